Background: an optimization exercise with open tools, aiming at small area and a short achievable clock period. Do not read the settings as production practice. At most, simulation tests tie the RTL to the original design; equivalence was not proved. Runs are listed by start time; runs that overlapped did not see each other's results, and the first one shown may already differ from the original design. Not every run is shown, and edits may drop behaviour that the tests do not exercise. Only the layout flow was run in run 1; the RTL was not checked for function there. Power and IR drop assume default switching activity.

[design.v]
module ALU(
	input [1:0] ALUSrcB,
	input [31:0] alu_a,
	input [31:0] alu_b,
	input [2:0] alu_op,
	output reg [31:0] alu_out,
	output less,
	output equal,
	output greater,
	output overflow
    );
localparam A_NOP = 3'd0, A_ADD = 3'd1, A_SUB = 3'd2, A_AND = 3'd3,
           A_OR = 3'd4, A_XOR = 3'd5, A_NOR = 3'd6, A_SLL = 3'd7;
wire sub = (alu_op == A_SUB);
wire [31:0] bx = alu_b ^ {32{sub}};
wire [31:0] lo = {1'b0, alu_a[30:0]} + {1'b0, bx[30:0]} + {31'b0, sub};
wire c31 = lo[31];                        
wire [31:0] sum = {alu_a[31] ^ bx[31] ^ c31, lo[30:0]};
wire big_shift = |alu_a[31:5];
wire [31:0] shl = big_shift ? 32'b0 : (alu_b << alu_a[4:0]);
always @(*) begin
	case (alu_op)
	A_ADD, A_SUB: alu_out = sum;
	A_AND: alu_out = alu_a & alu_b;
	A_OR:  alu_out = alu_a | alu_b;
	A_XOR: alu_out = alu_a ^ alu_b;
	A_SLL: alu_out = shl;
	default: alu_out = 32'b0;
	endcase
end
wire eq = (alu_a == alu_b);
assign equal = sub & eq;
assign less = sub & sum[31];
assign greater = sub & !sum[31] & !eq;
wire a31 = alu_a[31], b31 = alu_b[31];
wire is_as = (alu_op == A_ADD) | sub;
wire is_zero = (alu_op == A_NOP) | (alu_op == A_XOR) | (alu_op == A_NOR);
wire is_sll = (alu_op == A_SLL);
wire ovf_as = (a31 ~^ b31) & (c31 ^ a31 ^ sub);
wire ovf_sll = a31 ? b31 : (!b31 & shl[31]);
assign overflow = (ALUSrcB != 2'd3) &
                  ((is_as & ovf_as) | (is_zero & a31 & b31) | (is_sll & ovf_sll));
endmodule
module Decoder(
    input [31:0] Instr,
    output [16:0] ControlSignal,
    output Undefined
);
parameter add_A  =32'b0000_00xx_xxxx_xxxx_xxxx_xxxx_xx10_0000;
parameter addi_A =32'b0010_00xx_xxxx_xxxx_xxxx_xxxx_xxxx_xxxx;
parameter addu_A =32'b0000_00xx_xxxx_xxxx_xxxx_xxxx_xx10_0001;  
parameter sub_A  =32'b0000_00xx_xxxx_xxxx_xxxx_xxxx_xx10_0010; 
parameter subu_A =32'b0000_00xx_xxxx_xxxx_xxxx_xxxx_xx10_0011; 
parameter and_A  =32'b0000_00xx_xxxx_xxxx_xxxx_xxxx_xx10_0100;
parameter andi_A =32'b0011_00xx_xxxx_xxxx_xxxx_xxxx_xxxx_xxxx; 
parameter or_A   =32'b0000_00xx_xxxx_xxxx_xxxx_xxxx_xx10_0101;
parameter nor_A  =32'b0000_00xx_xxxx_xxxx_xxxx_xxxx_xx10_0111;
parameter xor_A  =32'b0000_00xx_xxxx_xxxx_xxxx_xxxx_xx10_0110;
parameter bgtz_A =32'b0001_11xx_xxxx_xxxx_xxxx_xxxx_xxxx_xxxx;
parameter addiu_A=32'b0010_01xx_xxxx_xxxx_xxxx_xxxx_xxxx_xxxx;
parameter bne_A  =32'b0001_01xx_xxxx_xxxx_xxxx_xxxx_xxxx_xxxx;
parameter j_A    =32'b0000_10xx_xxxx_xxxx_xxxx_xxxx_xxxx_xxxx;
parameter jr_A   =32'b0000_00xx_xxx0_0000_0000_0000_0000_1000;
parameter lw_A   =32'b1000_11xx_xxxx_xxxx_xxxx_xxxx_xxxx_xxxx;
parameter sw_A   =32'b1010_11xx_xxxx_xxxx_xxxx_xxxx_xxxx_xxxx;
parameter blez_A =32'b0001_10xx_xxxx_xxxx_xxxx_xxxx_xxxx_xxxx;
parameter beq_A  =32'b0001_00xx_xxxx_xxxx_xxxx_xxxx_xxxx_xxxx;
parameter bgez_A =32'b0000_01xx_xxxx_xxxx_xxxx_xxxx_xxxx_xxxx;
parameter bltz_A = 32'b0000_01xx_xxxx_xxxx_xxxx_xxxx_xxxx_xxxx; 
parameter lb_A = 32'b1000_00xx_xxxx_xxxx_xxxx_xxxx_xxxx_xxxx;
parameter ori_A = 32'b0011_01xx_xxxx_xxxx_xxxx_xxxx_xxxx_xxxx;
parameter sll_A = 32'b0000_00xx_xxxx_xxxx_xxxx_xxxx_xx00_0000;
parameter sllv_A = 32'b0000_00xx_xxxx_xxxx_xxxx_xxxx_xx00_0100;
parameter xori_A = 32'b0011_10xx_xxxx_xxxx_xxxx_xxxx_xxxx_xxxx;
parameter break_A = 32'b0000_00xx_xxxx_xxxx_xxxx_xxxx_xx00_1101;
reg MemToReg;
reg RegWrite;
reg MemWrite;
reg MemRead;
reg [2:0]ALUOp;
reg ALUSrcA;
reg [1:0]ALUSrcB;
reg RegDst;
reg BranchOnEqual;
reg BranchOnGreater;
reg BranchOnLess;
reg breakpoint;
reg Jump;
reg Jr;
assign ControlSignal = {
    Jump,
    Jr,
    breakpoint,
    BranchOnLess,
    BranchOnEqual,
    BranchOnGreater,
    RegDst,
    ALUSrcB[1:0],
    ALUSrcA,
    ALUOp[2:0],
    MemRead,
    MemWrite,
    RegWrite,
    MemToReg
};
always @(*)begin
    casex(Instr)
    j_A     : Jump <= 1;
    default : Jump <= 0;
    endcase
end
always @(*)begin
    casex(Instr)
    jr_A    : Jr <= 1;
    default : Jr <= 0;
    endcase
end
always @(*)begin
    casex(Instr)
    bltz_A  : BranchOnLess <= 1;
    blez_A  : BranchOnLess <= 1;
    bne_A   : BranchOnLess <= 1;
    default:
        BranchOnLess <= 0;
    endcase
end
always @(*)begin
    casex(Instr)
    beq_A   : BranchOnEqual <= 1;
    bgez_A  : BranchOnEqual <= 1;
    default:
        BranchOnEqual <= 0;
    endcase
end
always @(*)begin
    casex(Instr)
    bgtz_A  : BranchOnGreater <= 1;
    bne_A   : BranchOnGreater <= 1;
    bgez_A  : BranchOnGreater <= 1;
    default:
        BranchOnGreater <= 0;
    endcase
end
always @(*)begin
    casex(Instr)
    break_A : breakpoint <= 1;
    default : breakpoint <= 0;
    endcase
end
always @(*)begin
    casex(Instr)
    add_A   : RegDst <= 1;
    addu_A  : RegDst <= 1;
    sub_A   : RegDst <= 1;
    subu_A  : RegDst <= 1;
    and_A   : RegDst <= 1;
    xor_A   : RegDst <= 1;
    or_A    : RegDst <= 1;
    nor_A   : RegDst <= 1;
    sllv_A  : RegDst <= 1;
    sll_A   : RegDst <= 1;
    default:
        RegDst <= 0;
    endcase
end
always @(*)begin
    casex(Instr)
    sll_A   : ALUSrcB <= 1;
    lb_A    : ALUSrcB <= 2;
    addiu_A : ALUSrcB <= 3;
    addu_A  : ALUSrcB <= 3;
    subu_A  : ALUSrcB <= 3;
    default:
        ALUSrcB <= 2'b0;
    endcase
end
always @(*)begin
    casex(Instr)
    addi_A  : ALUSrcA <= 1;
    addiu_A : ALUSrcA <= 1;
    andi_A  : ALUSrcA <= 1;
    ori_A   : ALUSrcA <= 1;
    xori_A  : ALUSrcA <= 1;
    lb_A    : ALUSrcA <= 1;
    lw_A    : ALUSrcA <= 1;
    sw_A    : ALUSrcA <= 1;
    default:
        ALUSrcA <= 0;
    endcase
end
parameter A_NOP = 3'b000;
parameter A_ADD = 3'b001;
parameter A_SUB = 3'b010;
parameter A_AND = 3'b011;
parameter A_OR = 3'b100;
parameter A_XOR = 3'b101;
parameter A_NOR = 3'b110;
parameter A_SLL = 3'b111;
always @(*)begin
    casex(Instr)
    sub_A   : ALUOp <= A_SUB;
    subu_A  : ALUOp <= A_SUB;
    bne_A   : ALUOp <= A_SUB;
    bgez_A  : ALUOp <= A_SUB;
    bgtz_A  : ALUOp <= A_SUB;
    beq_A   : ALUOp <= A_SUB;
    blez_A  : ALUOp <= A_SUB;
    bltz_A  : ALUOp <= A_SUB;
    and_A   : ALUOp <= A_AND;
    andi_A  : ALUOp <= A_AND;
    or_A    : ALUOp <= A_OR;
    ori_A   : ALUOp <= A_OR;
    xori_A  : ALUOp <= A_XOR;
    xor_A   : ALUOp <= A_XOR;
    nor_A   : ALUOp <= A_NOR;
    sllv_A  : ALUOp <= A_SLL;
    sll_A   : ALUOp <= A_SLL;
    default:
        ALUOp <= 3'b001;
    endcase
end
always @(*)begin
    casex(Instr)
    lw_A    : MemRead <= 1;
    lb_A    : MemRead <= 1;
    default:
        MemRead <= 0;
    endcase
end
always @(*)begin
    casex(Instr)
    sw_A : MemWrite <= 1;
    default:
        MemWrite <= 0;
    endcase
end
always @(*)begin
    casex(Instr)
    add_A   : RegWrite <= 1;   
    addu_A  : RegWrite <= 1;       
    sub_A   : RegWrite <= 1;    
    subu_A  : RegWrite <= 1;      
    and_A   : RegWrite <= 1;   
    or_A    : RegWrite <= 1;     
    nor_A   : RegWrite <= 1;   
    xor_A   : RegWrite <= 1;   
    xori_A  : RegWrite <= 1;
    addi_A  : RegWrite <= 1;  
    addiu_A : RegWrite <= 1;   
    andi_A  : RegWrite <= 1;      
    lw_A    : RegWrite <= 1;    
    ori_A   : RegWrite <= 1;
    lb_A    : RegWrite <= 1;
    sllv_A  : RegWrite <= 1;
    sll_A   : RegWrite <= 1;
    default:
        RegWrite <= 0;
    endcase
end
always @(*)begin
    casex(Instr)
    lb_A    : MemToReg <= 1;
    lw_A    : MemToReg <= 1;
    default:
        MemToReg <= 0;
    endcase
end
endmodule
module Forwarding(
    input [4:0] ex_DestAddr,       
    input [4:0] ex_mem_RegWriteAddr,
    input ex_FwdWrite,             
    input mem_RegWrite,
    input branch_taken,
    input interrupt,
    input stall,
    input [4:0] held_Addr,         
    input [4:0] new_Addr,          
    output next_mem,
    output next_wb
);
wire [4:0] a = stall ? held_Addr : new_Addr;
wire m = interrupt ? (a == 5'd31) : (!branch_taken & ex_FwdWrite & (ex_DestAddr == a));
wire w = mem_RegWrite & (ex_mem_RegWriteAddr == a);
assign next_mem = m;
assign next_wb = !m & w;
endmodule
module Hazard(
    input [4:0] ex_RegWriteAddr,
    input [4:0] id_RsAddr,
    input [4:0] id_RtAddr,
    input ex_Load,
    output stall
);
assign stall = ex_Load & ((ex_RegWriteAddr == id_RsAddr) || (ex_RegWriteAddr == id_RtAddr));
endmodule
module Interruption(
    input EINT,
    input overflow,
    input instr_break,
    input single_step,
    output interrupt
);
assign interrupt = EINT & (instr_break | single_step | overflow);
endmodule
module RegisterFile(
	input clk,
	input rst_n,
	input [4:0]rAddr1,
	output [31:0]rDout1,
	input [4:0]rAddr2,
	output [31:0]rDout2,
	input [4:0]wAddr,
	input [31:0]wDin,
	input wEna
    );
reg [31:0] file [0:31];
reg [31:0] valid;
always @(posedge clk)
	if (wEna)
		file[wAddr] <= wDin;
always @(posedge clk or negedge rst_n)
	if (!rst_n)
		valid <= 32'b0;
	else if (wEna)
		valid[wAddr] <= 1'b1;
wire [31:0] sel1 = valid & (32'b1 << rAddr1);
wire [31:0] sel2 = valid & (32'b1 << rAddr2);
reg [31:0] r1, r2;
integer i;
always @(*) begin
	r1 = 32'b0;
	r2 = 32'b0;
	for (i = 0; i < 32; i = i + 1) begin
		r1 = r1 | (file[i] & {32{sel1[i]}});
		r2 = r2 | (file[i] & {32{sel2[i]}});
	end
end
assign rDout1 = (rAddr1 == wAddr && wEna == 1) ? wDin : r1;
assign rDout2 = (rAddr2 == wAddr && wEna == 1) ? wDin : r2;
endmodule
`timescale 1ns / 1ps
module SignExtend(in, out);
input signed [15:0] in;
output signed [31:0] out;
assign out = in;
endmodule
module CPUTop
(
	input clk,
	input rst_n,
	input single_step,
	input recover,
	output [9:0] imem_addr,
	input [31:0] imem_rdata,
	output [9:0] dmem_addr,
	output [31:0] dmem_wdata,
	output dmem_we,
	input [31:0] dmem_rdata
    );
reg [31:0] PC;
reg [31:0] Instr;
reg [31:0] if_id_NextPC;
reg [31:0] if_PCTemp;
reg [14:0] id_ex_Control;
reg [31:0] id_ex_NextPC;
reg [31:0] id_ex_RsData;
reg [31:0] id_ex_RtData;
reg [15:0] id_ex_Imm;
reg [4:0]  id_ex_RsAddr;
reg [4:0]  id_ex_RtAddr;
reg        fwdA_mem, fwdA_wb, fwdB_mem, fwdB_wb;
reg        ex_Bubble;         
reg        ex_BubbleOvf;      
reg [3:0]  ex_mem_Control;
reg        ex_mem_ByteLoad;
reg [31:0] ex_mem_AluOut;
reg [31:0] ex_mem_MemWriteData;
reg [4:0]  ex_mem_RegWriteAddr;
reg [1:0]  mem_wb_Control;
reg [31:0] mem_wb_Data;
reg [4:0]  mem_wb_RegWriteAddr;
reg EINT;
wire [16:0] ControlSignal;
wire Undefined;
Decoder decode(Instr, ControlSignal, Undefined);
wire id_Jump = ControlSignal[16];
wire id_JR = ControlSignal[15];
wire id_Branch = ControlSignal[13] | ControlSignal[12] | ControlSignal[11];
wire [4:0] id_RsAddr = Instr[25:21];
wire [4:0] id_RtAddr = Instr[20:16];
wire [31:0] SignImm;
SignExtend SE(Instr[15:0], SignImm);
wire wb_RegWrite = mem_wb_Control[1];
wire [31:0] wb_data = mem_wb_Data;
wire [31:0] id_RsData;
wire [31:0] id_RtData;
RegisterFile Reg(clk, rst_n, id_RsAddr, id_RsData, id_RtAddr, id_RtData,
                 mem_wb_RegWriteAddr, wb_data, wb_RegWrite);
wire [31:0] BranchAddr = {SignImm[29:0], 2'b00} + if_id_NextPC;
wire [31:0] JumpAddr = {if_id_NextPC[31:28], Instr[25:0], 2'b00};
wire [31:0] PCPlus4 = PC + 32'd4;
wire [31:0] PCTempPlus4 = if_PCTemp + 32'd4;
wire ex_RegWrite  = id_ex_Control[1];
wire ex_MemRead   = id_ex_Control[3];
wire [2:0] ex_ALUOp = id_ex_Control[6:4];
wire ex_ImmB      = id_ex_Control[7];
wire [1:0] ex_ALUSrcB = id_ex_Control[9:8];
wire ex_RegDst    = id_ex_Control[10];
wire ex_BrGreater = id_ex_Control[11];
wire ex_BrEqual   = id_ex_Control[12];
wire ex_BrLess    = id_ex_Control[13];
wire ex_breakpoint = id_ex_Control[14];
wire mem_MemToReg = ex_mem_Control[0];
wire mem_RegWrite = ex_mem_Control[1];
wire mem_MemWrite = ex_mem_Control[2];
wire [31:0] fwdA = fwdA_mem ? ex_mem_AluOut : fwdA_wb ? wb_data : id_ex_RsData;
wire [31:0] fwdB = fwdB_mem ? ex_mem_AluOut : fwdB_wb ? wb_data : id_ex_RtData;
wire [31:0] alu_a = (ex_ALUSrcB == 2'd1) ? {27'b0, id_ex_Imm[10:6]} : fwdA;
wire [31:0] alu_b = ex_ImmB ? {{16{id_ex_Imm[15]}}, id_ex_Imm} : fwdB;
wire [31:0] alu_out;
wire ex_Less, ex_Equal, ex_Greater, alu_overflow;
ALU MainAlu(ex_ALUSrcB, alu_a, alu_b, ex_ALUOp, alu_out, ex_Less, ex_Equal, ex_Greater, alu_overflow);
wire overflow = ex_Bubble ? ex_BubbleOvf : alu_overflow;
wire ex_BranchTrue = (ex_BrEqual & ex_Equal) | (ex_BrGreater & ex_Greater) | (ex_BrLess & ex_Less);
wire interrupt;
Interruption CheckInterruption(EINT, overflow, ex_breakpoint, single_step, interrupt);
wire [4:0] ex_DestAddr = ex_RegDst ? id_ex_Imm[15:11] : id_ex_RtAddr;
wire ex_Load = ex_MemRead & ex_RegWrite;
wire stall_n, stall_i;
Hazard HazN(ex_DestAddr, id_RsAddr, id_RtAddr, ex_Load, stall_n);
Hazard HazI(5'd31, id_RsAddr, id_RtAddr, ex_Load, stall_i);
wire stall = interrupt ? stall_i : stall_n;
wire nfA_mem, nfA_wb, nfB_mem, nfB_wb;
Forwarding FwdA(ex_DestAddr, ex_mem_RegWriteAddr, ex_RegWrite & !ex_MemRead, mem_RegWrite,
                ex_BranchTrue, interrupt, stall, id_ex_RsAddr, id_RsAddr, nfA_mem, nfA_wb);
Forwarding FwdB(ex_DestAddr, ex_mem_RegWriteAddr, ex_RegWrite & !ex_MemRead, mem_RegWrite,
                ex_BranchTrue, interrupt, stall, id_ex_RtAddr, id_RtAddr, nfB_mem, nfB_wb);
wire [31:0] spo = dmem_rdata;
wire [1:0] bsel = ex_mem_AluOut[1:0];
wire [31:0] mem_dout = !ex_mem_ByteLoad ? spo :
                       (bsel == 2'd0) ? {24'b0, spo[7:0]}  :
                       (bsel == 2'd1) ? {24'b0, spo[15:8]} :
                       (bsel == 2'd2) ? {24'b0, spo[23:16]} :
                                        {24'b0, spo[31:24]};
wire [31:0] mem_result = mem_MemToReg ? mem_dout : ex_mem_AluOut;
assign imem_addr = PC[11:2];
assign dmem_addr = ex_mem_AluOut[11:2];
assign dmem_wdata = ex_mem_MemWriteData;
assign dmem_we = mem_MemWrite;
wire [31:0] ex_result = interrupt ? id_ex_NextPC : alu_out;
wire bub_a31 = nfA_mem ? ex_result[31] : nfA_wb ? mem_result[31] : id_ex_RsData[31];
wire bub_b31 = nfB_mem ? ex_result[31] : nfB_wb ? mem_result[31] : id_ex_RtData[31];
wire [31:0] pc_jr = id_JR ? id_RsData : 32'd208;
wire [31:0] pc_n = stall_n ? PC : (id_JR | recover) ? pc_jr : id_Jump ? JumpAddr : PCPlus4;
wire [31:0] pc_i = stall_i ? PC : (id_JR | recover) ? pc_jr : 32'd76;
wire [31:0] pc_next = ex_BranchTrue ? if_PCTemp : interrupt ? pc_i : pc_n;
wire [31:0] npc_n = stall_n ? if_id_NextPC : PCPlus4;
wire [31:0] npc_i = stall_i ? if_id_NextPC : PCPlus4;
wire [31:0] npc_next = ex_BranchTrue ? PCTempPlus4 : interrupt ? npc_i : npc_n;
wire [31:0] ins_n = stall_n ? Instr : (id_JR | id_Jump) ? 32'b0 : imem_rdata;
wire [31:0] ins_i = stall_i ? Instr : 32'b0;
wire [31:0] ins_next = ex_BranchTrue ? 32'b0 : interrupt ? ins_i : ins_n;
wire [31:0] xpc_n = stall_n ? id_ex_NextPC : if_id_NextPC;
wire [31:0] xpc_i = stall_i ? id_ex_NextPC : if_id_NextPC;
wire [31:0] xpc_next = interrupt ? xpc_i : xpc_n;
always @(posedge clk or negedge rst_n) begin
	if (!rst_n) begin
		id_ex_Control <= 15'b0;
		ex_mem_Control <= 4'b0;
		mem_wb_Control <= 2'b0;
		fwdA_mem <= 1'b0;
		fwdA_wb <= 1'b0;
		fwdB_mem <= 1'b0;
		fwdB_wb <= 1'b0;
		ex_Bubble <= 1'b0;
		EINT <= 1'b1;
		PC <= 32'b0;
		Instr <= 32'b0;
		if_id_NextPC <= 32'd4;
	end else begin
		mem_wb_Control <= ex_mem_Control[1:0];
		ex_mem_Control <= interrupt ? 4'b0010 : ex_BranchTrue ? 4'b0000 : id_ex_Control[3:0];
		id_ex_Control <= (ex_BranchTrue | interrupt | stall) ? 15'b0 : ControlSignal[14:0];
		fwdA_mem <= nfA_mem;
		fwdA_wb <= nfA_wb;
		fwdB_mem <= nfB_mem;
		fwdB_wb <= nfB_wb;
		ex_Bubble <= stall;
		EINT <= id_JR | (EINT & !interrupt);
		PC <= pc_next;
		if_id_NextPC <= npc_next;
		Instr <= ins_next;
	end
end
always @(posedge clk)
	if (id_Branch)
		if_PCTemp <= BranchAddr;
always @(posedge clk) begin
	id_ex_Imm <= Instr[15:0];
	id_ex_RsData <= id_RsData;
	id_ex_RtData <= id_RtData;
	id_ex_RsAddr <= id_RsAddr;
	id_ex_RtAddr <= id_RtAddr;
	id_ex_NextPC <= xpc_next;
	ex_BubbleOvf <= bub_a31 & bub_b31;
end
always @(posedge clk) begin
	ex_mem_ByteLoad <= (ex_ALUSrcB == 2'd2);
	ex_mem_AluOut <= ex_result;
	ex_mem_MemWriteData <= (fwdB_mem | fwdB_wb) ? mem_result : id_ex_RtData;
	ex_mem_RegWriteAddr <= ex_DestAddr | {5{interrupt}};
	mem_wb_Data <= mem_result;
	mem_wb_RegWriteAddr <= ex_mem_RegWriteAddr;
end
endmodule
[run.sh]
#!/bin/bash
# synth_recipe.tcl (not shown) runs the flow's synth.tcl, then flattens the netlist and writes it again
# the make line also repeats each setting of config.mk as NAME=value (left out here)
make -C /OpenROAD-flow-scripts/flow DESIGN_CONFIG=/design/flow/config.mk WORK_HOME=/design/flow/orfs CLKGATE_MAP_FILE= SYNTH_SCRIPT=/design/flow/synth_recipe.tcl finish
[config.mk]
export PLATFORM = sky130hd
export DESIGN_NAME = CPUTop
export DESIGN_NICKNAME = CPUTop
export VERILOG_FILES = /design/flow/design.v
export SDC_FILE = /design/flow/constraint.sdc
export NUM_CORES = 4
export LEC_CHECK = 0
export CAP_MARGIN = 20
export CORE_MARGIN = 2
export CORE_UTILIZATION = 35
export PLACE_DENSITY = 0.5
export SETUP_SLACK_MARGIN = 5
export SLEW_MARGIN = 20
[constraint.sdc]
create_clock -name core_clock -period 10.0 [get_ports {clk}]
set_input_delay 2.0000 -clock core_clock [delete_from_list [all_inputs] [get_ports {clk}]]
set_output_delay 2.0000 -clock core_clock [all_outputs]
set_load 0.01 [all_outputs]
==> results of run 1 <==
-- flip-flops by register name (all words and copies together), names as in the netlist, 3 cells and up --
register / flops
Instr: 32
ex_mem_MemWriteData: 32
PC: 32
ex_mem_RegWriteAddr: 5
Reg.valid: 32
id_ex_RtAddr: 5
if_PCTemp: 32
id_ex_Imm: 16
id_ex_NextPC: 32
id_ex_RtData: 32
if_id_NextPC: 32
mem_wb_Data: 32
Reg.file: 1024
id_ex_RsData: 32
id_ex_Control: 14
id_ex_RsAddr: 5
ex_mem_AluOut: 32
mem_wb_RegWriteAddr: 5
ex_mem_Control: 3
-- routing by layer --
layer | wire length (µm) | share of wire
met5 | 194 | 0.00053
met2 | 143000 | 0.39
met3 | 57800 | 0.16
met1 | 137000 | 0.38
met4 | 24600 | 0.068
-- worst max-delay path, cell delays in order (launching register included) --
cell      delay, ns
dfrtp_4        0.57
buf_4          0.18
mux2i_2        0.19
a221o_2        0.47
inv_6          0.15
ha_1           0.29
buf_4          0.17
a32o_2         0.26
o31ai_4        0.30
o21bai_4       0.16
a21oi_4        0.26
o31ai_4        0.09
xor2_2         0.18
mux2i_4        0.22
o21a_4         0.29
buf_16         0.16
or3_4          0.34
o41ai_4        0.48
and2_4         0.22
nor3b_2        0.05
nor4b_4        0.25
-- final cells by class --
class / count / share of cell area
repair buffers: 442 / 0.0525
clock buffers: 191 / 0.0523
inverters: 140 / 0.00693
flip-flops and latches: 1438 / 0.501
multi-input cells: 3630 / 0.333
diodes: 35 / 0.00108
well taps: 2526 / 0.0391
repair inverters: 2 / 0.000155
clock inverters: 102 / 0.0148
-- stage by stage --
step	cell area (µm²)	util	power [µW]
2_1_floorplan	68200	-	8600
3_3_place_gp	72400	0.375	9870
3_5_place_dp	72400	0.375	9870
4_1_cts	80200	0.416	16200
5_1_grt	80800	0.419	16700
6_report	80800	0.419	16300
-- path summary, 6_finish.rpt --
check | to | start
setup / recovery | ex_BubbleOvf$_DFF_P_ | fwdA_wb$_DFF_PN0_
hold / removal | mem_wb_RegWriteAddr[1]$_DFF_P_ | ex_mem_RegWriteAddr[1]$_DFF_P_
setup reg to reg | ex_BubbleOvf$_DFF_P_ | fwdA_wb$_DFF_PN0_
hold reg to reg | mem_wb_RegWriteAddr[1]$_DFF_P_ | ex_mem_RegWriteAddr[1]$_DFF_P_
max in group asynchronous | Reg.valid[3]$_DFFE_PN0P_ | rst_n
min in group asynchronous | Instr[4]$_DFFE_PN0P_ | rst_n
-- cells by family (layout without fill, tap and decap cells) --
family                     after synthesis  after routing  share of synthesized area
other                                    0             35                          0
buffers and inverters                  602            877                     0.0355
AOI/OAI and AO/OA                     1847           1849                      0.201
xor gates and xnor gates               169            169                     0.0217
DFF                                   1438           1438                      0.594
and+or+nand+nor                       1309           1310                     0.0962
muxes                                  170            170                     0.0267
adders and majority gates              132            132                     0.0245
-- cell usage in the layout (no fill, tap or decap), types with 38 or more instances in the layout --
cell / n
a21oi_1: 209
clkdlybuf4s50_1: 119
a21o_1: 55
nand3_1: 78
mux2_2: 76
edfxtp_1: 1088
nor2_4: 38
buf_4: 272
a22o_1: 188
nor2_1: 290
dfrtp_1: 141
clkbuf_16: 164
nor3_1: 61
a22oi_1: 703
mux2i_1: 61
ha_1: 118
xnor2_1: 98
inv_1: 129
xor2_1: 67
nand2_1: 298
nand4_1: 223
dfxtp_1: 192
a222oi_1: 57
a221oi_1: 144
and3_2: 64
o21ai_0: 190
-- power groups by stage --
stage	Sequential (µW)	Combinational (µW)	Clock, µW
floorplan	7470	1130	0
global placement	7480	2390	0
detailed placement	7470	2390	0
CTS	7370	2560	6240
global route	7390	2800	6490
finish	7380	2700	6250
-- what timing repair did --
action,in CTS,in global routing
hold endpoints to repair,0,0
pin swaps,73,32
cloned,16,1
gates resized for setup,234,65
setup buffers,101,16
endpoints found under the setup margin,189,134
==> out/qor.txt, run 1 <==
PLACE
--------------------------------------------------------------------------------------
Number of placed instances with taps included                                    8,042
Half-perimeter wire length of the detailed placement result                 215,000 µm
Number of port buffers                                                             120
Worst slack at placement                                                       2.72 ns
Routability cong.                                                                0.974

YOSYS
--------------------------------------------------------------------------------------
Syn Nets                                                                         5,867
Warnings from Yosys                                                                  4
Cell taking the most area after synthesis                                     edfxtp_1
Number of standard cells after synthesis                                         5,667
Number of distinct standard cells referenced by the synthesized netlist            106
Leading cell types by total area after synthesis                          edfxtp_1, a22oi_1, dfxtp_1
Dominant register cell in the synthesized netlist                             edfxtp_1
Cell with the most instances after synthesis                                  edfxtp_1
Mean post-synth cell area                                                     12.0 µm²
Share of the yosys chip area belonging to registers                              0.594
Netlist area before placement                                               0.0681 mm²
Leading cell types by count after synthesis                               edfxtp_1, a22oi_1, clkbuf_1, nor2_1, nand2_1
Synthesis-stage register bit count                                               1,438
Number of flops mapped to enable cells by yosys                                  1,088
Async set-reset flop share out of synthesis                                      0.106
Area share of the leading cell type in the synthesized netlist                   0.480

TIMING
--------------------------------------------------------------------------------------
Total setup violations reported at the end of the flow                               0
Max Fclk                                                                       185 MHz
Actual transition at the worst max-transition pin                              1.17 ns
Worst setup margin                                                             4.59 ns
Post-layout minimum cycle time                                                 5.41 ns
Period Utilization, post-route                                                   0.541
Post-Route Setup TNS                                                              0 ns
Setup repair after global routing missed its margin                               true
Final hold slack                                                              0.391 ns
Number of failing hold endpoints at the final stage                                  0
Pins over their slew limit                                                           0
Worst slew slack as a fraction of its limit                                      0.208
Worst clock skew on the final layout                                         0.0507 ns

POWER
--------------------------------------------------------------------------------------
Proportion of power drawn by combinational gates                                 0.166
Internal Dissipation                                                         11,500 µW
Power dissipated by switching net loads                                        4850 µW
Worst IR drop on VDD                                                          0.201 mV
Power per standard cell area                                                202 mW/mm²
Clock Power Share                                                                0.383
Switching fraction of total power                                                0.297
Register share of total power                                                    0.452
Leak                                                                         0.0288 µW

CLOCKING
--------------------------------------------------------------------------------------
Root buffer cell                                                             clkbuf_16
TritonCTS buffer count                                                             160
H-tree depth reported by CTS                                                         4
Maximum clock path buffer count                                                      3
Clk Latency, worst-skew pair                                                   0.85 ns
Sink count of the clock tree                                                     1,438
Clock tree from TritonCTS                                                        built
Clock Pin Slew Worst Setup and Hold Paths                                      0.06 ns
Total of hold buffers inserted after clock tree synthesis                            0

ROUTE
--------------------------------------------------------------------------------------
WL per Instance                                                                42.7 µm
Count of vias placed by the detailed router                                     59,500
Via-to-Cell Ratio                                                                 6.99
Count of nets left with antenna violations after detail routing                      0
Count of TritonRoute iterations in the first routing pass                            9
Residual DRC count                                                                   0
Drt first-iter violations                                                       12,300
Aggregate routed wire length                                                363,000 µm

JOB
--------------------------------------------------------------------------------------
Max-cap viol count                                                                   0

WORST SETUP PATH
--------------------------------------------------------------------------------------
Setup slack on the worst flop-to-flop path                                     4.59 ns
Maximum fanout encountered on the critical timing path                              12
Endpoint type of the worst setup path                                             flop
Critical path launch point type                                                   flop
Worst path arrival time                                                        6.17 ns
WP data required                                                              10.76 ns
Logic depth of the worst register-to-register path                                  20
Worst setup path class                                                         reg2reg

DIE
--------------------------------------------------------------------------------------
Chip Width                                                                      445 µm
Die Height                                                                      445 µm
Boundary Pins                                                                      121
Area enclosed by the die boundary                                            0.198 mm²
Rows                                                                               161
Initial Utilization                                                              0.353
Core area                                                                    0.193 mm²

GLOBAL ROUTING
--------------------------------------------------------------------------------------
Met2 track demand over resource                                                  0.488
Overflow after GRT                                                                   0
Wire length of the first global-routing pass                                484,000 µm
Global routing usage summed across all routing layers                            0.357
Antenna violations before repair                                                    42
Largest net degree at the start of global routing                                   88
GR Layer Usage met1                                                              0.485
Number of global-route vias before repair                                       55,400
GRT Max-Usage Layer                                                               met2
Met3 global-route usage                                                          0.138

CELLS AND AREA
--------------------------------------------------------------------------------------
Register area                                                               0.0405 mm²
Final-layout fill cell count                                                    18,000
Fraction of layout cells with a size suffix above 1                              0.169
Post-layout nets                                                                 6,014
Multi-input gate area in the final layout                                   0.0269 mm²
Number of cells in the finished layout apart from fillers                        8,506
Layout-stage area growth over the synthesis result                               18.8%

OUTCOME
--------------------------------------------------------------------------------------
Result of the run                                                         finished clean

WORST HOLD PATH
--------------------------------------------------------------------------------------
Hold Path Stages                                                                     0
Hold/Removal Path Class                                                        reg2reg

==> run 2: changes to the inputs <==
--- a/design.v
+++ b/design.v
@@ -1,4 +1,5 @@
 module ALU(
+	input sub,
 	input [1:0] ALUSrcB,
 	input [31:0] alu_a,
 	input [31:0] alu_b,
@@ -11,7 +12,6 @@
     );
 localparam A_NOP = 3'd0, A_ADD = 3'd1, A_SUB = 3'd2, A_AND = 3'd3,
            A_OR = 3'd4, A_XOR = 3'd5, A_NOR = 3'd6, A_SLL = 3'd7;
-wire sub = (alu_op == A_SUB);
 wire [31:0] bx = alu_b ^ {32{sub}};
 wire [31:0] lo = {1'b0, alu_a[30:0]} + {1'b0, bx[30:0]} + {31'b0, sub};
 wire c31 = lo[31];                        
@@ -271,19 +271,21 @@
     input [4:0] ex_mem_RegWriteAddr,
     input ex_FwdWrite,             
     input mem_RegWrite,
-    input branch_taken,
-    input interrupt,
-    input stall,
+    input stall_n,                 
+    input stall_i,                 
     input [4:0] held_Addr,         
     input [4:0] new_Addr,          
-    output next_mem,
-    output next_wb
+    output m_n, output w_n,        
+    output m_i, output w_i         
 );
-wire [4:0] a = stall ? held_Addr : new_Addr;
-wire m = interrupt ? (a == 5'd31) : (!branch_taken & ex_FwdWrite & (ex_DestAddr == a));
-wire w = mem_RegWrite & (ex_mem_RegWriteAddr == a);
-assign next_mem = m;
-assign next_wb = !m & w;
+wire mh = ex_FwdWrite & (ex_DestAddr == held_Addr);
+wire mw = ex_FwdWrite & (ex_DestAddr == new_Addr);
+wire wh = mem_RegWrite & (ex_mem_RegWriteAddr == held_Addr);
+wire ww = mem_RegWrite & (ex_mem_RegWriteAddr == new_Addr);
+assign m_n = stall_n ? mh : mw;
+assign w_n = stall_n ? wh : ww;
+assign m_i = stall_i ? (held_Addr == 5'd31) : (new_Addr == 5'd31);
+assign w_i = stall_i ? wh : ww;
 endmodule
 module Hazard(
     input [4:0] ex_RegWriteAddr,
@@ -336,8 +338,8 @@
 		r2 = r2 | (file[i] & {32{sel2[i]}});
 	end
 end
-assign rDout1 = (rAddr1 == wAddr && wEna == 1) ? wDin : r1;
-assign rDout2 = (rAddr2 == wAddr && wEna == 1) ? wDin : r2;
+assign rDout1 = r1;
+assign rDout2 = r2;
 endmodule
 `timescale 1ns / 1ps
 module SignExtend(in, out);
@@ -361,7 +363,6 @@
 reg [31:0] PC;
 reg [31:0] Instr;
 reg [31:0] if_id_NextPC;
-reg [31:0] if_PCTemp;
 reg [14:0] id_ex_Control;
 reg [31:0] id_ex_NextPC;
 reg [31:0] id_ex_RsData;
@@ -369,7 +370,10 @@
 reg [15:0] id_ex_Imm;
 reg [4:0]  id_ex_RsAddr;
 reg [4:0]  id_ex_RtAddr;
-reg        fwdA_mem, fwdA_wb, fwdB_mem, fwdB_wb;
+reg        selA_sh, selA_mem, selA_wb, selA_rs;
+reg        selB_imm, selB_mem, selB_wb, selB_rt;
+reg        fwdB_any;          
+reg        ex_Sub;            
 reg        ex_Bubble;         
 reg        ex_BubbleOvf;      
 reg [3:0]  ex_mem_Control;
@@ -377,30 +381,24 @@
 reg [31:0] ex_mem_AluOut;
 reg [31:0] ex_mem_MemWriteData;
 reg [4:0]  ex_mem_RegWriteAddr;
-reg [1:0]  mem_wb_Control;
 reg [31:0] mem_wb_Data;
-reg [4:0]  mem_wb_RegWriteAddr;
 reg EINT;
 wire [16:0] ControlSignal;
 wire Undefined;
 Decoder decode(Instr, ControlSignal, Undefined);
 wire id_Jump = ControlSignal[16];
 wire id_JR = ControlSignal[15];
-wire id_Branch = ControlSignal[13] | ControlSignal[12] | ControlSignal[11];
 wire [4:0] id_RsAddr = Instr[25:21];
 wire [4:0] id_RtAddr = Instr[20:16];
 wire [31:0] SignImm;
 SignExtend SE(Instr[15:0], SignImm);
-wire wb_RegWrite = mem_wb_Control[1];
 wire [31:0] wb_data = mem_wb_Data;
 wire [31:0] id_RsData;
 wire [31:0] id_RtData;
-RegisterFile Reg(clk, rst_n, id_RsAddr, id_RsData, id_RtAddr, id_RtData,
-                 mem_wb_RegWriteAddr, wb_data, wb_RegWrite);
-wire [31:0] BranchAddr = {SignImm[29:0], 2'b00} + if_id_NextPC;
 wire [31:0] JumpAddr = {if_id_NextPC[31:28], Instr[25:0], 2'b00};
 wire [31:0] PCPlus4 = PC + 32'd4;
-wire [31:0] PCTempPlus4 = if_PCTemp + 32'd4;
+wire [31:0] BranchTarget = {{14{id_ex_Imm[15]}}, id_ex_Imm, 2'b00} + id_ex_NextPC;
+wire [31:0] BranchTargetPlus4 = BranchTarget + 32'd4;
 wire ex_RegWrite  = id_ex_Control[1];
 wire ex_MemRead   = id_ex_Control[3];
 wire [2:0] ex_ALUOp = id_ex_Control[6:4];
@@ -414,13 +412,17 @@
 wire mem_MemToReg = ex_mem_Control[0];
 wire mem_RegWrite = ex_mem_Control[1];
 wire mem_MemWrite = ex_mem_Control[2];
-wire [31:0] fwdA = fwdA_mem ? ex_mem_AluOut : fwdA_wb ? wb_data : id_ex_RsData;
-wire [31:0] fwdB = fwdB_mem ? ex_mem_AluOut : fwdB_wb ? wb_data : id_ex_RtData;
-wire [31:0] alu_a = (ex_ALUSrcB == 2'd1) ? {27'b0, id_ex_Imm[10:6]} : fwdA;
-wire [31:0] alu_b = ex_ImmB ? {{16{id_ex_Imm[15]}}, id_ex_Imm} : fwdB;
+wire [31:0] alu_a = ({32{selA_sh}}  & {27'b0, id_ex_Imm[10:6]}) |
+                    ({32{selA_mem}} & ex_mem_AluOut) |
+                    ({32{selA_wb}}  & wb_data) |
+                    ({32{selA_rs}}  & id_ex_RsData);
+wire [31:0] alu_b = ({32{selB_imm}} & {{16{id_ex_Imm[15]}}, id_ex_Imm}) |
+                    ({32{selB_mem}} & ex_mem_AluOut) |
+                    ({32{selB_wb}}  & wb_data) |
+                    ({32{selB_rt}}  & id_ex_RtData);
 wire [31:0] alu_out;
 wire ex_Less, ex_Equal, ex_Greater, alu_overflow;
-ALU MainAlu(ex_ALUSrcB, alu_a, alu_b, ex_ALUOp, alu_out, ex_Less, ex_Equal, ex_Greater, alu_overflow);
+ALU MainAlu(ex_Sub, ex_ALUSrcB, alu_a, alu_b, ex_ALUOp, alu_out, ex_Less, ex_Equal, ex_Greater, alu_overflow);
 wire overflow = ex_Bubble ? ex_BubbleOvf : alu_overflow;
 wire ex_BranchTrue = (ex_BrEqual & ex_Equal) | (ex_BrGreater & ex_Greater) | (ex_BrLess & ex_Less);
 wire interrupt;
@@ -431,11 +433,11 @@
 Hazard HazN(ex_DestAddr, id_RsAddr, id_RtAddr, ex_Load, stall_n);
 Hazard HazI(5'd31, id_RsAddr, id_RtAddr, ex_Load, stall_i);
 wire stall = interrupt ? stall_i : stall_n;
-wire nfA_mem, nfA_wb, nfB_mem, nfB_wb;
+wire fA_mn, fA_wn, fA_mi, fA_wi, fB_mn, fB_wn, fB_mi, fB_wi;
 Forwarding FwdA(ex_DestAddr, ex_mem_RegWriteAddr, ex_RegWrite & !ex_MemRead, mem_RegWrite,
-                ex_BranchTrue, interrupt, stall, id_ex_RsAddr, id_RsAddr, nfA_mem, nfA_wb);
+                stall_n, stall_i, id_ex_RsAddr, id_RsAddr, fA_mn, fA_wn, fA_mi, fA_wi);
 Forwarding FwdB(ex_DestAddr, ex_mem_RegWriteAddr, ex_RegWrite & !ex_MemRead, mem_RegWrite,
-                ex_BranchTrue, interrupt, stall, id_ex_RtAddr, id_RtAddr, nfB_mem, nfB_wb);
+                stall_n, stall_i, id_ex_RtAddr, id_RtAddr, fB_mn, fB_wn, fB_mi, fB_wi);
 wire [31:0] spo = dmem_rdata;
 wire [1:0] bsel = ex_mem_AluOut[1:0];
 wire [31:0] mem_dout = !ex_mem_ByteLoad ? spo :
@@ -444,48 +446,79 @@
                        (bsel == 2'd2) ? {24'b0, spo[23:16]} :
                                         {24'b0, spo[31:24]};
 wire [31:0] mem_result = mem_MemToReg ? mem_dout : ex_mem_AluOut;
+RegisterFile Reg(clk, rst_n, id_RsAddr, id_RsData, id_RtAddr, id_RtData,
+                 ex_mem_RegWriteAddr, mem_result, mem_RegWrite);
 assign imem_addr = PC[11:2];
 assign dmem_addr = ex_mem_AluOut[11:2];
 assign dmem_wdata = ex_mem_MemWriteData;
 assign dmem_we = mem_MemWrite;
 wire [31:0] ex_result = interrupt ? id_ex_NextPC : alu_out;
-wire bub_a31 = nfA_mem ? ex_result[31] : nfA_wb ? mem_result[31] : id_ex_RsData[31];
-wire bub_b31 = nfB_mem ? ex_result[31] : nfB_wb ? mem_result[31] : id_ex_RtData[31];
+wire bub_wA = mem_RegWrite & (ex_mem_RegWriteAddr == id_ex_RsAddr);
+wire bub_wB = mem_RegWrite & (ex_mem_RegWriteAddr == id_ex_RtAddr);
+wire bub_a31_n = bub_wA ? mem_result[31] : id_ex_RsData[31];
+wire bub_b31_n = bub_wB ? mem_result[31] : id_ex_RtData[31];
+wire bub_a31 = (interrupt & (id_ex_RsAddr == 5'd31)) ? id_ex_NextPC[31] : bub_a31_n;
+wire bub_b31 = (interrupt & (id_ex_RtAddr == 5'd31)) ? id_ex_NextPC[31] : bub_b31_n;
 wire [31:0] pc_jr = id_JR ? id_RsData : 32'd208;
 wire [31:0] pc_n = stall_n ? PC : (id_JR | recover) ? pc_jr : id_Jump ? JumpAddr : PCPlus4;
 wire [31:0] pc_i = stall_i ? PC : (id_JR | recover) ? pc_jr : 32'd76;
-wire [31:0] pc_next = ex_BranchTrue ? if_PCTemp : interrupt ? pc_i : pc_n;
+wire [31:0] pc_next = ex_BranchTrue ? BranchTarget : interrupt ? pc_i : pc_n;
 wire [31:0] npc_n = stall_n ? if_id_NextPC : PCPlus4;
 wire [31:0] npc_i = stall_i ? if_id_NextPC : PCPlus4;
-wire [31:0] npc_next = ex_BranchTrue ? PCTempPlus4 : interrupt ? npc_i : npc_n;
+wire [31:0] npc_next = ex_BranchTrue ? BranchTargetPlus4 : interrupt ? npc_i : npc_n;
 wire [31:0] ins_n = stall_n ? Instr : (id_JR | id_Jump) ? 32'b0 : imem_rdata;
 wire [31:0] ins_i = stall_i ? Instr : 32'b0;
 wire [31:0] ins_next = ex_BranchTrue ? 32'b0 : interrupt ? ins_i : ins_n;
 wire [31:0] xpc_n = stall_n ? id_ex_NextPC : if_id_NextPC;
 wire [31:0] xpc_i = stall_i ? id_ex_NextPC : if_id_NextPC;
 wire [31:0] xpc_next = interrupt ? xpc_i : xpc_n;
+wire id_kill = ex_BranchTrue | interrupt | stall;
+wire cs_sh  = (ControlSignal[9:8] == 2'd1);      
+wire cs_imm = ControlSignal[7];                  
+wire sh_n  = !stall_n & cs_sh;
+wire imm_n = !stall_n & cs_imm;
+wire nA_sh   = !ex_BranchTrue & sh_n;
+wire nA_mem  = interrupt ? fA_mi : (!ex_BranchTrue & !sh_n & fA_mn);
+wire nA_wb   = interrupt ? (!fA_mi & fA_wi) : (!nA_sh & !(!ex_BranchTrue & fA_mn) & fA_wn);
+wire nA_rs   = interrupt ? (!fA_mi & !fA_wi) : (!nA_sh & !(!ex_BranchTrue & fA_mn) & !fA_wn);
+wire nB_imm  = !ex_BranchTrue & imm_n;
+wire nB_mem  = interrupt ? fB_mi : (!ex_BranchTrue & !imm_n & fB_mn);
+wire nB_wb   = interrupt ? (!fB_mi & fB_wi) : (!nB_imm & !(!ex_BranchTrue & fB_mn) & fB_wn);
+wire nB_rt   = interrupt ? (!fB_mi & !fB_wi) : (!nB_imm & !(!ex_BranchTrue & fB_mn) & !fB_wn);
+wire nB_any  = interrupt ? (fB_mi | fB_wi) : ((!ex_BranchTrue & fB_mn) | fB_wn);
+wire n_sub   = !id_kill & (ControlSignal[6:4] == 3'd2);
 always @(posedge clk or negedge rst_n) begin
 	if (!rst_n) begin
 		id_ex_Control <= 15'b0;
 		ex_mem_Control <= 4'b0;
-		mem_wb_Control <= 2'b0;
-		fwdA_mem <= 1'b0;
-		fwdA_wb <= 1'b0;
-		fwdB_mem <= 1'b0;
-		fwdB_wb <= 1'b0;
+		selA_sh <= 1'b0;
+		selA_mem <= 1'b0;
+		selA_wb <= 1'b0;
+		selA_rs <= 1'b0;
+		selB_imm <= 1'b0;
+		selB_mem <= 1'b0;
+		selB_wb <= 1'b0;
+		selB_rt <= 1'b0;
+		fwdB_any <= 1'b0;
+		ex_Sub <= 1'b0;
 		ex_Bubble <= 1'b0;
 		EINT <= 1'b1;
 		PC <= 32'b0;
 		Instr <= 32'b0;
 		if_id_NextPC <= 32'd4;
 	end else begin
-		mem_wb_Control <= ex_mem_Control[1:0];
 		ex_mem_Control <= interrupt ? 4'b0010 : ex_BranchTrue ? 4'b0000 : id_ex_Control[3:0];
-		id_ex_Control <= (ex_BranchTrue | interrupt | stall) ? 15'b0 : ControlSignal[14:0];
-		fwdA_mem <= nfA_mem;
-		fwdA_wb <= nfA_wb;
-		fwdB_mem <= nfB_mem;
-		fwdB_wb <= nfB_wb;
+		id_ex_Control <= id_kill ? 15'b0 : ControlSignal[14:0];
+		selA_sh <= !interrupt & nA_sh;
+		selA_mem <= nA_mem;
+		selA_wb <= nA_wb;
+		selA_rs <= nA_rs;
+		selB_imm <= !interrupt & nB_imm;
+		selB_mem <= nB_mem;
+		selB_wb <= nB_wb;
+		selB_rt <= nB_rt;
+		fwdB_any <= nB_any;
+		ex_Sub <= n_sub;
 		ex_Bubble <= stall;
 		EINT <= id_JR | (EINT & !interrupt);
 		PC <= pc_next;
@@ -493,9 +526,6 @@
 		Instr <= ins_next;
 	end
 end
-always @(posedge clk)
-	if (id_Branch)
-		if_PCTemp <= BranchAddr;
 always @(posedge clk) begin
 	id_ex_Imm <= Instr[15:0];
 	id_ex_RsData <= id_RsData;
@@ -508,9 +538,8 @@
 always @(posedge clk) begin
 	ex_mem_ByteLoad <= (ex_ALUSrcB == 2'd2);
 	ex_mem_AluOut <= ex_result;
-	ex_mem_MemWriteData <= (fwdB_mem | fwdB_wb) ? mem_result : id_ex_RtData;
+	ex_mem_MemWriteData <= fwdB_any ? mem_result : id_ex_RtData;
 	ex_mem_RegWriteAddr <= ex_DestAddr | {5{interrupt}};
 	mem_wb_Data <= mem_result;
-	mem_wb_RegWriteAddr <= ex_mem_RegWriteAddr;
 end
 endmodule
--- a/config.mk
+++ b/config.mk
@@ -7,7 +7,8 @@
 export LEC_CHECK = 0
 export CAP_MARGIN = 20
 export CORE_MARGIN = 2
-export CORE_UTILIZATION = 35
-export PLACE_DENSITY = 0.5
+export CORE_UTILIZATION = 40
+export CTS_CLUSTER_DIAMETER = 80
+export CTS_CLUSTER_SIZE = 24
 export SETUP_SLACK_MARGIN = 5
 export SLEW_MARGIN = 20
==> out/qor.txt, run 2 <==
OUTCOME
--------------------------------------------------------------------------------------
Result of the run                                                         finished clean

WORST SETUP PATH
--------------------------------------------------------------------------------------
Endpoint type of the worst setup path                                             flop
Maximum fanout encountered on the critical timing path                              32
Worst path arrival time                                                        5.59 ns
Setup slack on the worst flop-to-flop path                                     4.97 ns
WP data required                                                              10.56 ns
Worst setup path class                                                         reg2reg
Logic depth of the worst register-to-register path                                  13
Critical path launch point type                                                   flop
Reg-to-Reg Start                                                          selA_wb$_DFF_PN0_
Reg-to-reg endpoint                                                       selA_mem$_DFF_PN0_

YOSYS
--------------------------------------------------------------------------------------
Syn Nets                                                                         5,638
Async set-reset flop share out of synthesis                                      0.111
Synthesis-stage register bit count                                               1,405
Area share of the leading cell type in the synthesized netlist                   0.481
Dominant register cell in the synthesized netlist                             edfxtp_1
Mean post-synth cell area                                                     12.1 µm²
Leading cell types by count after synthesis                               edfxtp_1, a22oi_1, nand2_1, clkbuf_1, a22o_1
Number of flops mapped to enable cells by yosys                                  1,056
Number of standard cells after synthesis                                         5,438
Warnings from Yosys                                                                  4
Cell with the most instances after synthesis                                  edfxtp_1
Netlist area before placement                                               0.0659 mm²
Leading cell types by total area after synthesis                          edfxtp_1, a22oi_1, dfxtp_1
Number of distinct standard cells referenced by the synthesized netlist             92
Cell taking the most area after synthesis                                     edfxtp_1
Share of the yosys chip area belonging to registers                              0.599

CELLS AND AREA
--------------------------------------------------------------------------------------
Highest-count cells in the layout ignoring fill and taps                  edfxtp_1, a22oi_1, nand2_1, a22o_1, a221oi_1
Fraction of layout cells with a size suffix above 1                              0.111
Final-layout fill cell count                                                    14,800
Layout-stage area growth over the synthesis result                               11.3%
Post-layout nets                                                                 5,607
Flip-flop count of the largest register, all copies and words added              1,024
Leading cell type in the layout, fill and taps excluded                       edfxtp_1
Register ranked first by flip-flop count                                      Reg.file
Post-route design area                                                      0.0733 mm²

ROUTE
--------------------------------------------------------------------------------------
Aggregate routed wire length                                                329,000 µm
Residual DRC count                                                                   0
Count of TritonRoute iterations in the first routing pass                           13
WL per Instance                                                                42.9 µm
Drt first-iter violations                                                       12,400
Count of vias placed by the detailed router                                     57,200
Via-to-Cell Ratio                                                                 7.47
Count of nets left with antenna violations after detail routing                      0

DIE
--------------------------------------------------------------------------------------
Boundary Pins                                                                      121
Die Height                                                                      410 µm
Chip Width                                                                      410 µm
Core area                                                                    0.163 mm²
Initial Utilization                                                              0.404
Rows                                                                               148
Area enclosed by the die boundary                                            0.168 mm²

PLACE
--------------------------------------------------------------------------------------
Half-perimeter wire length of the detailed placement result                 189,000 µm
Routability cong.                                                                 1.01
Worst slack at placement                                                       3.51 ns
Number of port buffers                                                             120
Cell area after placement                                                   0.0697 mm²

TIMING
--------------------------------------------------------------------------------------
Post-Route Setup TNS                                                              0 ns
Worst setup margin                                                             4.97 ns
Pins over their slew limit                                                           0
Max Fclk                                                                       199 MHz
Total setup violations reported at the end of the flow                               0
Actual transition at the worst max-transition pin                              1.21 ns
Worst slew slack as a fraction of its limit                                      0.192
Period Utilization, post-route                                                   0.503
Post-layout minimum cycle time                                                 5.03 ns
Final hold slack                                                              0.452 ns
Setup repair after global routing missed its margin                              false
Number of failing hold endpoints at the final stage                                  0
Worst clock skew on the final layout                                         0.0715 ns

POWER
--------------------------------------------------------------------------------------
Power per standard cell area                                                201 mW/mm²
Register share of total power                                                    0.511
Clock Power Share                                                                0.247
Power dissipated by switching net loads                                        5040 µW
Switching fraction of total power                                                0.342
Proportion of power drawn by combinational gates                                 0.242
Leak                                                                         0.0258 µW
Internal Dissipation                                                           9690 µW
Total Power                                                                  14,700 µW
Worst IR drop on VDD                                                          0.175 mV

CLOCKING
--------------------------------------------------------------------------------------
TritonCTS buffer count                                                              75
Root buffer cell                                                             clkbuf_16
Sink count of the clock tree                                                     1,405
Total of hold buffers inserted after clock tree synthesis                            0
H-tree depth reported by CTS                                                         3
Clock Pin Slew Worst Setup and Hold Paths                                      0.10 ns
Clk Latency, worst-skew pair                                                   0.78 ns
Maximum clock path buffer count                                                      3
Clock tree from TritonCTS                                                        built

GLOBAL ROUTING
--------------------------------------------------------------------------------------
Largest net degree at the start of global routing                                   94
Global routing usage summed across all routing layers                            0.377
Number of global-route vias before repair                                       52,700
Overflow after GRT                                                                   0
Wire length of the first global-routing pass                                440,000 µm
Antenna violations before repair                                                    31

WORST HOLD PATH
--------------------------------------------------------------------------------------
Hold Path Stages                                                                     0
Startpoint of the most critical hold path                                 if_id_NextPC[23]$_DFFE_PN0P_
Hold/Removal Path Class                                                        reg2reg
Destination of the worst hold path                                        id_ex_NextPC[23]$_DFFE_PN_

JOB
--------------------------------------------------------------------------------------
Max-cap viol count                                                                   0

[run 2: cell types whose count changed in the layout (fill, tap and decap cells not counted), moves of 78 or more]
cell | before | now
nor2_1 | 290 | 164
a21oi_1 | 209 | 109
nand3_1 | 78 | 176
a22oi_1 | 703 | 607
nand2_1 | 298 | 391
clkbuf_16 | 164 | 78
buf_4 | 272 | 194
[run 2: stage by stage]
step,instances,util
final,7660,0.450
after global placement,7438,0.427
after detailed placement,7438,0.428
after floorplan,5438,-
after global routing,7645,0.449
after CTS,7609,0.446
[run 2: layer usage]
metal | track usage | up-vias | part of all wire
met4 | 0.267 | 26 | 0.094
met3 | 0.153 | 1765 | 0.16
met1 | 0.456 | 27700 | 0.33
met2 | 0.543 | 5990 | 0.41
li1 | - | 21700 | -
met5 | 0.0121 | - | 0.0014
[run 2: worst max-delay path, cell delays in order (launching register included)]
cell,delay (ns)
dfrtp_2,0.48
buf_8,0.22
a222oi_1,0.50
buf_4,0.23
inv_1,0.08
ha_4,0.26
nand3_1,0.13
and4b_1,0.24
o311a_4,0.42
o2111ai_4,0.33
a21oi_4,0.14
or4_4,0.64
and3_2,0.40
o41ai_1,0.74
[run 2: timing repair]
action / CTS / global route
setup buffers: 34 / 24
gates resized for setup: 63 / 52
endpoints found under the setup margin: 188 / 135
pin swaps: 20 / 19
cloned: 8 / 1
[run 2: cells by family (layout without fill, tap and decap cells)]
family          Yosys count  count (layout)  share of synthesized area
xor+xnor                169             169                     0.0225
fa+ha+maj               132             132                     0.0253
buf+inv                 571             585                     0.0347
other cells               0              26                          0
mux                     125             127                     0.0200
compound gates         1698            1698                      0.198
simple gates           1338            1343                      0.101
flops                  1405            1405                      0.599
[run 2: area by class of cell]
cell class	instances	area (µm²)	area share
Clock inverter	23	350	0.00478
Antenna cell	26	65.1	0.000887
Clock buffer	106	2040	0.0278
Timing Repair Buffer	339	3090	0.0421
Inverter	117	457	0.00623
Sequential cell	1405	39500	0.538
Tap cell	2175	2720	0.0371
Multi-Input combinational cell	3469	25100	0.343
[run 2: power by group through the flow]
stage	clock network (µW)	registers [µW]	logic [µW]
after floorplan	0	7440	1810
after global placement	0	7630	3250
after detailed placement	0	7630	3260
after CTS	3600	7500	3340
after global routing	3810	7540	3670
final	3640	7530	3560
[run 2: worst max path at each step]
| stage | startpoint | cells after the start | end | slack (ns) |
|---|---|---|---|---|
| 2_1_floorplan | selA_wb$_DFF_PN0_ | 18 | id_ex_NextPC[0]$_DFFE_PN_ | 5.04 |
| 3_3_place_gp | selA_mem$_DFF_PN0_ | 13 | PC[22]$_DFFE_PN0P_ | 3.59 |
| 3_5_place_dp | selB_imm$_DFF_PN0_ | 15 | PC[22]$_DFFE_PN0P_ | 3.51 |
| 4_1_cts | selA_wb$_DFF_PN0_ | 17 | PC[0]$_DFFE_PN0P_ | 5.00 |
| 5_1_grt | selB_imm$_DFF_PN0_ | 19 | if_id_NextPC[29]$_DFFE_PN0P_ | 4.85 |
| 6_report | selA_wb$_DFF_PN0_ | 13 | selA_mem$_DFF_PN0_ | 4.97 |
==> run 3: changes to the inputs <==
==> flow/run.sh (new file) <==
#!/bin/bash
set -euo pipefail
export SETUP_SLACK_MARGIN=6.5
bash standard.sh > standard.log 2>&1
==> standard.sh (new file) <==
#!/bin/bash
# synth_recipe.tcl (not shown) runs the flow's synth.tcl, then flattens the netlist and writes it again
# the make line also repeats each setting of config.mk as NAME=value (left out here)
make -C /OpenROAD-flow-scripts/flow DESIGN_CONFIG=/design/flow/config.mk WORK_HOME=/design/flow/orfs CLKGATE_MAP_FILE= SYNTH_SCRIPT=/design/flow/synth_recipe.tcl "${@:-finish}"
--- a/config.mk
+++ b/config.mk
@@ -10,5 +10,5 @@
 export CORE_UTILIZATION = 40
 export CTS_CLUSTER_DIAMETER = 80
 export CTS_CLUSTER_SIZE = 24
-export SETUP_SLACK_MARGIN = 5
 export SLEW_MARGIN = 20
+export TNS_END_PERCENT = 0
removed: run.sh
==> out/qor.txt, run 3 <==
OUTCOME
--------------------------------------------------------------------------------------
Result of the run                                                         finished clean

PLACE
--------------------------------------------------------------------------------------
Worst slack at placement                                                       3.65 ns
Number of port buffers                                                             120
Routability cong.                                                                 1.00
Half-perimeter wire length of the detailed placement result                 185,000 µm

TIMING
--------------------------------------------------------------------------------------
Setup repair after global routing missed its margin                               true
Max Fclk                                                                       205 MHz
Period Utilization, post-route                                                   0.488
Worst slew slack as a fraction of its limit                                      0.197
Worst clock skew on the final layout                                         0.0748 ns
Pins over their slew limit                                                           0
Post-layout minimum cycle time                                                 4.88 ns
Total setup violations reported at the end of the flow                               0
Worst setup margin                                                             5.12 ns
Post-Route Setup TNS                                                              0 ns
Actual transition at the worst max-transition pin                              1.20 ns
Final hold slack                                                              0.440 ns
Number of failing hold endpoints at the final stage                                  0

WORST SETUP PATH
--------------------------------------------------------------------------------------
Family with the most delay on the worst path                              compound AO/OA/AOI/OAI gates
Critical path launch point type                                                   flop
Endpoint type of the worst setup path                                             flop
Largest stage delay, worst path                                                0.51 ns
Worst path arrival time                                                        5.56 ns
Worst setup path class                                                         reg2reg
CP Buf/Inv Count                                                                     7
CP Depth                                                                            19
Sequence of cells on the critical path                                    buf_12 -> a222oi_1 -> buf_4 -> inv_4 -> ha_4 -> nand3_4 -> and4b_1 -> o311a_4 -> o2111ai_4 -> buf_6 -> a2111oi_4 -> nor4_4 -> buf_4 -> a31oi_4 -> mux2_4 -> buf_12 -> nor2_4 -> clkbuf_16 -> a22o_1
Maximum fanout encountered on the critical timing path                               8
WP data required                                                              10.68 ns
Cell with the biggest individual delay on the critical path                    dfrtp_2
Logic depth of the worst register-to-register path                                  19

POWER
--------------------------------------------------------------------------------------
Total Power                                                                  14,700 µW
Leak                                                                         0.0258 µW
Power per standard cell area                                                199 mW/mm²
Worst IR drop on VDD                                                          0.151 mV

ROUTE
--------------------------------------------------------------------------------------
Drt first-iter violations                                                       11,800
Aggregate routed wire length                                                326,000 µm
Count of nets left with antenna violations after detail routing                      0
WL per Instance                                                                42.5 µm
Count of vias placed by the detailed router                                     56,900
Residual DRC count                                                                   0
Count of TritonRoute iterations in the first routing pass                           12
Via-to-Cell Ratio                                                                 7.42

CLOCKING
--------------------------------------------------------------------------------------
TritonCTS buffer count                                                              73
Root buffer cell                                                             clkbuf_16
Clock Pin Slew Worst Setup and Hold Paths                                      0.10 ns
Sink count of the clock tree                                                     1,405
Clock tree from TritonCTS                                                        built
H-tree depth reported by CTS                                                         3
Clk Latency, worst-skew pair                                                   0.75 ns
Maximum clock path buffer count                                                      3

DIE
--------------------------------------------------------------------------------------
Chip Width                                                                      410 µm
Area enclosed by the die boundary                                            0.168 mm²
Rows                                                                               148
Core area                                                                    0.163 mm²
Boundary Pins                                                                      121
Die Height                                                                      410 µm
Initial Utilization                                                              0.404

CELLS AND AREA
--------------------------------------------------------------------------------------
Highest-count cells in the layout ignoring fill and taps                  edfxtp_1, a22oi_1, nand2_1, a22o_1, a221oi_1
Register ranked first by flip-flop count                                      Reg.file
Fraction of layout cells with a size suffix above 1                              0.118
Layout-stage area growth over the synthesis result                               11.8%
Flip-flop count of the largest register, all copies and words added              1,024
Leading cell type in the layout, fill and taps excluded                       edfxtp_1
Post-layout nets                                                                 5,610
Final Core Density                                                               0.452

YOSYS
--------------------------------------------------------------------------------------
Number of flops mapped to enable cells by yosys                                  1,056
Cell taking the most area after synthesis                                     edfxtp_1
Async set-reset flop share out of synthesis                                      0.111
Number of distinct standard cells referenced by the synthesized netlist             92
Syn Nets                                                                         5,638
Number of standard cells after synthesis                                         5,438
Leading cell types by total area after synthesis                          edfxtp_1, a22oi_1, dfxtp_1
Cell with the most instances after synthesis                                  edfxtp_1
Dominant register cell in the synthesized netlist                             edfxtp_1
Synthesis-stage register bit count                                               1,405
Share of the yosys chip area belonging to registers                              0.599
Area share of the leading cell type in the synthesized netlist                   0.481
Leading cell types by count after synthesis                               edfxtp_1, a22oi_1, nand2_1, clkbuf_1, a22o_1
Warnings from Yosys                                                                  4
Mean post-synth cell area                                                     12.1 µm²
Netlist area before placement                                               0.0659 mm²

GLOBAL ROUTING
--------------------------------------------------------------------------------------
Number of global-route vias before repair                                       52,500
Overflow after GRT                                                                   0
Antenna violations before repair                                                    29
Largest net degree at the start of global routing                                   98
Global routing usage summed across all routing layers                            0.374
Wire length of the first global-routing pass                                437,000 µm

WORST HOLD PATH
--------------------------------------------------------------------------------------
Hold/Removal Path Class                                                        reg2reg
Hold Path Stages                                                                     1

JOB
--------------------------------------------------------------------------------------
Max-cap viol count                                                                   0

run 3: per-layer routing:
metal / vias up / GRT usage / share of wire
met5: - / 0.0190 / 0.00078
met4: 18 / 0.252 / 0.095
met3: 1731 / 0.157 / 0.17
met2: 6013 / 0.542 / 0.41
met1: 27500 / 0.451 / 0.33
li1: 21600 / - / -
run 3: metrics by stage:
step | instance area [µm²] | cells
4_1_cts | 73200 | 7626
6_report | 73700 | 7669
3_3_place_gp | 70000 | 7439
5_1_grt | 73700 | 7660
3_5_place_dp | 70000 | 7439
2_1_floorplan | 66300 | 5438
run 3: logic make-up (layout without fill, tap and decap cells):
logic type / count (synthesis) / in the layout / synth area share
XOR/XNOR: 169 / 169 / 0.0225
AO/OA/AOI/OAI: 1698 / 1698 / 0.198
multiplexers: 125 / 126 / 0.0200
other: 0 / 24 / 0
buffers and inverters: 571 / 599 / 0.0347
adder cells (fa/ha/maj): 132 / 132 / 0.0253
flip-flops: 1405 / 1405 / 0.599
AND/OR/NAND/NOR: 1338 / 1341 / 0.101
run 3: what timing repair did:
| item | 4_1_cts | 5_1_grt |
|---|---|---|
| pin swaps | 29 | 30 |
| buffers inserted | 47 | 14 |
| gates cloned | 5 | 4 |
| endpoints found under the setup margin | 264 | 334 |
| hold endpoints to repair | 0 | 0 |
| hold buffers | 0 | 0 |
| gates resized for setup | 85 | 64 |
run 3: area by class of cell:
| type | count | area, µm² |
|---|---|---|
| Multi-Input combinational cell | 3466 | 25400 |
| Tap cell | 2175 | 2720 |
| Clock buffer | 112 | 2020 |
| Clock inverter | 23 | 330 |
| Antenna cell | 24 | 60.1 |
| Sequential cell | 1405 | 39500 |
| Inverter | 117 | 463 |
| Timing Repair Buffer | 347 | 3270 |
| Fill cell | 14800 | 89400 |
run 3: report_power, final:
part	internal, µW	switching, µW	leakage [µW]
sequential	7130	402	0.0134
combinational	1070	2520	0.0113
clock	1510	2060	0.00111
run 3: final timing paths:
| kind | to | start | slack, ns |
|---|---|---|---|
| max in group asynchronous | Reg.valid[22]$_DFFE_PN0P_ | rst_n | 7.42 |
| worst max register to register | Instr[26]$_DFFE_PN0P_ | selA_mem$_DFF_PN0_ | 5.12 |
| worst min-delay path | ex_mem_ByteLoad$_DFF_P_ | id_ex_Control[8]$_DFF_PN0_ | 0.44 |
| worst max-delay path | Instr[26]$_DFFE_PN0P_ | selA_mem$_DFF_PN0_ | 5.12 |
| worst min register to register | ex_mem_ByteLoad$_DFF_P_ | id_ex_Control[8]$_DFF_PN0_ | 0.44 |
| min in group asynchronous | selA_mem$_DFF_PN0_ | rst_n | 1.34 |
run 3: worst reg2reg max path, delay by kind of cell, from the launching register on:
kind            cells  cell delay [ns]
compound gates      6             1.77
buf+inv             7             1.20
simple gates        4             0.65
flops               1             0.51
mux                 1             0.43
fa+ha+maj           1             0.28
==> run 4: changes to the inputs <==
--- a/config.mk
+++ b/config.mk
@@ -7,7 +7,7 @@
 export LEC_CHECK = 0
 export CAP_MARGIN = 20
 export CORE_MARGIN = 2
-export CORE_UTILIZATION = 40
+export CORE_UTILIZATION = 45
 export CTS_CLUSTER_DIAMETER = 80
 export CTS_CLUSTER_SIZE = 24
 export SLEW_MARGIN = 20
==> out/qor.txt, run 4 <==
OUTCOME
-----------------------------------------------------------------------------------------------------
Result of the run                                                                        finished clean

TIMING
-----------------------------------------------------------------------------------------------------
Post-Route Setup TNS                                                                             0 ns
Post-layout minimum cycle time                                                                4.76 ns
Actual transition at the worst max-transition pin                                             1.23 ns
Pins over their slew limit                                                                          0
Max Fclk                                                                                      210 MHz
Period Utilization, post-route                                                                  0.476
Total setup violations reported at the end of the flow                                              0
Number of failing hold endpoints at the final stage                                                 0
Worst slew slack as a fraction of its limit                                                     0.179
Setup repair after global routing missed its margin                                              true
Worst clock skew on the final layout                                                        0.0542 ns

POWER
-----------------------------------------------------------------------------------------------------
Power per standard cell area                                                               203 mW/mm²
Leak                                                                                        0.0262 µW
Worst IR drop on VDD                                                                         0.149 mV

YOSYS
-----------------------------------------------------------------------------------------------------
Xor and xnor area share after synthesis                                                        0.0225
Combinational family with the most area after synthesis                                  compound AO/OA/AOI/OAI gates
Cell taking the most area after synthesis                                                    edfxtp_1
Area share of the leading cell type in the synthesized netlist                                  0.481
Mean post-synth cell area                                                                    12.1 µm²
Warnings from Yosys                                                                                 4
Syn Nets                                                                                        5,638
Share of the yosys chip area belonging to registers                                             0.599
Post-synthesis simple-gate area fraction                                                        0.101
Async set-reset flop share out of synthesis                                                     0.111
Synthesis-stage register bit count                                                              1,405
Multiplexer fraction of the synthesized cell area                                              0.0200
Number of flops mapped to enable cells by yosys                                                 1,056
Post-synthesis share of cell area spent on full adders, half adders and majority gates         0.0253
Cell with the most instances after synthesis                                                 edfxtp_1
Number of distinct standard cells referenced by the synthesized netlist                            92
Compound-Gate Fraction of Synth Area                                                            0.198
Dominant register cell in the synthesized netlist                                            edfxtp_1
Number of standard cells after synthesis                                                        5,438
Leading cell types by count after synthesis                                              edfxtp_1, a22oi_1, nand2_1, clkbuf_1, a22o_1
Leading cell types by total area after synthesis                                         edfxtp_1, a22oi_1, dfxtp_1
Netlist area before placement                                                              0.0659 mm²

WORST SETUP PATH
-----------------------------------------------------------------------------------------------------
Maximum fanout encountered on the critical timing path                                             32
Largest stage delay, worst path                                                               0.48 ns
WP data required                                                                             10.68 ns
Cell with the biggest individual delay on the critical path                                  a222oi_1
Endpoint type of the worst setup path                                                            flop
Reg-to-reg endpoint                                                                      Instr[17]$_DFFE_PN0P_
Worst path arrival time                                                                       5.44 ns
Worst setup path class                                                                        reg2reg
Critical path launch point type                                                                  flop
Sequence of cells on the critical path                                                   buf_12 -> a222oi_1 -> inv_1 -> ha_2 -> nand3_1 -> nor3_4 -> o311a_4 -> o2111ai_4 -> a2111oi_4 -> nor4_4 -> buf_4 -> a31oi_4 -> buf_12 -> mux2_8 -> buf_4 -> nor2_4 -> buf_12 -> a22o_1
Setup slack on the worst flop-to-flop path                                                    5.24 ns
Reg-to-Reg Start                                                                         selA_mem$_DFF_PN0_
Logic depth of the worst register-to-register path                                                 18
Most frequent cell on the critical path                                                        buf_12

CELLS AND AREA
-----------------------------------------------------------------------------------------------------
Leading cell type in the layout, fill and taps excluded                                      edfxtp_1
Register ranked first by flip-flop count                                                     Reg.file
Post-layout nets                                                                                5,644
Layout-stage area growth over the synthesis result                                              12.1%
Highest-count cells in the layout ignoring fill and taps                                 edfxtp_1, a22oi_1, nand2_1, a22o_1, buf_4
Flip-flop count of the largest register, all copies and words added                             1,024
Fraction of layout cells with a size suffix above 1                                             0.130
Post-route design area                                                                     0.0739 mm²

DIE
-----------------------------------------------------------------------------------------------------
Die Height                                                                                     387 µm
Chip Width                                                                                     387 µm
Initial Utilization                                                                             0.453
Boundary Pins                                                                                     121
Core area                                                                                   0.146 mm²
Rows                                                                                              140
Area enclosed by the die boundary                                                           0.150 mm²

CLOCKING
-----------------------------------------------------------------------------------------------------
Total of hold buffers inserted after clock tree synthesis                                           0
TritonCTS buffer count                                                                             80
Clock tree from TritonCTS                                                                       built
Clock Pin Slew Worst Setup and Hold Paths                                                     0.09 ns
Clk Latency, worst-skew pair                                                                  0.78 ns
Maximum clock path buffer count                                                                     3
Sink count of the clock tree                                                                    1,405
H-tree depth reported by CTS                                                                        3
Root buffer cell                                                                            clkbuf_16

GLOBAL ROUTING
-----------------------------------------------------------------------------------------------------
Number of global-route vias before repair                                                      53,300
Largest net degree at the start of global routing                                                  77
Overflow after GRT                                                                                  0
Antenna violations before repair                                                                   26
Wire length of the first global-routing pass                                               444,000 µm
Global routing usage summed across all routing layers                                           0.430

PLACE
-----------------------------------------------------------------------------------------------------
Routability cong.                                                                                1.00
Number of port buffers                                                                            120
Half-perimeter wire length of the detailed placement result                                188,000 µm
Cell area after placement                                                                  0.0696 mm²

WORST HOLD PATH
-----------------------------------------------------------------------------------------------------
Destination of the worst hold path                                                       ex_mem_ByteLoad$_DFF_P_
Hold/Removal Path Class                                                                       reg2reg
Startpoint of the most critical hold path                                                id_ex_Control[8]$_DFF_PN0_
Hold Path Stages                                                                                    1

ROUTE
-----------------------------------------------------------------------------------------------------
Count of TritonRoute iterations in the first routing pass                                          11
Drt first-iter violations                                                                      11,300
Residual DRC count                                                                                  0
Aggregate routed wire length                                                               332,000 µm
Count of nets left with antenna violations after detail routing                                     0
WL per Instance                                                                               44.6 µm
Count of vias placed by the detailed router                                                    56,800
Via-to-Cell Ratio                                                                                7.63

JOB
-----------------------------------------------------------------------------------------------------
Max-cap viol count                                                                                  0

[run 4: cell types whose count changed in the layout (fill, tap and decap cells not counted), sizes merged, moves of 2 or more]
cell and change:
and3 +2, clkbuf -12, buf +26, inv +8, clkinv +7, diode -4
[run 4: area by class of cell]
class                   instances  area, µm²
clock buffers                 104       2150
fillers                     12600      71600
inverters                     117        470
well taps                    1917       2400
repair buffers                368       3280
multi-input cells            3472      25500
clock inverters                38        536
flip-flops and latches       1405      39500
diodes                         20       50.0
[run 4: critical path, delay by kind of cell (launching register included)]
family,cells,cell delay [ns]
buffers and inverters,6,1.04
muxes,1,0.42
and+or+nand+nor,4,0.57
AOI/OAI and AO/OA,6,1.76
DFF,1,0.41
adders and majority gates,1,0.42
[run 4: stage by stage]
step | power, µW | util | hold slack (ns) | worst slack [ns] | cells
6_report | 15000 | 0.508 | 0.440 | 5.24 | 7441
5_1_grt | 15300 | 0.508 | 0.458 | 5.16 | 7428
4_1_cts | 14700 | 0.504 | 0.451 | 5.33 | 7399
3_5_place_dp | 10900 | 0.478 | 0.430 | 3.55 | 7184
3_3_place_gp | 10900 | 0.478 | 0.427 | 3.62 | 7184
2_1_floorplan | 9290 | - | 0.345 | 5.89 | 5438
[run 4: cell families (layout without fill, tap and decap cells)]
logic type,count (synthesis),count (layout)
XOR/XNOR,169,169
flip-flops,1405,1405
AO/OA/AOI/OAI,1698,1698
multiplexers,125,127
adder cells (fa/ha/maj),132,132
AND/OR/NAND/NOR,1338,1346
buffers and inverters,571,627
other,0,20
[run 4: how the worst max path moves through the flow]
stage | start | to | slack, ns
final | selA_mem$_DFF_PN0_ | Instr[17]$_DFFE_PN0P_ | 5.24
after detailed placement | selB_imm$_DFF_PN0_ | PC[22]$_DFFE_PN0P_ | 3.55
after CTS | selB_imm$_DFF_PN0_ | Instr[15]$_DFFE_PN0P_ | 5.33
after floorplan | selA_wb$_DFF_PN0_ | selB_rt$_DFF_PN0_ | 5.89
after global placement | selB_imm$_DFF_PN0_ | PC[22]$_DFFE_PN0P_ | 3.62
after global routing | selB_mem$_DFF_PN0_ | Instr[28]$_DFFE_PN0P_ | 5.16
[run 4: per-layer routing]
metal | wire [µm] | GRT usage | vias up
met3 | 50700 | 0.170 | 1714
met1 | 109000 | 0.509 | 27700
met5 | 465 | 0.0163 | -
met2 | 137000 | 0.621 | 5590
met4 | 34500 | 0.339 | 38
li1 | - | - | 21700
[run 4: what timing repair did]
item,in CTS,in global routing
pin swaps,49,33
buffers inserted,63,22
gates resized for setup,103,53
setup endpoints to repair,256,282
cloned,10,0
[run 4: where the power goes]
| group | internal [µW] | total, µW | switching [µW] |
|---|---|---|---|
| Combinational | 1120 | 3630 | 2520 |
| Sequential | 7120 | 7530 | 407 |
| Clock | 1670 | 3840 | 2160 |
==> run 5: changes to the inputs <==
--- a/design.v
+++ b/design.v
@@ -491,16 +491,6 @@
 	if (!rst_n) begin
 		id_ex_Control <= 15'b0;
 		ex_mem_Control <= 4'b0;
-		selA_sh <= 1'b0;
-		selA_mem <= 1'b0;
-		selA_wb <= 1'b0;
-		selA_rs <= 1'b0;
-		selB_imm <= 1'b0;
-		selB_mem <= 1'b0;
-		selB_wb <= 1'b0;
-		selB_rt <= 1'b0;
-		fwdB_any <= 1'b0;
-		ex_Sub <= 1'b0;
 		ex_Bubble <= 1'b0;
 		EINT <= 1'b1;
 		PC <= 32'b0;
@@ -509,16 +499,6 @@
 	end else begin
 		ex_mem_Control <= interrupt ? 4'b0010 : ex_BranchTrue ? 4'b0000 : id_ex_Control[3:0];
 		id_ex_Control <= id_kill ? 15'b0 : ControlSignal[14:0];
-		selA_sh <= !interrupt & nA_sh;
-		selA_mem <= nA_mem;
-		selA_wb <= nA_wb;
-		selA_rs <= nA_rs;
-		selB_imm <= !interrupt & nB_imm;
-		selB_mem <= nB_mem;
-		selB_wb <= nB_wb;
-		selB_rt <= nB_rt;
-		fwdB_any <= nB_any;
-		ex_Sub <= n_sub;
 		ex_Bubble <= stall;
 		EINT <= id_JR | (EINT & !interrupt);
 		PC <= pc_next;
@@ -527,6 +507,18 @@
 	end
 end
 always @(posedge clk) begin
+	selA_sh <= !interrupt & nA_sh;
+	selA_mem <= nA_mem;
+	selA_wb <= nA_wb;
+	selA_rs <= nA_rs;
+	selB_imm <= !interrupt & nB_imm;
+	selB_mem <= nB_mem;
+	selB_wb <= nB_wb;
+	selB_rt <= nB_rt;
+	fwdB_any <= nB_any;
+	ex_Sub <= n_sub;
+end
+always @(posedge clk) begin
 	id_ex_Imm <= Instr[15:0];
 	id_ex_RsData <= id_RsData;
 	id_ex_RtData <= id_RtData;
--- a/config.mk
+++ b/config.mk
@@ -7,7 +7,7 @@
 export LEC_CHECK = 0
 export CAP_MARGIN = 20
 export CORE_MARGIN = 2
-export CORE_UTILIZATION = 45
+export CORE_UTILIZATION = 40
 export CTS_CLUSTER_DIAMETER = 80
 export CTS_CLUSTER_SIZE = 24
 export SLEW_MARGIN = 20
==> out/qor.txt, run 5 <==
OUTCOME
--------------------------------------------------------------------------------------
Result of the run                                                         finished clean

TIMING
--------------------------------------------------------------------------------------
Worst slew slack as a fraction of its limit                                      0.195
Period Utilization, post-route                                                   0.479
Post-layout minimum cycle time                                                 4.79 ns
Number of failing hold endpoints at the final stage                                  0
Post-Route Setup TNS                                                              0 ns
Worst clock skew on the final layout                                         0.0784 ns
Worst setup margin                                                             5.21 ns
Setup repair after global routing missed its margin                               true
Max Fclk                                                                       209 MHz
Pins over their slew limit                                                           0
Total setup violations reported at the end of the flow                               0
Actual transition at the worst max-transition pin                              1.21 ns

WORST SETUP PATH
--------------------------------------------------------------------------------------
CP Launch Point                                                           selA_mem$_DFF_P_
Endpoint type of the worst setup path                                             flop
Maximum fanout encountered on the critical timing path                              13
Largest stage delay, worst path                                                0.39 ns
Most frequent cell on the critical path                                          buf_4
Worst path arrival time                                                        5.43 ns
Cell with the biggest individual delay on the critical path                    dfxtp_4
WP data required                                                              10.64 ns
Reg-to-Reg Start                                                          selA_mem$_DFF_P_
Sequence of cells on the critical path                                    buf_12 -> buf_12 -> a222oi_1 -> buf_4 -> buf_4 -> buf_4 -> buf_4 -> buf_4 -> buf_4 -> nand4_1 -> nor3_1 -> nand2_1 -> clkinv_2 -> nand3_1 -> o211a_4 -> a21oi_4 -> buf_12 -> mux2i_4 -> buf_12 -> clkinv_8 -> nand2_8 -> mux2_2
Critical path launch point type                                                   flop
Worst setup path class                                                         reg2reg

ROUTE
--------------------------------------------------------------------------------------
Count of TritonRoute iterations in the first routing pass                           15
Count of nets left with antenna violations after detail routing                      0
Aggregate routed wire length                                                331,000 µm
Via-to-Cell Ratio                                                                 7.41
Drt first-iter violations                                                       11,900
WL per Instance                                                                42.8 µm
Residual DRC count                                                                   0
Count of vias placed by the detailed router                                     57,300

YOSYS
--------------------------------------------------------------------------------------
Cell taking the most area after synthesis                                     edfxtp_1
Syn Nets                                                                         5,606
Leading cell types by total area after synthesis                          edfxtp_1, a22oi_1, dfxtp_1
Cell with the most instances after synthesis                                  edfxtp_1
Number of standard cells after synthesis                                         5,406
Leading cell types by count after synthesis                               edfxtp_1, a22oi_1, nand2_1, clkbuf_1, a22o_1
Dominant register cell in the synthesized netlist                             edfxtp_1
Warnings from Yosys                                                                  4
Netlist area before placement                                               0.0660 mm²
Number of flops mapped to enable cells by yosys                                  1,056
Synthesis-stage register bit count                                               1,405
Mean post-synth cell area                                                     12.2 µm²
Async set-reset flop share out of synthesis                                      0.104
Area share of the leading cell type in the synthesized netlist                   0.481
Number of distinct standard cells referenced by the synthesized netlist             98
Share of the yosys chip area belonging to registers                              0.598

POWER
--------------------------------------------------------------------------------------
Leak                                                                         0.0270 µW
Worst IR drop on VDD                                                          0.135 mV
Power per standard cell area                                                194 mW/mm²

WORST HOLD PATH
--------------------------------------------------------------------------------------
Hold/Removal Path Class                                                        reg2reg
Startpoint of the most critical hold path                                 if_id_NextPC[22]$_DFFE_PN0P_

CLOCKING
--------------------------------------------------------------------------------------
Root buffer cell                                                             clkbuf_16
Maximum clock path buffer count                                                      3
Clock tree from TritonCTS                                                        built
Clk Latency, worst-skew pair                                                   0.79 ns
H-tree depth reported by CTS                                                         3
Sink count of the clock tree                                                     1,405
Clock Pin Slew Worst Setup and Hold Paths                                      0.10 ns
TritonCTS buffer count                                                              83

DIE
--------------------------------------------------------------------------------------
Rows                                                                               149
Die Height                                                                      410 µm
Area enclosed by the die boundary                                            0.168 mm²
Core area                                                                    0.164 mm²
Initial Utilization                                                              0.401
Boundary Pins                                                                      121
Chip Width                                                                      410 µm

CELLS AND AREA
--------------------------------------------------------------------------------------
Fraction of layout cells with a size suffix above 1                              0.143
Leading cell type in the layout, fill and taps excluded                       edfxtp_1
Highest-count cells in the layout ignoring fill and taps                  edfxtp_1, a22oi_1, nand2_1, buf_4, a22o_1
Register ranked first by flip-flop count                                      Reg.file
Flip-flop count of the largest register, all copies and words added              1,024
Post-layout nets                                                                 5,655
Layout-stage area growth over the synthesis result                               13.5%

GLOBAL ROUTING
--------------------------------------------------------------------------------------
Overflow after GRT                                                                   0
Antenna violations before repair                                                    23
Largest net degree at the start of global routing                                   97
Global routing usage summed across all routing layers                            0.380
Number of global-route vias before repair                                       53,400
Wire length of the first global-routing pass                                442,000 µm

PLACE
--------------------------------------------------------------------------------------
Half-perimeter wire length of the detailed placement result                 194,000 µm
Worst slack at placement                                                       3.30 ns
Number of port buffers                                                             120
Routability cong.                                                                 1.05

JOB
--------------------------------------------------------------------------------------
Max-cap viol count                                                                   0

==> run 5: cell types whose count changed after synthesis, sizes merged, moves of 20 or more <==
| cell | previous run | this run |
|---|---|---|
| a22oi | 614 | 641 |
| xnor2 | 97 | 76 |
| nand3 | 189 | 215 |
| and3 | 98 | 77 |
| a21o | 29 | 62 |
| nor3 | 122 | 85 |
| buf | 112 | 90 |
| mux2 | 51 | 78 |
| mux2i | 74 | 94 |
| nand2 | 398 | 375 |
| xor2 | 72 | 94 |
| a221oi | 200 | 173 |
| o21bai | 35 | 11 |
==> run 5: power by group <==
group	internal (µW)	switching, µW
sequential	7020	403
clock	1730	2240
combinational	991	2130
total	9740	4780
==> run 5: what timing repair did <==
action	in CTS	in global routing
resized for setup	158	18
setup buffers	102	9
gates cloned	18	1
setup endpoints to repair	266	284
pin swaps	67	14
hold buffers	0	0
==> run 5: cell type report <==
class	instances	area (µm²)
Fill cell	14900	89500
Antenna cell	27	67.6
Multi-Input combinational cell	3443	25600
Inverter	114	445
Clock buffer	108	2230
Timing Repair inverter	3	30.0
Clock inverter	39	566
Timing Repair Buffer	405	3780
Sequential cell	1405	39500
Tap cell	2189	2740
==> run 5: layer usage <==
layer  routed length (µm)  vias up  track usage
met5                  243        -      0.00690
met4                30100       15        0.270
met3                51300     1715        0.141
met2               136000     5848        0.542
met1               114000    28000        0.472
li1                     -    21700            -
==> run 5: worst paths after layout <==
path	endpoint	slack, ns	cells after the start
max	PC[4]$_DFFE_PN0P_	5.21	22
min	id_ex_NextPC[22]$_DFFE_PN_	0.44	0
max reg2reg	PC[4]$_DFFE_PN0P_	5.21	22
min reg2reg	id_ex_NextPC[22]$_DFFE_PN_	0.44	0
max in group asynchronous	Reg.valid[17]$_DFFE_PN0P_	7.30	2
min in group asynchronous	if_id_NextPC[5]$_DFFE_PN0P_	1.36	1
==> run 5: worst max-delay path: cells and delay by family, from the launching register on <==
family	cells	cell delay, ns
and+or+nand+nor	5	1.09
AOI/OAI and AO/OA	3	0.91
DFF	1	0.39
muxes	2	0.62
buffers and inverters	12	1.62
==> run 5: kinds of logic (layout without fill, tap and decap cells) <==
logic type | after synthesis | in the layout | share of synthesized area
mux | 173 | 173 | 0.0290
compound gates | 1694 | 1695 | 0.195
other cells | 0 | 27 | 0
fa+ha+maj | 132 | 132 | 0.0253
simple gates | 1267 | 1271 | 0.0951
buf+inv | 563 | 669 | 0.0344
flops | 1405 | 1405 | 0.598
xor+xnor | 172 | 172 | 0.0234
==> run 5: metrics by stage <==
stage,area (µm²),hold slack (ns),total power (µW),std cells,util
2_1_floorplan,66200,0.345,8900,5406,-
3_3_place_gp,70000,0.431,10300,7427,0.425
3_5_place_dp,70000,0.433,10300,7429,0.426
4_1_cts,74600,0.452,14300,7696,0.454
5_1_grt,74800,0.468,14800,7709,0.455
6_report,74900,0.445,14500,7733,0.455
==> run 6: changes to the inputs <==
--- a/design.v
+++ b/design.v
@@ -491,6 +491,16 @@
 	if (!rst_n) begin
 		id_ex_Control <= 15'b0;
 		ex_mem_Control <= 4'b0;
+		selA_sh <= 1'b0;
+		selA_mem <= 1'b0;
+		selA_wb <= 1'b0;
+		selA_rs <= 1'b0;
+		selB_imm <= 1'b0;
+		selB_mem <= 1'b0;
+		selB_wb <= 1'b0;
+		selB_rt <= 1'b0;
+		fwdB_any <= 1'b0;
+		ex_Sub <= 1'b0;
 		ex_Bubble <= 1'b0;
 		EINT <= 1'b1;
 		PC <= 32'b0;
@@ -499,6 +509,16 @@
 	end else begin
 		ex_mem_Control <= interrupt ? 4'b0010 : ex_BranchTrue ? 4'b0000 : id_ex_Control[3:0];
 		id_ex_Control <= id_kill ? 15'b0 : ControlSignal[14:0];
+		selA_sh <= !interrupt & nA_sh;
+		selA_mem <= nA_mem;
+		selA_wb <= nA_wb;
+		selA_rs <= nA_rs;
+		selB_imm <= !interrupt & nB_imm;
+		selB_mem <= nB_mem;
+		selB_wb <= nB_wb;
+		selB_rt <= nB_rt;
+		fwdB_any <= nB_any;
+		ex_Sub <= n_sub;
 		ex_Bubble <= stall;
 		EINT <= id_JR | (EINT & !interrupt);
 		PC <= pc_next;
@@ -507,18 +527,6 @@
 	end
 end
 always @(posedge clk) begin
-	selA_sh <= !interrupt & nA_sh;
-	selA_mem <= nA_mem;
-	selA_wb <= nA_wb;
-	selA_rs <= nA_rs;
-	selB_imm <= !interrupt & nB_imm;
-	selB_mem <= nB_mem;
-	selB_wb <= nB_wb;
-	selB_rt <= nB_rt;
-	fwdB_any <= nB_any;
-	ex_Sub <= n_sub;
-end
-always @(posedge clk) begin
 	id_ex_Imm <= Instr[15:0];
 	id_ex_RsData <= id_RsData;
 	id_ex_RtData <= id_RtData;
--- a/config.mk
+++ b/config.mk
@@ -7,7 +7,7 @@
 export LEC_CHECK = 0
 export CAP_MARGIN = 20
 export CORE_MARGIN = 2
-export CORE_UTILIZATION = 40
+export CORE_UTILIZATION = 50
 export CTS_CLUSTER_DIAMETER = 80
 export CTS_CLUSTER_SIZE = 24
 export SLEW_MARGIN = 20
==> out/qor.txt, run 6 <==
CELLS AND AREA
-----------------------------------------------------------------------------------------------------
Register ranked first by flip-flop count                                                     Reg.file
Leading cell type in the layout, fill and taps excluded                                      edfxtp_1
Layout-stage area growth over the synthesis result                                              13.3%
Flip-flop count of the largest register, all copies and words added                             1,024
Highest-count cells in the layout ignoring fill and taps                                 edfxtp_1, a22oi_1, nand2_1, buf_4, a22o_1
Final Core Density                                                                              0.570
Fraction of layout cells with a size suffix above 1                                             0.146
Post-layout nets                                                                                5,699

POWER
-----------------------------------------------------------------------------------------------------
Power per standard cell area                                                               204 mW/mm²
Clock Power Share                                                                               0.257
Worst IR drop on VDD                                                                         0.142 mV
Leak                                                                                        0.0266 µW
Register share of total power                                                                   0.493
Internal Dissipation                                                                        10,000 µW
Proportion of power drawn by combinational gates                                                0.250
Switching fraction of total power                                                               0.341
Power dissipated by switching net loads                                                       5190 µW
Total Power                                                                                 15,200 µW

YOSYS
-----------------------------------------------------------------------------------------------------
Share of the yosys chip area belonging to registers                                             0.599
Number of standard cells after synthesis                                                        5,438
Leading cell types by count after synthesis                                              edfxtp_1, a22oi_1, nand2_1, clkbuf_1, a22o_1
Cell with the most instances after synthesis                                                 edfxtp_1
Mean post-synth cell area                                                                    12.1 µm²
Post-synthesis share of cell area spent on full adders, half adders and majority gates         0.0253
Area share of the leading cell type in the synthesized netlist                                  0.481
Leading cell types by total area after synthesis                                         edfxtp_1, a22oi_1, dfxtp_1
Xor and xnor area share after synthesis                                                        0.0225
Combinational family with the most area after synthesis                                  compound AO/OA/AOI/OAI gates
Compound-Gate Fraction of Synth Area                                                            0.198
Netlist area before placement                                                              0.0659 mm²
Dominant register cell in the synthesized netlist                                            edfxtp_1
Async set-reset flop share out of synthesis                                                     0.111
Multiplexer fraction of the synthesized cell area                                              0.0200
Cell taking the most area after synthesis                                                    edfxtp_1
Syn Nets                                                                                        5,638
Number of flops mapped to enable cells by yosys                                                 1,056
Warnings from Yosys                                                                                 4
Number of distinct standard cells referenced by the synthesized netlist                            92
Post-synthesis simple-gate area fraction                                                        0.101
Synthesis-stage register bit count                                                              1,405

WORST SETUP PATH
-----------------------------------------------------------------------------------------------------
Worst setup path class                                                                        reg2reg
Reg-to-reg endpoint                                                                      PC[7]$_DFFE_PN0P_
Capturing instance or port of the critical path                                          PC[7]$_DFFE_PN0P_
Endpoint type of the worst setup path                                                            flop
WP data required                                                                             10.63 ns
Critical path launch point type                                                                  flop
Reg-to-Reg Start                                                                         selA_mem$_DFF_PN0_
Logic depth of the worst register-to-register path                                                 16
Worst path arrival time                                                                       5.38 ns
Setup slack on the worst flop-to-flop path                                                    5.25 ns
Maximum fanout encountered on the critical timing path                                             32
CP Launch Point                                                                          selA_mem$_DFF_PN0_

TIMING
-----------------------------------------------------------------------------------------------------
Post-layout minimum cycle time                                                                4.75 ns
Max Fclk                                                                                      210 MHz
Worst clock skew on the final layout                                                        0.0737 ns
Post-Route Setup TNS                                                                             0 ns
Worst slew slack as a fraction of its limit                                                     0.160
Number of failing hold endpoints at the final stage                                                 0
Setup repair after global routing missed its margin                                              true
Actual transition at the worst max-transition pin                                             1.26 ns
Period Utilization, post-route                                                                  0.475
Pins over their slew limit                                                                          0
Total setup violations reported at the end of the flow                                              0

ROUTE
-----------------------------------------------------------------------------------------------------
Count of nets left with antenna violations after detail routing                                     0
WL per Instance                                                                               45.9 µm
Residual DRC count                                                                                  0
Count of vias placed by the detailed router                                                    57,500
Drt first-iter violations                                                                      12,100
Count of TritonRoute iterations in the first routing pass                                          13
Aggregate routed wire length                                                               337,000 µm
Via-to-Cell Ratio                                                                                7.83

DIE
-----------------------------------------------------------------------------------------------------
Die Height                                                                                     367 µm
Core area                                                                                   0.131 mm²
Chip Width                                                                                     367 µm
Initial Utilization                                                                             0.503
Area enclosed by the die boundary                                                           0.135 mm²
Boundary Pins                                                                                     121
Rows                                                                                              133

GLOBAL ROUTING
-----------------------------------------------------------------------------------------------------
Wire length of the first global-routing pass                                               450,000 µm
Number of global-route vias before repair                                                      53,500
Largest net degree at the start of global routing                                                  80
Antenna violations before repair                                                                   32
Overflow after GRT                                                                                  0
Global routing usage summed across all routing layers                                           0.487

PLACE
-----------------------------------------------------------------------------------------------------
Routability cong.                                                                                1.01
Half-perimeter wire length of the detailed placement result                                191,000 µm
Number of port buffers                                                                            120

CLOCKING
-----------------------------------------------------------------------------------------------------
H-tree depth reported by CTS                                                                        3
TritonCTS buffer count                                                                             80
Total of hold buffers inserted after clock tree synthesis                                           0
Sink count of the clock tree                                                                    1,405
Root buffer cell                                                                            clkbuf_16
Clock tree from TritonCTS                                                                       built
Clock Pin Slew Worst Setup and Hold Paths                                                     0.09 ns
Maximum clock path buffer count                                                                     3
Clk Latency, worst-skew pair                                                                  0.81 ns

OUTCOME
-----------------------------------------------------------------------------------------------------
Result of the run                                                                        finished clean

JOB
-----------------------------------------------------------------------------------------------------
Max-cap viol count                                                                                  0

WORST HOLD PATH
-----------------------------------------------------------------------------------------------------
Hold/Removal Path Class                                                                       reg2reg
Hold Path Stages                                                                                    1

run 6: changes by cell type after synthesis, sizes merged, moves of 20 or more:
cell,before,now
a21o,62,29
and3,77,98
xor2,94,72
a221oi,173,200
nor3,85,122
xnor2,76,97
o21bai,11,35
a22oi,641,614
nand3,215,189
mux2,78,51
nand2,375,398
buf,90,112
mux2i,94,74
run 6: worst min path at each step:
stage                                 endpoint                          from
floorplan                 id_ex_Imm[0]$_DFF_P_          Instr[0]$_DFFE_PN0P_
global placement       ex_mem_ByteLoad$_DFF_P_    id_ex_Control[8]$_DFF_PN0_
detailed placement  id_ex_NextPC[18]$_DFFE_PN_  if_id_NextPC[18]$_DFFE_PN0P_
CTS                    ex_mem_ByteLoad$_DFF_P_    id_ex_Control[8]$_DFF_PN0_
global route           ex_mem_ByteLoad$_DFF_P_    id_ex_Control[8]$_DFF_PN0_
finish                 ex_mem_ByteLoad$_DFF_P_    id_ex_Control[8]$_DFF_PN0_
run 6: what timing repair did:
item	4_1_cts	5_1_grt
pin swaps	79	44
gates resized for setup	174	50
gates cloned	12	1
setup buffers	94	36
endpoints found under the setup margin	266	345
run 6: cells by family (layout without fill, tap and decap cells):
group,count (synthesis),count (layout)
xor gates and xnor gates,169,169
DFF,1405,1405
and+or+nand+nor,1338,1342
adders and majority gates,132,132
AOI/OAI and AO/OA,1698,1698
other,0,28
muxes,125,125
buffers and inverters,571,690
run 6: layout make-up:
type,count,area (µm²)
repair buffers,429,4090
clock buffers,103,2180
inverters,117,453
fillers,11100,56400
well taps,1755,2200
multi-input cells,3466,25600
clock inverters,41,571
flip-flops and latches,1405,39500
diodes,28,70.1
run 6: power by group through the flow:
stage	combinational, µW	sequential (µW)	clock, µW
5_1_grt	3900	7520	4070
3_5_place_dp	3310	7600	0
4_1_cts	3520	7470	3870
2_1_floorplan	1850	7440	0
3_3_place_gp	3310	7600	0
6_report	3800	7500	3900
run 6: per-layer routing:
| layer | vias to the layer above | global-route usage | share of wire | routed length, µm |
|---|---|---|---|---|
| met1 | 27800 | 0.577 | 0.32 | 109000 |
| met4 | 37 | 0.419 | 0.12 | 39200 |
| met2 | 5860 | 0.694 | 0.41 | 137000 |
| met5 | - | 0.0210 | 0.0021 | 720 |
| li1 | 21800 | - | - | - |
| met3 | 1923 | 0.186 | 0.15 | 51000 |
run 6: critical path, cell delays in order, from the launching register on:
cell and delay (ns):
dfrtp_1 0.41, buf_12 0.18, a222oi_1 0.46, inv_1 0.16, ha_2 0.41, nand4_1 0.28
or2_2 0.42, o221a_4 0.26, a2111oi_4 0.43, nor4_4 0.10, a31oi_4 0.22, buf_12 0.16
mux2_4 0.39, buf_12 0.15, bufbuf_16 0.29, nor3_2 0.17, a21oi_1 0.06
run 6: through the flow:
step	cell area [µm²]	hold slack [ns]	cells	setup slack, ns
2_1_floorplan	66300	0.345	5438	5.89
3_3_place_gp	69500	0.429	7028	3.31
3_5_place_dp	69500	0.432	7028	3.14
4_1_cts	74100	0.447	7278	5.43
5_1_grt	74600	0.459	7320	5.23
6_report	74700	0.446	7344	5.25

==> static timing again, ports no longer ideal <==
The flow's constraints put no driver on any port. The routed layouts listed below were extracted and timed again, unchanged, in two steps.
Step 1, drivers: a clkbuf_16 drives clk and a buf_2 each remaining input, both assumed.
Step 2 moves the port delays by t, midway between the first and last clock arrival at a register: inputs arrive t later, outputs are due t later. That takes back most of the time a late clock gives input paths.
a / b / c = no drivers / after step 1 / after step 2; a / b = the first two.
run | t, ns | setup slack, ns | hold WS [ns] | pins driven straight from the clock port
run 1 | 0.901 | 4.586 / 4.586 / 4.586 | 0.391 / 0.391 / 0.391 | 1
run 2 | 0.833 | 4.971 / 4.971 / 4.971 | 0.452 / 0.452 / 0.452 | 1
run 3 | 0.799 | 5.118 / 5.118 / 5.087 | 0.440 / 0.440 / 0.440 | 1
run 4 | 0.830 | 5.243 / 5.243 / 5.150 | 0.440 / 0.440 / 0.440 | 1
run 5 | 0.823 | 5.208 / 5.208 / 4.789 | 0.445 / 0.445 / 0.445 | 1
run 6 | 0.850 | 5.249 / 5.249 / 4.967 | 0.446 / 0.446 / 0.446 | 1
After both steps setup and hold are still met in every run listed. The setup slack of run 5, which loses most, moves by 0.000 ns with the drivers and by -0.419 ns with both steps.
